This design comes from an exercise in tuning for small area on the open sky130 flow, not from production work.
Where RTL was checked, it was by simulation tests only, not by an equivalence proof against the original.
Runs are listed by start time; runs that overlapped did not see each other's results, and the first one shown may already differ from the original design.
Some runs may be left out. An edit can pass the tests and still lose a function that they never use.
For runs 3 to 6 and 8, only the layout was checked, not whether the RTL still works.
In runs 13 and 14 the design's own scripts or RTL, not TritonCTS, make the clock network.
The clock port is modelled as an ideal driver, which makes a skipped or thinned clock tree look cheaper than it is; a real chip needs a root buffer or a tree.
No activity file was given, so power comes from the tool's default toggle rates.

===== flow/design.v =====
module bullsCows (
    input logic [15:0] guess,
    input logic confirm,
    input logic clock,
    input logic reset,
    output logic [5:0] d1,
    output logic [5:0] d2,
    output logic [5:0] d3,
    output logic [5:0] d4,
    output logic [5:0] d5,
    output logic [5:0] d6,
    output logic [5:0] d7,
    output logic [5:0] d8,
    output logic [7:0] j1_count,
    output logic [7:0] j2_count
  );
  typedef enum {
      SECRET_J1,
      SECRET_J2,
      GUESS_J1,
      GUESS_J2,
      DISPLAY,
      FIM
  } state_t;
state_t current_state;
logic [2:0] bulls, cows;
logic [7:0] aux;
logic [15:0] secret_j1, secret_j2;
logic [15:0] guess_i;
logic confirmed, jogador;
logic btn_prev, btn_tick;
  always @(posedge clock) begin
    btn_tick <= confirm & ~btn_prev;
    btn_prev <= confirm;
  end
  function automatic repetidos(input logic [15:0] arr);
    logic [3:0] num0, num1, num2, num3;
    num0 = arr[3:0];
    num1 = arr[7:4];
    num2 = arr[11:8];
    num3 = arr[15:12];
    if (num0 == num1 || num0 == num2 || num0 == num3 ||
        num1 == num2 || num1 == num3 || num2 == num3) begin
      repetidos = 1'b1;
    end else begin
      repetidos = 1'b0;
    end
  endfunction
  function automatic [2:0] count_bulls(input logic [15:0] guess, input logic [15:0] secret);
    logic [3:0] num0, num1, num2, num3;
    logic [2:0] bulls;
    num0 = guess[3:0];
    num1 = guess[7:4];
    num2 = guess[11:8];
    num3 = guess[15:12];
    bulls = 0;
    if (num0 == secret[3:0]) bulls = bulls + 1;
    if (num1 == secret[7:4]) bulls = bulls + 1;
    if (num2 == secret[11:8]) bulls = bulls + 1;
    if (num3 == secret[15:12]) bulls = bulls + 1;
    count_bulls = bulls;
  endfunction
  function automatic [2:0] count_cows(input logic [15:0] guess, input logic [15:0] secret);
    logic [3:0] g0, g1, g2, g3;
    logic [3:0] s0, s1, s2, s3;
    logic [2:0] cows;
    logic bull0, bull1, bull2, bull3;
    g0 = guess[3:0];
    g1 = guess[7:4];
    g2 = guess[11:8];
    g3 = guess[15:12];
    s0 = secret[3:0];
    s1 = secret[7:4];
    s2 = secret[11:8];
    s3 = secret[15:12];
    bull0 = (g0 == s0);
    bull1 = (g1 == s1);
    bull2 = (g2 == s2);
    bull3 = (g3 == s3);
    cows = 0;
    if (!bull0 && (g0 == s1 || g0 == s2 || g0 == s3)) cows += 1;
    if (!bull1 && (g1 == s0 || g1 == s2 || g1 == s3)) cows += 1;
    if (!bull2 && (g2 == s0 || g2 == s1 || g2 == s3)) cows += 1;
    if (!bull3 && (g3 == s0 || g3 == s1 || g3 == s2)) cows += 1;
    count_cows = cows;
  endfunction
  always @(posedge clock , posedge reset) begin
    if (reset) begin
      current_state <= SECRET_J1;
      d1 <= 6'b100001; d2 <= 6'b100001; d3 <= 6'b100001; d4 <= 6'b100001;
      d5 <= 6'b100001; d6 <= 6'b100001; d7 <= 6'b100001; d8 <= 6'b100001;
      j1_count <= 0;
      j2_count <= 0;
      bulls <= 0;
      cows <= 0;
      secret_j1 <= 0;
      secret_j2 <= 0;
      confirmed <= 0;
      jogador <= 0;
    end else begin
      case (current_state)
        SECRET_J1: begin
          d1 <= 6'b111011; d2 <= 6'b111001; d3 <= 6'b101111; d4 <= 6'b111101;
          d5 <= 6'b101011; d6 <= 6'b000001; d7 <= 6'b100011; d8 <= 6'b110111;
          if (btn_tick) begin
            if (repetidos(guess)) begin
              d1 <= 6'b100001; d2 <= 6'b100001; d3 <= 6'b100001; d4 <= 6'b100001;
              d5 <= 6'b100001; d6 <= 6'b100001; d7 <= 6'b100001; d8 <= 6'b100001;
            end else begin
              secret_j1 <= guess;
              current_state <= SECRET_J2;
            end
          end
        end
        SECRET_J2: begin
          d1 <= 6'b111011; d2 <= 6'b111001; d3 <= 6'b101111; d4 <= 6'b111101;
          d5 <= 6'b101011; d6 <= 6'b000001; d7 <= 6'b100101; d8 <= 6'b110111;
          if (btn_tick) begin
            if (repetidos(guess)) begin
              d1 <= 6'b100001; d2 <= 6'b100001; d3 <= 6'b100001; d4 <= 6'b100001;
              d5 <= 6'b100001; d6 <= 6'b100001; d7 <= 6'b100001; d8 <= 6'b100001;
            end else begin
              secret_j2 <= guess;
              current_state <= GUESS_J1;
            end
          end
        end
        GUESS_J1: begin
          d1 <= 6'b000000; d2 <= 6'b000000; d3 <= 6'b000000; d4 <= 6'b000000;
          d5 <= 6'b000000; d6 <= 6'b000000; d7 <= 6'b100011; d8 <= 6'b110111;
          if (btn_tick) begin
            logic [2:0] current_bulls, current_cows;
              current_bulls = count_bulls(guess, secret_j2);
                      current_cows = count_cows(guess, secret_j2);
            bulls <= current_bulls;
            cows <= current_cows;
            if (current_bulls == 3'b100) begin  
              j1_count <= j1_count + 1;
              current_state <= FIM;
            end else begin 
              jogador <= 0;
              current_state <= DISPLAY;
            end
          end
        end
        GUESS_J2: begin
          d1 <= 6'b000000; d2 <= 6'b000000; d3 <= 6'b000000; d4 <= 6'b000000;
          d5 <= 6'b000000; d6 <= 6'b000000; d7 <= 6'b100101; d8 <= 6'b110111;
          if (btn_tick) begin
            logic [2:0] current_bulls, current_cows;
            current_bulls = count_bulls(guess, secret_j1);
            current_cows = count_cows(guess, secret_j1);
            bulls <= current_bulls;
            cows <= current_cows;
            if (current_bulls == 3'b100) begin  
              j2_count <= j2_count + 1;
              current_state <= FIM;
            end else begin
              jogador <= 1;
              current_state <= DISPLAY;
            end
          end
        end
        DISPLAY: begin
          d1 <= 6'b110101;
          d2 <= 6'b111001;
          d3 <= 6'b000000;
          d4 <= {2'b10, cows, 1'b1};
          d5 <= 6'b100001;
          d6 <= 6'b101111;
          d7 <= 6'b000000;
          d8 <= {2'b10, bulls, 1'b1};
          if (btn_tick) begin
            bulls <= 0;
            cows <= 0;
            current_state <= !jogador ? GUESS_J2 : GUESS_J1;
          end
        end
        FIM: begin
          d1 <= 6'b111101; d2 <= 6'b101001; d3 <= 6'b111101; d4 <= 6'b101011;
          d5 <= 6'b110011; d6 <= 6'b110011; d7 <= 6'b111001; d8 <= 6'b110001;
          if (btn_tick) begin
            current_state <= SECRET_J1;
          end
        end
      endcase
    end
  end
endmodule

===== flow/run.sh =====
#!/bin/bash
# synth_recipe.tcl (not shown) runs the flow's synth.tcl, then flattens the netlist and writes it again
# the make line also repeats each setting of config.mk as NAME=value (left out here)
make -C /OpenROAD-flow-scripts/flow DESIGN_CONFIG=/design/flow/config.mk WORK_HOME=/design/flow/orfs CLKGATE_MAP_FILE= SYNTH_SCRIPT=/design/flow/synth_recipe.tcl finish

===== flow/config.mk =====
export PLATFORM = sky130hd
export DESIGN_NAME = bullsCows
export DESIGN_NICKNAME = bullsCows
export VERILOG_FILES = /design/flow/design.v
export SDC_FILE = /design/flow/constraint.sdc
export NUM_CORES = 4
export LEC_CHECK = 0
export CAP_MARGIN = 20
export CORE_MARGIN = 2
export CORE_UTILIZATION = 40
export SLEW_MARGIN = 20

===== flow/constraint.sdc =====
create_clock -name core_clock -period 5.0 [get_ports {clock}]
set_input_delay 1.0000 -clock core_clock [delete_from_list [all_inputs] [get_ports {clock}]]
set_output_delay 1.0000 -clock core_clock [all_outputs]
set_load 0.01 [all_outputs]

==> impl_metrics.json, run 1 <==
{
  "nFillCells": 1465,
  "design.die.area_um2": 16900,
  "dr_total_vias": 4613,
  "synth_top_cell_area_share": 0.3073,
  "clkLatencyLatePin_ps": 350,
  "normalized_max_slew_margin": 0.4371,
  "layout.core_utilization": 0.4640,
  "dpl_cell_area_um2": 7008,
  "grt_antenna_before_repair": 0,
  "drcViolationCount": 0,
  "synthAdderAreaFrac": 0.02364,
  "endpoint_kind": "register",
  "setup_violations": 0,
  "top_cell_type_by_total_area_after_synthesis": "dfrtp_1",
  "holdBufCountCts": 0,
  "tns_ps": 0,
  "std_cell_rows": 46,
  "cp_data_required_time_ps": 5240,
  "main_combinational_cell_family_by_area_after_synthesis": "XOR/XNOR gates",
  "rsz0062_at_grt": "no",
  "cts_setup_buffers": 0,
  "cts_resized": 0,
  "cts_tree": "yes",
  "finalMaxSlewViolations": 0,
  "number_of_i_o_port_buffers": 77,
  "cts_root_buffer": "clkbuf_16",
  "numCtsBuffers": 9,
  "portion_of_the_clock_cycle_consumed_by_the_worst_path_in_the_final_layout": 0.8323,
  "fmax_mhz": 240.3,
  "critical_path.max_fanout": 9,
  "gp_congestion": 0.8910,
  "power.leakage_nw": 2.977,
  "cts_buffer_depth": 2,
  "yosys_warnings": 1,
  "netlist_top_cells_area": "dfrtp_1 31%, xnor2_1 13%, xor2_1 10%, buf_4 4.1%, mux2_2 4.1%",
  "maximum_number_of_pins_on_one_net_before_global_route_repair": 60,
  "first_global_vias": 4654,
  "outcome": "finished clean",
  "p_per_area_nw_per_um2": 546.8,
  "antenna_cells": 0,
  "mappedNetlistArea_um2": 6351,
  "layout.cells.most_common": "xnor2_1",
  "drv.max_cap_violation_count": 0,
  "synthDistinctLibCells": 68,
  "fp.coreArea_um2": 15710,
  "synth_simple_gate_area_share": 0.1424,
  "cts_sinks": 84,
  "synth-compound-area-share": 0.08117,
  "avgViaCountPerCell": 5.248,
  "timing.hold.worst.class": "reg2reg",
  "worst-setup-path-type": "in2reg",
  "finish.instance_area_um2": 7291,
  "ys_ff_latch": 84,
  "worst_clock_skew_ps": 7.077,
  "h-tree-depth": 3,
  "synth_edf_count": 0,
  "synthFlopType": "dfrtp_1",
  "place_hpwl_um": 10980,
  "global_route.usage.total": 0.1916,
  "final_antenna_net_count": 0,
  "synth-xor-area-share": 0.2480,
  "drtPass1Iterations": 4,
  "cp_data_arrival_time_ps": 4400,
  "width_of_the_die_um": 130.0,
  "chipHeight_um": 130.0,
  "io-pin-count": 83,
  "fin_crit_ps": 4161,
  "async_reset_ff_frac": 0.9762,
  "syn-mean-instance-area_um2": 9.970,
  "wirelength_um": 15110,
  "worst_setup_path_start_kind": "input pin",
  "routed_wl_per_cell_um": 17.19,
  "syn_to_final_growth_pct": 14.80,
  "muxShareOfSynthArea": 0.07486,
  "timing_hold_violations_final": 0,
  "layout.nets": 689,
  "grt.overflow.total": 0,
  "layout-drive-gt1-share": 0.1554,
  "initial_utilization": 0.4042,
  "multi_input_gate_area_um2": 3640,
  "grt_first_pass_wirelength_um": 24980,
  "path_clk_slew_ps": 70,
  "most-common-layout-cells": "94 x xnor2_1, 78 x dfrtp_1, 77 x clkdlybuf4s50_1",
  "drt_iter0_markers": 254,
  "timing_worst_slew_pin_value_ps": 844.4,
  "register_area_um2": 2097,
  "worst_ir_drop_vdd_mv": 0.3347,
  "synthCells": 637,
  "part_of_the_yosys_area_used_for_sequential_elements": 0.3302
}
==> worst paths after layout <==
| kind | startpoint | endpoint | slack, ps | depth (start not counted) |
|---|---|---|---|---|
| worst max-delay path | guess[1] | j1_count[1] | 840 | 10 |
| min in group asynchronous | reset | d7[4] | 1120 | 2 |
| worst min register to register | btn_prev | btn_tick | 390 | 1 |
| worst min-delay path | btn_prev | btn_tick | 390 | 1 |
| max in group asynchronous | reset | secret_j1[13] | 3080 | 3 |
| worst max register to register | secret_j2[1] | j1_count[1] | 1720 | 9 |
==> report_power, final <==
part / switching [mW] / internal (mW) / leakage, nW
Clock: 0.298 / 0.343 / 0.137
Sequential: 0.434 / 0.944 / 1.04
Combinational: 0.922 / 1.05 / 1.80
Total: 1.65 / 2.33 / 2.98
==> through the flow <==
step / cells / setup WS (ps) / power (mW) / hold WS (ps)
6_report: 879 / 838.5 / 3.986 / 388.4
2_1_floorplan: 640 / 1331 / 2.858 / 367.4
3_5_place_dp: 863 / 493.1 / 3.355 / 372.5
3_3_place_gp: 863 / 578.2 / 3.290 / 375.1
4_1_cts: 879 / 856.8 / 4.022 / 389.7
5_1_grt: 879 / 619.8 / 4.301 / 409.5
==> final cells by class <==
type                            count  share of cell area
Clock buffer                        9             0.03089
Multi-Input combinational cell    449              0.4992
Sequential cell                    84              0.2876
Timing Repair Buffer              101              0.1304
Tap cell                          216             0.03707
Inverter                           13            0.007036
Clock inverter                      7            0.007723
==> metal layers <==
layer | share of wire | GRT usage
met5 | 0 | 0
met4 | 0.026 | 0.06894
met3 | 0.052 | 0.04674
met1 | 0.46 | 0.2532
met2 | 0.46 | 0.3067
==> critical path: stages <==
cell and delay, ps:
clkdlybuf4s50_1 620, xor2_1 250, nor4_1 600, ha_1 380
xnor2_1 140, ha_1 190, a211oi_1 330, o211ai_2 320
nor3_4 250, mux2_4 310
==> cell usage after synthesis, types with 10 or more instances <==
library cell  count
nor4_1           11
dfrtp_1          78
nor2_1           14
nor3_1           11
a21oi_1          17
xor2_1           74
ha_1             12
buf_1            10
nand4_1          28
clkbuf_1         28
mux2_4           11
and3_1           12
o21ai_0          10
mux2_2           23
xnor2_1          94
buf_4            35
inv_1            13
nand2_1          34
==> flip-flops by register name (all words and copies together) (netlist names), 5 cells and up <==
| name | cells |
|---|---|
| secret_j2 | 16 |
| j2_count | 8 |
| j1_count | 8 |
| d6 | 5 |
| secret_j1 | 16 |
==> cells by family after synthesis <==
kind of cell    Yosys count
xor+xnor                174
fa+ha+maj                12
simple gates            146
flops                    84
buf+inv                 107
mux                      39
other cells               2
compound gates           73
==> run 2: changes to the inputs <==
==> flow/design.v (replaced) <==
module bullsCows (
    input logic [15:0] guess,
    input logic confirm,
    input logic clock,
    input logic reset,
    output logic [5:0] d1,
    output logic [5:0] d2,
    output logic [5:0] d3,
    output logic [5:0] d4,
    output logic [5:0] d5,
    output logic [5:0] d6,
    output logic [5:0] d7,
    output logic [5:0] d8,
    output logic [7:0] j1_count,
    output logic [7:0] j2_count
  );
  localparam logic [2:0] S1 = 3'd0, S2 = 3'd1, G1 = 3'd2, G2 = 3'd3,
                         D1 = 3'd4, D2 = 3'd5, FM = 3'd6, BL = 3'd7;
  logic [2:0] st, dm;
  logic [15:0] secret_j1, secret_j2;
  logic [1:0] bulls;
  logic [2:0] cows;
  logic btn_prev, btn_tick;
  always @(posedge clock) begin
    btn_tick <= confirm & ~btn_prev;
    btn_prev <= confirm;
  end
  wire setup = (st == S1) | (st == S2);
  logic [15:0] opb;
  always_comb begin
    if (setup) opb = guess;
    else if (st == G1) opb = secret_j2;
    else opb = secret_j1;
  end
  logic [15:0] eq;
  logic [3:0] bl, cw;
  genvar gi, gj;
  generate
    for (gi = 0; gi < 4; gi++) begin : g_i
      for (gj = 0; gj < 4; gj++) begin : g_j
        assign eq[4*gi+gj] = (guess[4*gi +: 4] == opb[4*gj +: 4]);
      end
      assign bl[gi] = eq[5*gi];
      assign cw[gi] = |(eq[4*gi +: 4] & ~(4'b0001 << gi));
    end
  endgenerate
  wire rep = |cw;
  wire win = &bl;
  wire [1:0] nb = bl[0] + bl[1] + bl[2] + bl[3];
  wire [2:0] nc = cw[0] + cw[1] + cw[2] + cw[3];
  always @(posedge clock) begin
    if (btn_tick) begin
      if (st == S1 && !rep) secret_j1 <= guess;
      if (st == S2 && !rep) secret_j2 <= guess;
      if (st == G1 || st == G2) begin
        bulls <= nb;
        cows <= nc;
      end
    end
  end
  always @(posedge clock, posedge reset) begin
    if (reset) begin
      st <= S1;
      dm <= BL;
      j1_count <= 0;
      j2_count <= 0;
    end else begin
      dm <= (setup && btn_tick && rep) ? BL : st;
      if (btn_tick) begin
        case (st)
          S1: if (!rep) st <= S2;
          S2: if (!rep) st <= G1;
          G1: if (win) begin st <= FM; j1_count <= j1_count + 1; end else st <= D1;
          G2: if (win) begin st <= FM; j2_count <= j2_count + 1; end else st <= D2;
          D1: st <= G2;
          D2: st <= G1;
          default: st <= S1;
        endcase
      end
    end
  end
  wire cB = (dm == BL);
  wire cT = (dm == S1) | (dm == S2);
  wire cG = (dm == G1) | (dm == G2);
  wire cD = (dm == D1) | (dm == D2);
  wire cF = (dm == FM);
  wire p = dm[0];
  always_comb begin
    d1 = 6'b000000; d2 = 6'b000000; d3 = 6'b000000; d4 = 6'b000000;
    d5 = 6'b000000; d6 = 6'b000000; d7 = 6'b000000; d8 = 6'b000000;
    if (cB) begin
      d1 = 6'b100001; d2 = 6'b100001; d3 = 6'b100001; d4 = 6'b100001;
      d5 = 6'b100001; d6 = 6'b100001; d7 = 6'b100001; d8 = 6'b100001;
    end
    if (cT) begin
      d1 = 6'b111011; d2 = 6'b111001; d3 = 6'b101111; d4 = 6'b111101;
      d5 = 6'b101011; d6 = 6'b000001; d7 = p ? 6'b100101 : 6'b100011; d8 = 6'b110111;
    end
    if (cG) begin
      d7 = p ? 6'b100101 : 6'b100011; d8 = 6'b110111;
    end
    if (cD) begin
      d1 = 6'b110101; d2 = 6'b111001; d3 = 6'b000000; d4 = {2'b10, cows, 1'b1};
      d5 = 6'b100001; d6 = 6'b101111; d7 = 6'b000000; d8 = {3'b100, bulls, 1'b1};
    end
    if (cF) begin
      d1 = 6'b111101; d2 = 6'b101001; d3 = 6'b111101; d4 = 6'b101011;
      d5 = 6'b110011; d6 = 6'b110011; d7 = 6'b111001; d8 = 6'b110001;
    end
  end
endmodule
==> run 2 against run 1 <==
Area after synthesis decreased by 34%. Power is 35% lower. Utilization increased by 2.2 points. Final cell count decreased by 33%. Critical path depth is 1 lower. Wire length shrank 36%. Largest power group unchanged.
==> impl_metrics.json, run 2 <==
{
  "number_of_i_o_port_buffers": 76,
  "cts_buffer_depth": 2,
  "cts_tree": "yes",
  "postLayoutSetupSlackWorst_ps": 854.8,
  "worst_path_dominant_cell_family": "simple AND/OR/NAND/NOR gates",
  "power.leakage_nw": 1.829,
  "fin_crit_ps": 4145,
  "io-pin-count": 83,
  "part_of_the_yosys_area_used_for_sequential_elements": 0.4098,
  "synth_top_cell_area_share": 0.2670,
  "worst-r2r-cell-count": 10,
  "finalNonFillerCells": 586,
  "syn-mean-instance-area_um2": 10.20,
  "first_global_vias": 3025,
  "drt_iter0_markers": 209,
  "outcome": "finished clean",
  "cts_resized": 0,
  "finalMaxSlewViolations": 0,
  "path_clk_slew_ps": 80,
  "layout-drive-gt1-share": 0.08000,
  "grt.overflow.total": 0,
  "grt_first_pass_wirelength_um": 15570,
  "synthDistinctLibCells": 58,
  "drtPass1Iterations": 4,
  "layout.cells.most_common": "clkdlybuf4s50_1",
  "antenna_cells": 0,
  "rsz0062_at_grt": "no",
  "nFillCells": 955,
  "avgViaCountPerCell": 5.312,
  "synthTopCellsByCount": "69 x xnor2_1, 37 x edfxtp_1, 33 x buf_4",
  "top_cell_type_by_total_area_after_synthesis": "edfxtp_1",
  "chipHeight_um": 106,
  "multi_input_gate_area_um2": 2043,
  "fmax_mhz": 241.2,
  "final_antenna_net_count": 0,
  "worst_setup_path_start_kind": "input pin",
  "layout.nets": 472,
  "fin_total_pwr_mw": 2.579,
  "endpoint_kind": "register",
  "gp_congestion": 0.8512,
  "seqPwrFrac": 0.282,
  "place_hpwl_um": 7037,
  "synth_edf_count": 37,
  "place.detailed.instances": 570,
  "critical_path_max_stage_delay_ps": 820,
  "timing_worst_slew_pin_value_ps": 1125,
  "cp_data_arrival_time_ps": 4180,
  "h-tree-depth": 3,
  "width_of_the_die_um": 106,
  "synthCells": 408,
  "worst-path-buf-inv": 2,
  "most-common-layout-cells": "76 x clkdlybuf4s50_1, 69 x xnor2_1, 37 x edfxtp_1",
  "p_per_area_nw_per_um2": 518.5,
  "clock_network_power_share": 0.168,
  "cts_setup_buffers": 0,
  "numCtsBuffers": 9,
  "normalized_max_slew_margin": 0.2487,
  "drcViolationCount": 0,
  "cp_data_required_time_ps": 5030,
  "worst_r2r_startpoint": "st[1]",
  "timing_hold_violations_final": 0,
  "yosys_warnings": 1,
  "cell_internal_pwr_mw": 1.515,
  "register_area_um2": 1705,
  "reg.largest.list": "secret_j1: 16 flops, secret_j2: 16 flops",
  "std_cell_rows": 37,
  "netlist_top_cells_area": "edfxtp_1 27%, xnor2_1 15%, dfrtp_1 11%, buf_4 6.0%, xor2_1 4.2%",
  "worst_ir_drop_vdd_mv": 0.2166,
  "wirelength_um": 9708,
  "worst_clock_skew_ps": 12.09,
  "synthFlopType": "edfxtp_1",
  "setup.worst_path.end": "secret_j2[5]",
  "comb_power_frac": 0.550,
  "dr_total_vias": 3113,
  "crit_path_cell_trace": "clkdlybuf4s50_1, a221oi_1, xnor2_1, nor4_1, nor3_1, nand4_1, or2_1, nor2_1, buf_4",
  "routed_wl_per_cell_um": 16.57,
  "critPathSlowestCell": "a221oi_1",
  "timing.hold.worst.class": "reg2reg",
  "ys_ff_latch": 61,
  "clkLatencyLatePin_ps": 350,
  "cts_sinks": 61,
  "drv.max_cap_violation_count": 0,
  "critical_path.max_fanout": 16,
  "critical_path.startpoint": "guess[11]",
  "maximum_number_of_pins_on_one_net_before_global_route_repair": 23,
  "dp_slack_ps": 509.5,
  "fp.coreArea_um2": 10230,
  "r2r_setup_slack_ps": 960,
  "yosys.cell_count.top_type": "xnor2_1",
  "global_route.usage.total": 0.1787,
  "grt_antenna_before_repair": 0,
  "cp.depth": 9,
  "tns_ps": 0,
  "cts_root_buffer": "clkbuf_8",
  "layout.core_utilization": 0.4861,
  "setup_violations": 0,
  "holdBufCountCts": 0,
  "syn_to_final_growth_pct": 19.51,
  "crit-reg2reg-capture": "secret_j2[5]",
  "power.net_switching_mw": 1.064,
  "async_reset_ff_frac": 0.3607,
  "mappedNetlistArea_um2": 4161,
  "worst-setup-path-type": "in2reg",
  "portion_of_the_clock_cycle_consumed_by_the_worst_path_in_the_final_layout": 0.8290,
  "design.die.area_um2": 11240,
  "swShare": 0.4124,
  "initial_utilization": 0.4068
}
[run 2: changes by cell type after synthesis, sizes merged, moves of 17 or more]
cell    previous run  this run
nand4             29        11
buf               64        45
edfxtp             0        37
xor2              75        20
nand2             34        14
mux2              35         2
clkbuf            30        13
dfrtp             78        19
xnor2             98        69
[run 2: cell type report]
class / instances / area share
clock buffer: 10 / 0.02994
clock inverter: 6 / 0.01031
inverter: 17 / 0.01283
multi-input combinational: 276 / 0.4108
sequential: 61 / 0.3429
tap: 136 / 0.03421
timing repair buffer: 80 / 0.1590
[run 2: how the worst min path moves through the flow]
| stage | slack, ps | depth (start not counted) | end | from |
|---|---|---|---|---|
| CTS | 390 | 1 | btn_tick | btn_prev |
| detailed placement | 380 | 1 | btn_tick | btn_prev |
| floorplan | 370 | 1 | btn_tick | btn_prev |
| global route | 400 | 1 | btn_tick | btn_prev |
| global placement | 370 | 1 | btn_tick | btn_prev |
| finish | 390 | 1 | btn_tick | btn_prev |
[run 2: layer usage]
metal | wire [um] | vias to the layer above | global-route usage
met5 | 0 | - | 0
met4 | 154 | 0 | 0.06015
met3 | 680 | 17 | 0.04169
met2 | 4649 | 140 | 0.2991
met1 | 4223 | 1479 | 0.2276
li1 | - | 1477 | -
[run 2: per-stage QoR]
stage	hold slack, ps	cell area [um2]
floorplan	367.4	4177
global placement	372.1	4773
detailed placement	378.0	4773
CTS	390.0	4974
global route	402.9	4974
finish	386.7	4974
[run 2: kinds of logic after synthesis]
group,after synthesis,synth area share
adder cells (fa/ha/maj),8,0.02766
AO/OA/AOI/OAI,66,0.1197
other,2,0.001805
XOR/XNOR,89,0.1873
multiplexers,2,0.005412
flip-flops,61,0.4098
AND/OR/NAND/NOR,105,0.1443
buffers and inverters,75,0.1040
[run 2: power groups by stage]
stage                     registers, mW  clock network [mW]  logic, mW
final                             0.727               0.435       1.42
after floorplan                   0.703                   0       1.01
after CTS                         0.728               0.449       1.42
after global placement            0.737                   0       1.39
after detailed placement          0.739                   0       1.41
after global routing              0.739               0.474       1.55
==> run 3: changes to the inputs <==
--- a/flow/design.v
+++ b/flow/design.v
@@ -16,5 +16,7 @@
   );
-  localparam logic [2:0] S1 = 3'd0, S2 = 3'd1, G1 = 3'd2, G2 = 3'd3,
-                         D1 = 3'd4, D2 = 3'd5, FM = 3'd6, BL = 3'd7;
-  logic [2:0] st, dm;
+  localparam logic [1:0] PS = 2'b00, PG = 2'b01, PD = 2'b10, PF = 2'b11;
+  logic [1:0] ph;
+  logic pl;
+  logic [1:0] dph;
+  logic dpl;
   logic [15:0] secret_j1, secret_j2;
@@ -27,9 +29,5 @@
   end
-  wire setup = (st == S1) | (st == S2);
-  logic [15:0] opb;
-  always_comb begin
-    if (setup) opb = guess;
-    else if (st == G1) opb = secret_j2;
-    else opb = secret_j1;
-  end
+  wire setup = (ph == PS);
+  wire guessing = (ph == PG);
+  wire [15:0] opb = setup ? guess : (pl ? secret_j1 : secret_j2);
   logic [15:0] eq;
@@ -52,5 +50,5 @@
     if (btn_tick) begin
-      if (st == S1 && !rep) secret_j1 <= guess;
-      if (st == S2 && !rep) secret_j2 <= guess;
-      if (st == G1 || st == G2) begin
+      if (setup && !rep && !pl) secret_j1 <= guess;
+      if (setup && !rep && pl) secret_j2 <= guess;
+      if (guessing) begin
         bulls <= nb;
@@ -62,4 +60,6 @@
     if (reset) begin
-      st <= S1;
-      dm <= BL;
+      ph <= PS;
+      pl <= 1'b0;
+      dph <= PF;
+      dpl <= 1'b1;
       j1_count <= 0;
@@ -67,12 +67,26 @@
     end else begin
-      dm <= (setup && btn_tick && rep) ? BL : st;
+      if (setup && btn_tick && rep) begin
+        dph <= PF;
+        dpl <= 1'b1;
+      end else begin
+        dph <= ph;
+        dpl <= pl;
+      end
       if (btn_tick) begin
-        case (st)
-          S1: if (!rep) st <= S2;
-          S2: if (!rep) st <= G1;
-          G1: if (win) begin st <= FM; j1_count <= j1_count + 1; end else st <= D1;
-          G2: if (win) begin st <= FM; j2_count <= j2_count + 1; end else st <= D2;
-          D1: st <= G2;
-          D2: st <= G1;
-          default: st <= S1;
+        case (ph)
+          PS: if (!rep) begin
+                ph <= pl ? PG : PS;
+                pl <= ~pl;
+              end
+          PG: if (win) begin
+                ph <= PF;
+                pl <= 1'b0;
+                if (pl) j2_count <= j2_count + 1;
+                else j1_count <= j1_count + 1;
+              end else ph <= PD;
+          PD: begin
+                ph <= PG;
+                pl <= ~pl;
+              end
+          default: ph <= PS;
         endcase
@@ -81,8 +95,7 @@
   end
-  wire cB = (dm == BL);
-  wire cT = (dm == S1) | (dm == S2);
-  wire cG = (dm == G1) | (dm == G2);
-  wire cD = (dm == D1) | (dm == D2);
-  wire cF = (dm == FM);
-  wire p = dm[0];
+  wire cT = (dph == PS);
+  wire cG = (dph == PG);
+  wire cD = (dph == PD);
+  wire cF = (dph == PF) & ~dpl;
+  wire cB = (dph == PF) & dpl;
   always_comb begin
@@ -96,6 +109,6 @@
       d1 = 6'b111011; d2 = 6'b111001; d3 = 6'b101111; d4 = 6'b111101;
-      d5 = 6'b101011; d6 = 6'b000001; d7 = p ? 6'b100101 : 6'b100011; d8 = 6'b110111;
+      d5 = 6'b101011; d6 = 6'b000001; d7 = dpl ? 6'b100101 : 6'b100011; d8 = 6'b110111;
     end
     if (cG) begin
-      d7 = p ? 6'b100101 : 6'b100011; d8 = 6'b110111;
+      d7 = dpl ? 6'b100101 : 6'b100011; d8 = 6'b110111;
     end
==> flow/flow/run.sh (new file) <==
#!/bin/bash
# Standard layout, but with the smallest buffer on each input and output port,
# and power recovery (downsizing of non-critical gates) after global routing.
set -euo pipefail
export BUFFER_PORTS_ARGS="-buffer_cell sky130_fd_sc_hd__buf_1"
export RECOVER_POWER=100
bash standard.sh > make_finish.log 2>&1
==> flow/standard.sh (new file) <==
#!/bin/bash
# synth_recipe.tcl (not shown) runs the flow's synth.tcl, then flattens the netlist and writes it again
# the make line also repeats each setting of config.mk as NAME=value (left out here)
make -C /OpenROAD-flow-scripts/flow DESIGN_CONFIG=/design/flow/config.mk WORK_HOME=/design/flow/orfs CLKGATE_MAP_FILE= SYNTH_SCRIPT=/design/flow/synth_recipe.tcl "${@:-finish}"
removed: flow/run.sh
==> run 3 against run 2 <==
Critical endpoint is now secret_j1[11]. Register-to-register slack better by 90 ps. Sequential power grew 7.2%. Final cell count decreased by 10%. Setup slack gained 190 ps. Sequential cell count unchanged. Critical path type is now reg2reg. Non-clock buffer count fell by 2. Count of clock-buffer cells in the layout rose by 4.
==> impl_metrics.json, run 3 <==
{
  "worst_ir_drop_vdd_mv": 0.1991,
  "part_of_the_yosys_area_used_for_sequential_elements": 0.4407,
  "global_route.usage.total": 0.1527,
  "synthDistinctLibCells": 41,
  "reg.largest.list": "secret_j1: 16 flops, secret_j2: 16 flops",
  "synthCells": 356,
  "cts_setup_buffers": 0,
  "number_of_i_o_port_buffers": 76,
  "finalMaxSlewViolations": 0,
  "grt.met2_usage": 0.2348,
  "synth-xor-area-share": 0.1788,
  "avgViaCountPerCell": 4.951,
  "cts_resized": 0,
  "tns_ps": 0,
  "worst-path-buf-inv": 1,
  "yosys.cell_count.top_type": "xor2_1",
  "fin_crit_ps": 3955,
  "numCtsBuffers": 9,
  "layout-drive-gt1-share": 0.06801,
  "fmax_mhz": 252.8,
  "worst_clock_skew_ps": 11.15,
  "syn-mean-instance-area_um2": 10.87,
  "grt_first_pass_wirelength_um": 12100,
  "synthAdderAreaFrac": 0.02974,
  "antenna_cells": 0,
  "async_reset_ff_frac": 0.3607,
  "synth-compound-area-share": 0.07759,
  "cts_sinks": 61,
  "portion_of_the_clock_cycle_consumed_by_the_worst_path_in_the_final_layout": 0.7910,
  "muxShareOfSynthArea": 0.04817,
  "synthTopCellsByCount": "54 x xor2_1, 37 x edfxtp_1, 30 x buf_4",
  "gr-usage-met3": 0.02873,
  "grt.met1_usage": 0.2077,
  "endpoint_kind": "register",
  "drtPass1Iterations": 4,
  "outcome": "finished clean",
  "maximum_number_of_pins_on_one_net_before_global_route_repair": 25,
  "yosys_warnings": 1,
  "timing.hold.worst.class": "reg2reg",
  "cpMostUsedCell": "nand3_1",
  "final_antenna_net_count": 0,
  "top_cell_type_by_total_area_after_synthesis": "edfxtp_1",
  "width_of_the_die_um": 102.4,
  "fp.coreArea_um2": 9328,
  "main_combinational_cell_family_by_area_after_synthesis": "XOR/XNOR gates",
  "layout.nets": 419,
  "power.leakage_nw": 1.681,
  "crit_path_cell_trace": "or2_0, a21o_1, xor2_1, nand4_1, nand3_1, nor4_2, nand3_1, nor2_1, buf_4",
  "dpl_cell_area_um2": 3995,
  "rsz0062_at_grt": "no",
  "cts_root_buffer": "clkbuf_8",
  "most-common-layout-cells": "60 x buf_1, 54 x xor2_1, 37 x edfxtp_1",
  "syn_to_final_growth_pct": 7.954,
  "finish.instance_area_um2": 4178,
  "wirelength_um": 7828,
  "setup_violations": 0,
  "synth_top_cell_area_share": 0.2871,
  "std_cell_rows": 35,
  "nFillCells": 890,
  "worst-setup-path-type": "reg2reg",
  "drcViolationCount": 0,
  "critical_path_max_stage_delay_ps": 990,
  "clkLatencyLatePin_ps": 340,
  "worst_path_dominant_cell_family": "simple AND/OR/NAND/NOR gates",
  "io-pin-count": 83,
  "routed_wl_per_cell_um": 14.88,
  "synthFlopType": "edfxtp_1",
  "design.die.area_um2": 10480,
  "h-tree-depth": 3,
  "cp_data_required_time_ps": 5020,
  "place_hpwl_um": 5644,
  "drv.max_cap_violation_count": 0,
  "cts_buffer_depth": 2,
  "grt.overflow.total": 0,
  "critPathSlowestCell": "or2_0",
  "dr_total_vias": 2604,
  "p_per_area_nw_per_um2": 582.9,
  "normalized_max_slew_margin": 0.2033,
  "synth_edf_count": 37,
  "timing_worst_slew_pin_value_ps": 1195,
  "critical_path.max_fanout": 22,
  "register_area_um2": 1705,
  "first_global_vias": 2342,
  "grt_antenna_before_repair": 0,
  "busiest_layer": "met2",
  "gp_congestion": 0.9383,
  "synth_simple_gate_area_share": 0.1187,
  "initial_utilization": 0.4149,
  "cts_tree": "yes",
  "drt_iter0_markers": 198,
  "path_clk_slew_ps": 70,
  "layout.cells.most_common": "buf_1",
  "netlist_top_cells_area": "edfxtp_1 29%, dfrtp_1 12%, xor2_1 12%, buf_4 5.8%, xnor2_1 5.7%",
  "timing_hold_violations_final": 0,
  "ys_ff_latch": 61,
  "multi_input_gate_area_um2": 1743,
  "worst_setup_path_start_kind": "register",
  "chipHeight_um": 102.4,
  "cp_data_arrival_time_ps": 3970,
  "holdBufCountCts": 0,
  "mappedNetlistArea_um2": 3870
}
==> run 3: cell count changes after synthesis, sizes merged, moves of 10 or more <==
cell	before	now
a21o	2	18
a2bb2oi	10	0
mux2i	0	16
nor2	20	10
nor3	6	18
o221ai	11	0
xnor2	69	25
xor2	20	54
==> run 3: cells by family after synthesis <==
family,Yosys count
simple gates,79
compound gates,38
other cells,2
xor+xnor,79
fa+ha+maj,8
buf+inv,71
flops,61
mux,18
==> run 3: through the flow <==
stage	utilization	total power [mW]	std cells	setup slack, ps	hold WS (ps)
5_1_grt	0.4479	2.641	526	714.2	396.4
3_3_place_gp	0.4283	1.992	510	1428	373.4
3_5_place_dp	0.4283	2.007	510	1389	375.7
2_1_floorplan	-	1.791	360	1416	367.4
4_1_cts	0.4514	2.470	526	1358	385.3
6_report	0.4479	2.435	526	1045	383.7
==> run 3: cell type report <==
type	instances	share of cell area
inverter	14	0.01258
clock buffer	14	0.04912
multi-input combinational	228	0.4172
timing repair buffer	78	0.07188
sequential	61	0.4082
tap	129	0.03863
clock inverter	2	0.002396
==> run 3: power breakdown <==
group | switching, mW | leakage (nW) | internal (mW)
registers | 0.132 | 0.605 | 0.647
logic | 0.743 | 0.964 | 0.463
clock network | 0.185 | 0.113 | 0.266
==> run 3: worst paths after layout <==
check,start,end,slack (ps),cells after the start
max in group asynchronous,reset,pl,3680,2
min in group asynchronous,reset,j2_count[5],790,2
setup reg to reg,ph[1],secret_j1[11],1050,9
hold reg to reg,btn_prev,btn_tick,380,1
hold / removal,btn_prev,btn_tick,380,1
setup / recovery,ph[1],secret_j1[11],1050,9
==> run 3: per-layer routing <==
layer,part of all wire,wire (um),vias to the layer above
met5,0,0,-
met4,0.021,163,0
met3,0.047,370,13
met2,0.46,3584,88
met1,0.47,3710,1237
li1,-,-,1266
==> run 4: changes to the inputs <==
==> flow/flow/run.sh (replaced) <==
#!/bin/bash
# Standard layout, but with the smallest buffer on each input and output port.
set -euo pipefail
export BUFFER_PORTS_ARGS="-buffer_cell sky130_fd_sc_hd__buf_1"
bash standard.sh > make_finish.log 2>&1
==> run 4 against run 3 <==
Count of clock-buffer cells in the layout stayed put. Still clean. Cell area increased by 0.78%. Register-to-register slack better by 300 ps. Area after synthesis did not move. Sequential power hardly changed. Setup slack improved by 300 ps. Via count shrank 0.15%. Synthesized cell count unchanged.
==> impl_metrics.json, run 4 <==
{
  "chipHeight_um": 102.4,
  "yosys_warnings": 1,
  "grt.met2_usage": 0.2348,
  "final_antenna_net_count": 0,
  "gr-usage-met3": 0.02873,
  "place.detailed.instances": 510,
  "routed_wl_per_cell_um": 14.78,
  "drcViolationCount": 0,
  "cts_buffer_depth": 2,
  "grt.met1_usage": 0.2077,
  "io-pin-count": 83,
  "critical_path.max_fanout": 22,
  "width_of_the_die_um": 102.4,
  "netlist_top_cells_area": "edfxtp_1 29%, dfrtp_1 12%, xor2_1 12%, buf_4 5.8%, xnor2_1 5.7%",
  "cp_data_arrival_time_ps": 3660,
  "worst_setup_path_start_kind": "register",
  "place_hpwl_um": 5644,
  "clkLatencyLatePin_ps": 330,
  "layout.cells.most_common": "buf_1",
  "worst-path-buf-inv": 1,
  "most-common-layout-cells": "76 x buf_1, 54 x xor2_1, 37 x edfxtp_1",
  "holdBufCountCts": 0,
  "power.leakage_nw": 1.691,
  "std_cell_rows": 35,
  "numCtsBuffers": 9,
  "avgViaCountPerCell": 4.943,
  "cts_tree": "yes",
  "critical_path_max_stage_delay_ps": 820,
  "initial_utilization": 0.4149,
  "syn-mean-instance-area_um2": 10.87,
  "drv.max_cap_violation_count": 0,
  "finalMaxSlewViolations": 0,
  "busiest_layer": "met2",
  "h-tree-depth": 3,
  "maximum_number_of_pins_on_one_net_before_global_route_repair": 25,
  "synthDistinctLibCells": 41,
  "cts_resized": 0,
  "grt_first_pass_wirelength_um": 12100,
  "reg.largest.list": "secret_j1: 16 flops, secret_j2: 16 flops",
  "tns_ps": 0,
  "global_route.usage.total": 0.1527,
  "layout.nets": 419,
  "cp_data_required_time_ps": 5010,
  "antenna_cells": 0,
  "drt_iter0_markers": 223,
  "fp.coreArea_um2": 9328,
  "fin_crit_ps": 3655,
  "gp_congestion": 0.9383,
  "rsz0062_at_grt": "no",
  "worst_path_dominant_cell_family": "simple AND/OR/NAND/NOR gates",
  "endpoint_kind": "register",
  "synthTopCellsByCount": "54 x xor2_1, 37 x edfxtp_1, 30 x buf_4",
  "part_of_the_yosys_area_used_for_sequential_elements": 0.4407,
  "cts_setup_buffers": 0,
  "top_cell_type_by_total_area_after_synthesis": "edfxtp_1",
  "synth_top_cell_area_share": 0.2871,
  "yosys.cell_count.top_type": "xor2_1",
  "synthFlopType": "edfxtp_1",
  "grt.overflow.total": 0,
  "mappedNetlistArea_um2": 3870,
  "dr_total_vias": 2600,
  "outcome": "finished clean",
  "async_reset_ff_frac": 0.3607,
  "cts_sinks": 61,
  "timing_worst_slew_pin_value_ps": 1087,
  "synthCells": 356,
  "design.die.area_um2": 10480,
  "normalized_max_slew_margin": 0.2753,
  "worst_ir_drop_vdd_mv": 0.2000,
  "grt_antenna_before_repair": 0,
  "setup_violations": 0,
  "fmax_mhz": 273.6,
  "first_global_vias": 2342,
  "layout-drive-gt1-share": 0.08564,
  "critPathSlowestCell": "dfrtp_1",
  "ys_ff_latch": 61,
  "path_clk_slew_ps": 70,
  "synth_edf_count": 37,
  "timing_hold_violations_final": 0,
  "wirelength_um": 7772,
  "syn_to_final_growth_pct": 8.794,
  "worst_clock_skew_ps": 9.512,
  "drtPass1Iterations": 4,
  "portion_of_the_clock_cycle_consumed_by_the_worst_path_in_the_final_layout": 0.7309,
  "p_per_area_nw_per_um2": 580.9,
  "number_of_i_o_port_buffers": 76,
  "crit_path_cell_trace": "or2_1, a21o_1, xor2_1, nand4_1, nand3_1, nor4_2, nand3_1, nor2_1, buf_4",
  "cpMostUsedCell": "nand3_1",
  "cts_root_buffer": "clkbuf_8",
  "worst-setup-path-type": "reg2reg",
  "finalNonFillerCells": 526,
  "timing.hold.worst.class": "reg2reg"
}
==> run 4: changes by cell type in the layout (fill, tap and decap cells not counted), sizes merged <==
cell    before  now
clkbuf      30   14
buf         62   78
==> run 4: worst paths after layout <==
check	depth (start not counted)	slack, ps	to	start
hold reg to reg	1	380	btn_tick	btn_prev
hold / removal	1	380	btn_tick	btn_prev
setup reg to reg	9	1350	secret_j1[11]	ph[1]
setup / recovery	9	1350	secret_j1[11]	ph[1]
max in group asynchronous	2	3670	pl	reset
min in group asynchronous	2	800	j2_count[5]	reset
==> run 4: layout make-up <==
| type | instances | area (um2) |
|---|---|---|
| clock inverters | 2 | 10.01 |
| flip-flops and latches | 61 | 1705 |
| fillers | 882 | 5117 |
| repair buffers | 78 | 300.3 |
| multi-input cells | 228 | 1775 |
| inverters | 14 | 52.55 |
| well taps | 129 | 161.4 |
| clock buffers | 14 | 205.2 |
==> run 4: power breakdown <==
| part | switching [mW] | internal [mW] |
|---|---|---|
| registers | 0.131 | 0.650 |
| logic | 0.749 | 0.466 |
| clock network | 0.183 | 0.266 |
==> run 4: cells by family (layout without fill, tap and decap cells) <==
logic type      Yosys count  in the layout  synth area share
flops                    61             61            0.4407
mux                      18             18           0.04817
other cells               2              6          0.001941
fa+ha+maj                 8              8           0.02974
simple gates             79             79            0.1187
xor+xnor                 79             79            0.1788
buf+inv                  71            108            0.1044
compound gates           38             38           0.07760
==> run 4: routing by layer <==
layer  part of all wire  vias to the layer above
met2               0.46                       95
met5                  0                        -
met1               0.47                     1234
met4              0.019                        0
met3              0.051                       12
li1                   -                     1259
==> run 4: through the flow <==
stage / hold slack, ps / total power, mW / util / setup slack (ps) / instance area, um2
after global placement: 373.4 / 1.992 / 0.4283 / 1428 / 3995
after global routing: 396.4 / 2.654 / 0.4514 / 1044 / 4210
final: 384.0 / 2.446 / 0.4514 / 1345 / 4210
after floorplan: 367.4 / 1.791 / - / 1416 / 3885
after CTS: 385.3 / 2.470 / 0.4514 / 1358 / 4210
after detailed placement: 375.7 / 2.007 / 0.4283 / 1389 / 3995
==> run 4: worst register-to-register path, cell delays in order (launching register included) <==
cell,delay [ps]
dfrtp_1,820
or2_1,690
a21o_1,340
xor2_1,100
nand4_1,150
nand3_1,160
nor4_2,510
nand3_1,170
nor2_1,110
buf_4,290
==> run 5: changes to the inputs <==
==> flow/flow/run.sh (replaced) <==
#!/bin/bash
# Standard layout, but with the smallest buffer on each input and output port,
# and power recovery (downsizing of non-critical gates) after global routing.
set -euo pipefail
export BUFFER_PORTS_ARGS="-buffer_cell sky130_fd_sc_hd__buf_1"
export RECOVER_POWER=100
bash standard.sh > make_finish.log 2>&1
--- a/flow/config.mk
+++ b/flow/config.mk
@@ -9,3 +9,4 @@
 export CORE_MARGIN = 2
-export CORE_UTILIZATION = 40
+export CORE_UTILIZATION = 70
+export CTS_BUF_LIST = sky130_fd_sc_hd__clkbuf_8
 export SLEW_MARGIN = 20
==> run 5 against run 4 <==
Still clean on timing, DRC and antenna. Count of clock-buffer cells in the layout is 3 lower. Utilization rose by 31 points. Non-clock buffer count unchanged. Clock power fell by 3%. Cell area down 2.8%. Setup slack worse by 250 ps. Maximum frequency shrank 6.4%. Critical path type unchanged. Largest cell class unchanged. Largest power group unchanged.
==> impl_metrics.json, run 5 <==
{
  "outcome": "finished clean",
  "power.net_switching_mw": 1.019,
  "dpl_cell_area_um2": 3924,
  "top_cell_type_by_total_area_after_synthesis": "edfxtp_1",
  "synthTopCellsByCount": "54 x xor2_1, 37 x edfxtp_1, 30 x buf_4",
  "tns_ps": 0,
  "number_of_i_o_port_buffers": 76,
  "synthCells": 356,
  "avgViaCountPerCell": 5.465,
  "netlist_top_cells_area": "edfxtp_1 29%, dfrtp_1 12%, xor2_1 12%, buf_4 5.8%, xnor2_1 5.7%",
  "dr_total_vias": 2563,
  "rsz0062_at_grt": "no",
  "fin_total_pwr_mw": 2.380,
  "fmax_mhz": 256.1,
  "endpoint_kind": "register",
  "clock_network_power_share": 0.182,
  "gp_congestion": 1.010,
  "first_global_vias": 2364,
  "nFillCells": 397,
  "worst_ir_drop_vdd_mv": 0.3180,
  "worst_setup_path_start_kind": "register",
  "swShare": 0.4280,
  "cp_data_arrival_time_ps": 4180,
  "fin_crit_ps": 3905,
  "most-common-layout-cells": "60 x buf_1, 54 x xor2_1, 37 x edfxtp_1",
  "holdBufCountCts": 0,
  "setup_violations": 0,
  "drt_iter0_markers": 148,
  "final_antenna_net_count": 0,
  "layout.cells.most_common": "buf_1",
  "synth_top_cell_area_share": 0.2871,
  "worst_clock_skew_ps": 11.17,
  "grt_first_pass_wirelength_um": 11540,
  "power.leakage_nw": 1.679,
  "timing.hold.worst.class": "reg2reg",
  "design.die.area_um2": 6140,
  "synthFlopType": "edfxtp_1",
  "timing_hold_violations_final": 0,
  "cp_data_required_time_ps": 5270,
  "grt_antenna_before_repair": 0,
  "syn-mean-instance-area_um2": 10.87,
  "yosys.cell_count.top_type": "xor2_1",
  "h-tree-depth": 3,
  "antenna_cells": 0,
  "cts_buffer_depth": 2,
  "clkLatencyLatePin_ps": 340,
  "drtPass1Iterations": 4,
  "normalized_max_slew_margin": 0.2227,
  "layout-drive-gt1-share": 0.06801,
  "synth_edf_count": 37,
  "grt.overflow.total": 0,
  "place_hpwl_um": 5085,
  "layout.core_utilization": 0.7572,
  "layout.nets": 419,
  "initial_utilization": 0.7160,
  "critical_path.max_fanout": 21,
  "chipHeight_um": 78.36,
  "seqPwrFrac": 0.325,
  "reg.largest.list": "secret_j1: 16 flops, secret_j2: 16 flops",
  "p_per_area_nw_per_um2": 581.6,
  "global_route.usage.total": 0.2481,
  "finish.instance_area_um2": 4093,
  "fp.coreArea_um2": 5405,
  "syn_to_final_growth_pct": 5.755,
  "maximum_number_of_pins_on_one_net_before_global_route_repair": 25,
  "numCtsBuffers": 9,
  "timing_worst_slew_pin_value_ps": 1166,
  "yosys_warnings": 1,
  "cell_internal_pwr_mw": 1.362,
  "ys_ff_latch": 61,
  "width_of_the_die_um": 78.36,
  "cts_setup_buffers": 0,
  "cts_root_buffer": "clkbuf_8",
  "io-pin-count": 83,
  "comb_power_frac": 0.493,
  "routed_wl_per_cell_um": 14.83,
  "part_of_the_yosys_area_used_for_sequential_elements": 0.4407,
  "path_clk_slew_ps": 70,
  "worst-setup-path-type": "reg2reg",
  "cts_sinks": 61,
  "std_cell_rows": 27,
  "wirelength_um": 6955,
  "drv.max_cap_violation_count": 0,
  "cts_resized": 0,
  "async_reset_ff_frac": 0.3607,
  "cts_tree": "yes",
  "drcViolationCount": 0,
  "finalMaxSlewViolations": 0,
  "minimum_hold_slack_ps": 387.0,
  "synthDistinctLibCells": 41,
  "portion_of_the_clock_cycle_consumed_by_the_worst_path_in_the_final_layout": 0.7810,
  "mappedNetlistArea_um2": 3870
}
## run 5: final timing paths
| path | cells past startpoint | endpoint | start | slack (ps) |
|---|---|---|---|---|
| setup / recovery | 7 | j1_count[7] | pl | 1100 |
| hold reg to reg | 1 | btn_tick | btn_prev | 390 |
| setup reg to reg | 7 | j1_count[7] | pl | 1100 |
| max in group asynchronous | 2 | j1_count[3] | reset | 3730 |
| hold / removal | 1 | btn_tick | btn_prev | 390 |
| min in group asynchronous | 2 | j1_count[0] | reset | 770 |
## run 5: area by class of cell
cell class,count,area [um2],area share
Multi-Input combinational cell,228,1743,0.4259
Sequential cell,61,1705,0.4167
Timing Repair Buffer,78,300.3,0.07337
Clock buffer,11,151.4,0.03699
Tap cell,72,90.09,0.02201
Inverter,14,52.55,0.01284
Clock inverter,5,50.05,0.01223
## run 5: critical path, stage by stage (launching register included)
cell and delay (ps):
dfrtp_1 1030, mux2i_1 360, xnor2_1 100, o41ai_1 870
nand2_2 160, or4_1 690, nor4_1 420, xor2_1 180
## run 5: metal layers
layer / vias to the layer above / routed length [um] / track usage
met3: 16 / 451 / 0.05862
met1: 1196 / 3284 / 0.3575
met4: 0 / 154 / 0.09474
met2: 89 / 3064 / 0.3681
met5: - / 0 / 0
li1: 1262 / - / -
## run 5: power by group through the flow
stage | Combinational (mW) | Clock [mW] | Sequential [mW]
2_1_floorplan | 1.07 | 0 | 0.722
3_3_place_gp | 1.17 | 0 | 0.784
3_5_place_dp | 1.17 | 0 | 0.786
4_1_cts | 1.18 | 0.442 | 0.777
5_1_grt | 1.31 | 0.466 | 0.793
6_report | 1.17 | 0.434 | 0.773
## run 5: cells by family (layout without fill, tap and decap cells)
kind of cell	count (synthesis)	count (layout)	synth area share
XOR/XNOR	79	79	0.1788
AND/OR/NAND/NOR	79	79	0.1187
buffers and inverters	71	108	0.1044
flip-flops	61	61	0.4407
AO/OA/AOI/OAI	38	38	0.07760
multiplexers	18	18	0.04817
adder cells (fa/ha/maj)	8	8	0.02974
other	2	6	0.001941
## run 5: per-stage QoR
stage / instances / worst slack [ps]
final: 469 / 1095
after global routing: 469 / 799.8
after CTS: 469 / 1431
after detailed placement: 453 / 1452
after global placement: 453 / 1482
after floorplan: 360 / 1416
==> run 6: changes to the inputs <==
--- a/flow/config.mk
+++ b/flow/config.mk
@@ -10,3 +10,3 @@
 export CORE_UTILIZATION = 70
-export CTS_BUF_LIST = sky130_fd_sc_hd__clkbuf_8
+export CTS_BUF_LIST = sky130_fd_sc_hd__clkbuf_4
 export SLEW_MARGIN = 20
==> run 6 against run 5 <==
Still clean. Power is 4.7% lower. Worst hold slack better by 3.9 ps. Die area unchanged. Sequential share of layout area grew 0.75 points. Cell area fell by 1.8%. Sequential cell count is the same. Non-clock buffer count is the same. Setup slack worse by 23 ps. Largest cell class unchanged.
==> impl_metrics.json, run 6 <==
{
  "outcome": "finished clean",
  "fp.coreArea_um2": 5405,
  "avgViaCountPerCell": 5.510,
  "finalMaxSlewViolations": 0,
  "holdBufCountCts": 0,
  "worst-setup-path-type": "reg2reg",
  "critical_path_max_stage_delay_ps": 1050,
  "timing.hold.worst.class": "reg2reg",
  "top_cell_type_by_total_area_after_synthesis": "edfxtp_1",
  "rsz0062_at_grt": "no",
  "wirelength_um": 6985,
  "reg.largest.list": "secret_j1: 16 flops, secret_j2: 16 flops",
  "critical_path.max_fanout": 21,
  "holdPathStages": 1,
  "cts_setup_buffers": 0,
  "drcViolationCount": 0,
  "layout-drive-gt1-share": 0.06801,
  "drt_iter0_markers": 152,
  "cts_sinks": 61,
  "width_of_the_die_um": 78.36,
  "drtPass1Iterations": 4,
  "critPathSlowestCell": "dfrtp_1",
  "antenna_cells": 0,
  "worst_path_dominant_cell_family": "simple AND/OR/NAND/NOR gates",
  "layout.cells.most_common": "buf_1",
  "layout.nets": 419,
  "cp.depth": 7,
  "clkLatencyLatePin_ps": 420,
  "fin_crit_ps": 3928,
  "syn_to_final_growth_pct": 3.880,
  "finalNonFillerCells": 469,
  "worst_clock_skew_ps": 20.60,
  "timing_hold_violations_final": 0,
  "worst-path-buf-inv": 0,
  "final_antenna_net_count": 0,
  "drv.max_cap_violation_count": 0,
  "fmax_mhz": 254.6,
  "cp_data_required_time_ps": 5350,
  "first_global_vias": 2366,
  "numCtsBuffers": 9,
  "netlist_top_cells_area": "edfxtp_1 29%, dfrtp_1 12%, xor2_1 12%, buf_4 5.8%, xnor2_1 5.7%",
  "cts_resized": 0,
  "synthCells": 356,
  "grt.overflow.total": 0,
  "cts_tree": "yes",
  "worst_ir_drop_vdd_mv": 0.3464,
  "ys_ff_latch": 61,
  "maximum_number_of_pins_on_one_net_before_global_route_repair": 25,
  "number_of_i_o_port_buffers": 76,
  "gp_congestion": 1.010,
  "power.leakage_nw": 1.647,
  "io-pin-count": 83,
  "p_per_area_nw_per_um2": 564.5,
  "async_reset_ff_frac": 0.3607,
  "std_cell_rows": 27,
  "grt_antenna_before_repair": 0,
  "grt_first_pass_wirelength_um": 11520,
  "synthTopCellsByCount": "54 x xor2_1, 37 x edfxtp_1, 30 x buf_4",
  "dr_total_vias": 2584,
  "part_of_the_yosys_area_used_for_sequential_elements": 0.4407,
  "mappedNetlistArea_um2": 3870,
  "cp_data_arrival_time_ps": 4280,
  "global_route.usage.total": 0.2469,
  "routed_wl_per_cell_um": 14.89,
  "place_hpwl_um": 5085,
  "endpoint_kind": "register",
  "yosys.cell_count.top_type": "xor2_1",
  "setup_violations": 0,
  "syn-mean-instance-area_um2": 10.87,
  "design.die.area_um2": 6140,
  "most-common-layout-cells": "60 x buf_1, 54 x xor2_1, 37 x edfxtp_1",
  "worst_setup_path_start_kind": "register",
  "timing_worst_slew_pin_value_ps": 1171,
  "yosys_warnings": 1,
  "synth_edf_count": 37,
  "place.detailed.instances": 453,
  "h-tree-depth": 3,
  "crit_path_cell_trace": "mux2i_1, xnor2_1, o41ai_1, nand2_2, or4_1, nor4_1, xor2_1",
  "worst-r2r-cell-count": 7,
  "normalized_max_slew_margin": 0.2195,
  "path_clk_slew_ps": 110,
  "portion_of_the_clock_cycle_consumed_by_the_worst_path_in_the_final_layout": 0.7856,
  "tns_ps": 0,
  "synth_top_cell_area_share": 0.2871,
  "synthDistinctLibCells": 41,
  "cts_root_buffer": "clkbuf_4",
  "cts_buffer_depth": 2,
  "chipHeight_um": 78.36,
  "synthFlopType": "edfxtp_1",
  "initial_utilization": 0.7160
}
==> run 6: cell counts after synthesis <==
Identical to the previous run, type by type.
==> run 6: stage by stage <==
step                hold slack [ps]  setup slack, ps  power [mW]    util  cell area, um2
detailed placement            381.2             1452       1.961  0.7259            3924
global route                  421.3            777.9       2.455  0.7438            4020
floorplan                     367.4             1416       1.791       -            3885
CTS                           393.9             1418       2.288  0.7498            4053
global placement              371.3             1482       1.950  0.7259            3924
finish                        390.9             1072       2.269  0.7438            4020
==> run 6: kinds of logic (layout without fill, tap and decap cells) <==
| kind of cell | Yosys count | in the layout | synth area share |
|---|---|---|---|
| compound gates | 38 | 38 | 0.07760 |
| xor+xnor | 79 | 79 | 0.1788 |
| fa+ha+maj | 8 | 8 | 0.02974 |
| buf+inv | 71 | 108 | 0.1044 |
| flops | 61 | 61 | 0.4407 |
| mux | 18 | 18 | 0.04817 |
| other cells | 2 | 6 | 0.001941 |
| simple gates | 79 | 79 | 0.1187 |
==> run 6: path summary, 6_finish.rpt <==
| path | startpoint | end | slack [ps] |
|---|---|---|---|
| max reg2reg | pl | j1_count[7] | 1070 |
| max in group asynchronous | reset | j2_count[0] | 3810 |
| min | btn_prev | btn_tick | 390 |
| min reg2reg | btn_prev | btn_tick | 390 |
| min in group asynchronous | reset | pl | 690 |
| max | pl | j1_count[7] | 1070 |
==> run 6: routing by layer <==
metal  share of wire  track usage
met4           0.026       0.1105
met1            0.47       0.3583
met3           0.062      0.04483
met2            0.44       0.3655
met5               0            0
==> run 6: final cells by class <==
| type | instances | area (um2) |
|---|---|---|
| clock buffer | 10 | 75.07 |
| clock inverter | 6 | 53.80 |
| fill | 402 | 1385 |
| inverter | 14 | 52.55 |
| multi-input combinational | 228 | 1743 |
| sequential | 61 | 1705 |
| tap | 72 | 90.09 |
| timing repair buffer | 78 | 300.3 |
==> run 6: worst reg2reg max path, delay by kind of cell (launching register included) <==
family	cells	cell delay, ps
AND/OR/NAND/NOR	3	1280
flip-flops	1	1050
AO/OA/AOI/OAI	1	860
multiplexers	1	380
XOR/XNOR	2	280
==> run 6: power by group <==
group	switching (mW)	internal (mW)
Combinational	0.710	0.459
Clock	0.172	0.154
Sequential	0.128	0.646
Total	1.01	1.26
==> run 7: changes to the inputs <==
--- a/flow/design.v
+++ b/flow/design.v
@@ -58,2 +58,20 @@
   end
+  logic [7:0] t1, t2;
+  always_comb begin
+    t1[0] = btn_tick & guessing & win & ~pl;
+    t2[0] = btn_tick & guessing & win & pl;
+    for (int k = 1; k < 8; k++) begin
+      t1[k] = t1[k-1] & j1_count[k-1];
+      t2[k] = t2[k-1] & j2_count[k-1];
+    end
+  end
+  always @(posedge clock, posedge reset) begin
+    if (reset) begin
+      j1_count <= 0;
+      j2_count <= 0;
+    end else begin
+      j1_count <= j1_count ^ t1;
+      j2_count <= j2_count ^ t2;
+    end
+  end
   always @(posedge clock, posedge reset) begin
@@ -64,4 +82,2 @@
       dpl <= 1'b1;
-      j1_count <= 0;
-      j2_count <= 0;
     end else begin
@@ -83,4 +99,2 @@
                 pl <= 1'b0;
-                if (pl) j2_count <= j2_count + 1;
-                else j1_count <= j1_count + 1;
               end else ph <= PD;
==> flow/flow/run.sh (replaced) <==
#!/bin/bash
# Own layout flow: the standard synthesis, its combinational logic re-mapped
# for area (registers untouched), then the standard layout steps with the
# smallest buffer on each port and a smaller clock tree.
set -euo pipefail
work=$(pwd)
res=$work/orfs/results/$FLOW_PLATFORM/bullsCows/base
export LIB=$FLOW_HOME/platforms/sky130hd/lib/sky130_fd_sc_hd__tt_025C_1v80.lib
export BUFFER_PORTS_ARGS="-buffer_cell sky130_fd_sc_hd__buf_1"
if [[ -f flow/cts_args ]]; then export CTS_ARGS="$(cat flow/cts_args)"; fi

bash standard.sh "$res/1_2_yosys.v" > make_synth.log 2>&1
cp "$res/1_2_yosys.v" standard_synth.v
NETLIST_IN=$work/standard_synth.v NETLIST_OUT=$res/1_2_yosys.v ABC_SCRIPT=$work/flow/resynth.abc \
  yosys -c flow/resynth.tcl > yosys_resynth.log 2>&1
bash standard.sh > make_finish.log 2>&1
==> flow/flow/cts_args (new file) <==
-sink_clustering_enable -repair_clock_nets -buf_list sky130_fd_sc_hd__clkbuf_4 -dont_use_dummy_load
==> flow/flow/resynth.abc (new file) <==
strash
&get -n
&fraig -x
&put
scorr
dc2
strash
&get -n
&dch -f
&nf -R 1000
&put
strash
&get -n
&dch -f
&nf -R 1000
&put
topo
stime -c
==> flow/flow/resynth.tcl (new file) <==
# Re-map the combinational logic of the standard synthesis for area.
# Registers (and tie cells) are kept as they are: same cells, same names.
yosys read_liberty -ignore_miss_func $::env(LIB)
yosys read_verilog $::env(NETLIST_IN)
yosys hierarchy -top $::env(FLOW_TOP)
yosys setattr -mod -set keep_hierarchy 1 sky130_fd_sc_hd__df* sky130_fd_sc_hd__edf* sky130_fd_sc_hd__conb*
yosys flatten
yosys delete t:\$scopeinfo
yosys blackbox sky130_fd_sc_hd__*
yosys rename -hide w:*.*
yosys opt_clean -purge
yosys abc -liberty $::env(LIB) -dont_use sky130_fd_sc_hd__fill_1 -dont_use sky130_fd_sc_hd__fill_2 -dont_use sky130_fd_sc_hd__fill_4 -dont_use sky130_fd_sc_hd__fill_8 -dont_use sky130_fd_sc_hd__lpflow_bleeder_1 -dont_use sky130_fd_sc_hd__lpflow_clkbufkapwr_1 -dont_use sky130_fd_sc_hd__lpflow_clkbufkapwr_16 -dont_use sky130_fd_sc_hd__lpflow_clkbufkapwr_2 -dont_use sky130_fd_sc_hd__lpflow_clkbufkapwr_4 -dont_use sky130_fd_sc_hd__lpflow_clkbufkapwr_8 -dont_use sky130_fd_sc_hd__lpflow_clkinvkapwr_1 -dont_use sky130_fd_sc_hd__lpflow_clkinvkapwr_16 -dont_use sky130_fd_sc_hd__lpflow_clkinvkapwr_2 -dont_use sky130_fd_sc_hd__lpflow_clkinvkapwr_4 -dont_use sky130_fd_sc_hd__lpflow_clkinvkapwr_8 -dont_use sky130_fd_sc_hd__lpflow_decapkapwr_12 -dont_use sky130_fd_sc_hd__lpflow_decapkapwr_3 -dont_use sky130_fd_sc_hd__lpflow_decapkapwr_4 -dont_use sky130_fd_sc_hd__lpflow_decapkapwr_6 -dont_use sky130_fd_sc_hd__lpflow_decapkapwr_8 -dont_use sky130_fd_sc_hd__lpflow_inputiso0n_1 -dont_use sky130_fd_sc_hd__lpflow_inputiso0p_1 -dont_use sky130_fd_sc_hd__lpflow_inputiso1n_1 -dont_use sky130_fd_sc_hd__lpflow_inputiso1p_1 -dont_use sky130_fd_sc_hd__lpflow_inputisolatch_1 -dont_use sky130_fd_sc_hd__lpflow_isobufsrc_1 -dont_use sky130_fd_sc_hd__lpflow_isobufsrc_16 -dont_use sky130_fd_sc_hd__lpflow_isobufsrc_2 -dont_use sky130_fd_sc_hd__lpflow_isobufsrc_4 -dont_use sky130_fd_sc_hd__lpflow_isobufsrc_8 -dont_use sky130_fd_sc_hd__lpflow_isobufsrckapwr_16 -dont_use sky130_fd_sc_hd__lpflow_lsbuf_lh_hl_isowell_tap_1 -dont_use sky130_fd_sc_hd__lpflow_lsbuf_lh_hl_isowell_tap_2 -dont_use sky130_fd_sc_hd__lpflow_lsbuf_lh_hl_isowell_tap_4 -dont_use sky130_fd_sc_hd__lpflow_lsbuf_lh_isowell_4 -dont_use sky130_fd_sc_hd__lpflow_lsbuf_lh_isowell_tap_1 -dont_use sky130_fd_sc_hd__lpflow_lsbuf_lh_isowell_tap_2 -dont_use sky130_fd_sc_hd__lpflow_lsbuf_lh_isowell_tap_4 -dont_use sky130_fd_sc_hd__probe_p_8 -dont_use sky130_fd_sc_hd__probec_p_8  -script $::env(ABC_SCRIPT)
yosys read_liberty -lib -overwrite -ignore_miss_func $::env(LIB)
yosys splitnets
yosys rename -hide w:*.*
yosys opt_clean -purge
yosys hilomap -singleton -hicell sky130_fd_sc_hd__conb_1 HI -locell sky130_fd_sc_hd__conb_1 LO
yosys insbuf -buf sky130_fd_sc_hd__buf_1 A X
yosys check -assert
yosys stat -liberty $::env(LIB)
yosys write_verilog -noattr -nohex -nodec $::env(NETLIST_OUT)
--- a/flow/config.mk
+++ b/flow/config.mk
@@ -10,3 +10,2 @@
 export CORE_UTILIZATION = 70
-export CTS_BUF_LIST = sky130_fd_sc_hd__clkbuf_4
 export SLEW_MARGIN = 20
==> run 7 against run 6 <==
Still clean on timing, DRC and antenna. Power fell by 8.9%. Sequential share of layout area up 2.8 points. Critical path depth grew 4. Critical endpoint is now j2_count[7]. Highest routed layer unchanged. First-iteration DRC count is 20% higher. Clock skew increased by 14 ps. Wire length decreased by 0.11%. Non-clock buffer count did not move.
==> impl_metrics.json, run 7 <==
{
  "worst_ir_drop_vdd_mv": 0.2646,
  "routed_wl_per_cell_um": 15.27,
  "cp_data_required_time_ps": 5350,
  "cts_buffer_depth": 2,
  "drt_iter0_markers": 183,
  "critical_path.max_fanout": 22,
  "layout-drive-gt1-share": 0.03846,
  "grt_antenna_before_repair": 0,
  "critical_path.startpoint": "pl",
  "normalized_max_slew_margin": 0.2744,
  "r2r_setup_slack_ps": 900,
  "reg.largest.list": "secret_j1: 16 flops, secret_j2: 16 flops",
  "seqPwrFrac": 0.348,
  "dpl_cell_area_um2": 3700,
  "outcome": "finished clean",
  "syn_to_final_growth_pct": 10.45,
  "maximum_number_of_pins_on_one_net_before_global_route_repair": 36,
  "antenna_cells": 0,
  "portion_of_the_clock_cycle_consumed_by_the_worst_path_in_the_final_layout": 0.8199,
  "place.detailed.instances": 448,
  "drcViolationCount": 0,
  "critPathSlowestCell": "dfrtp_1",
  "cpMostUsedCell": "and3_1",
  "timing_worst_slew_pin_value_ps": 1088,
  "std_cell_rows": 25,
  "yosys_warnings": 1,
  "grt.overflow.total": 0,
  "fin_total_pwr_mw": 2.068,
  "worst_r2r_startpoint": "pl",
  "worst-setup-path-type": "reg2reg",
  "rsz0062_at_grt": "no",
  "design.die.area_um2": 5447,
  "avgViaCountPerCell": 5.551,
  "first_global_vias": 2351,
  "power.net_switching_mw": 0.9245,
  "syn-mean-instance-area_um2": 10.34,
  "layout.core_utilization": 0.7976,
  "fp.coreArea_um2": 4723,
  "setup_violations": 0,
  "place_hpwl_um": 5202,
  "grt_first_pass_wirelength_um": 10900,
  "mappedNetlistArea_um2": 3411,
  "hold_path_startpoint": "btn_prev",
  "crit_path_cell_trace": "mux2i_1, xnor2_1, nor4_1, a21oi_1, nor4b_1, and3_1, and3_1, nand4_1, nor2_1, and3_1, xor2_1",
  "clkLatencyLatePin_ps": 410,
  "synthCells": 330,
  "layout.nets": 411,
  "timing_hold_violations_final": 0,
  "finalMaxSlewViolations": 0,
  "initial_utilization": 0.7221,
  "cts_setup_buffers": 0,
  "chipHeight_um": 73.81,
  "worst_clock_skew_ps": 34.79,
  "drv.max_cap_violation_count": 0,
  "global_route.usage.total": 0.2742,
  "dp_slack_ps": 948.6,
  "cell_internal_pwr_mw": 1.144,
  "minimum_hold_slack_ps": 387.9,
  "fin_crit_ps": 4100,
  "h-tree-depth": 3,
  "cts_resized": 0,
  "layout.cells.most_common": "buf_1",
  "p_per_area_nw_per_um2": 549.0,
  "gp_congestion": 0.8460,
  "finalNonFillerCells": 457,
  "swShare": 0.4470,
  "cp_data_arrival_time_ps": 4450,
  "cts_tree": "yes",
  "number_of_i_o_port_buffers": 76,
  "numCtsBuffers": 9,
  "tns_ps": 0,
  "postLayoutSetupSlackWorst_ps": 900.5,
  "path_clk_slew_ps": 100,
  "worst_setup_path_start_kind": "register",
  "drtPass1Iterations": 4,
  "most-common-layout-cells": "76 x buf_1, 46 x xnor2_1, 37 x edfxtp_1",
  "holdBufCountCts": 0,
  "finish.instance_area_um2": 3767,
  "comb_power_frac": 0.539,
  "clock_network_power_share": 0.113,
  "dr_total_vias": 2537,
  "cts_sinks": 61,
  "timing.hold.worst.class": "reg2reg",
  "critical_path_max_stage_delay_ps": 1070,
  "io-pin-count": 83,
  "final_antenna_net_count": 0,
  "endpoint_kind": "register",
  "cts_root_buffer": "clkbuf_4",
  "width_of_the_die_um": 73.81,
  "wirelength_um": 6977,
  "fmax_mhz": 243.9,
  "power.leakage_nw": 1.429
}
run 7: critical path: cells and delay by family (launching register included):
| kind | cells | cell delay [ps] |
|---|---|---|
| compound gates | 1 | 180 |
| simple gates | 7 | 2140 |
| mux | 1 | 360 |
| xor+xnor | 2 | 290 |
| flops | 1 | 1070 |
run 7: final cells by class:
cell class | count | area, um2
Sequential cell | 61 | 1705
Fill cell | 312 | 955.9
Clock buffer | 9 | 67.56
Tap cell | 67 | 83.83
Inverter | 9 | 33.78
Multi-Input combinational cell | 233 | 1577
Timing Repair Buffer | 78 | 300.3
run 7: power by group through the flow:
stage          combinational, mW  clock [mW]  sequential (mW)
2_1_floorplan              0.867           0            0.707
4_1_cts                     1.11       0.238            0.718
5_1_grt                     1.23       0.258            0.730
6_report                    1.12       0.233            0.719
3_3_place_gp                1.08           0            0.725
3_5_place_dp                1.11           0            0.729
run 7: per-layer routing:
metal,track usage,up-vias,share of wire
met1,0.3207,1193,0.41
met3,0.06447,15,0.050
li1,-,1239,-
met5,0,-,0
met4,0.1374,0,0.022
met2,0.4692,90,0.52
run 7: final timing paths:
check | to | cells past startpoint
worst max-delay path | j2_count[7] | 11
worst min-delay path | btn_tick | 1
worst max register to register | j2_count[7] | 11
worst min register to register | btn_tick | 1
max in group asynchronous | dph[0] | 2
min in group asynchronous | j2_count[2] | 2
==> run 8: changes to the inputs <==
--- a/flow/design.v
+++ b/flow/design.v
@@ -31,3 +31,4 @@
   wire guessing = (ph == PG);
-  wire [15:0] opb = setup ? guess : (pl ? secret_j1 : secret_j2);
+  wire selg = setup, sel1 = ~setup & pl, sel2 = ~setup & ~pl;
+  wire [15:0] opb = (guess & {16{selg}}) | (secret_j1 & {16{sel1}}) | (secret_j2 & {16{sel2}});
   logic [15:0] eq;
==> flow/flow/cts_args (replaced) <==
-sink_clustering_enable -repair_clock_nets -buf_list sky130_fd_sc_hd__clkbuf_4 -dont_use_dummy_load -sink_clustering_size 32 -sink_clustering_max_diameter 300
==> flow/flow/resynth.abc (replaced) <==
strash
&get -n
&fraig -x
&put
scorr
dc2
strash
dc2
dch -f
amap
topo
stime -c
==> run 8 against run 7 <==
First-iteration DRC count increased by 97%. Via count up 30%. Count of clock-buffer cells in the layout stayed put. Critical path type unchanged. Critical endpoint is now secret_j2[5]. Setup slack worse by 81 ps. Still clean on timing, DRC and antenna.
==> impl_metrics.json, run 8 <==
{
  "yosys_warnings": 1,
  "fmax_mhz": 239.2,
  "layout.cells.most_common": "buf_1",
  "cts_root_buffer": "clkbuf_4",
  "minimum_hold_slack_ps": 398.9,
  "chipHeight_um": 72.59,
  "cts_resized": 0,
  "p_per_area_nw_per_um2": 557.5,
  "rsz0062_at_grt": "no",
  "global_route.usage.total": 0.3362,
  "cpMostUsedCell": "clkinv_1",
  "routed_wl_per_cell_um": 16.76,
  "grt_first_pass_wirelength_um": 13500,
  "finish.instance_area_um2": 3645,
  "fp.coreArea_um2": 4444,
  "gp_congestion": 1.062,
  "io-pin-count": 83,
  "maximum_number_of_pins_on_one_net_before_global_route_repair": 24,
  "design.die.area_um2": 5269,
  "drcViolationCount": 0,
  "layout.nets": 464,
  "timing_hold_violations_final": 0,
  "dr_total_vias": 3308,
  "cts_setup_buffers": 0,
  "syn-mean-instance-area_um2": 8.643,
  "normalized_max_slew_margin": 0.4989,
  "h-tree-depth": 3,
  "power.leakage_nw": 1.315,
  "endpoint_kind": "register",
  "crit_path_cell_trace": "nor2_1, buf_4, clkinv_1, o22ai_1, clkinv_1, o22ai_1, nor4_1, nor3_1, nand3_1, clkinv_1, nand2_1, nor2_1, buf_4",
  "drt_iter0_markers": 361,
  "tns_ps": 0,
  "dp_slack_ps": 995.4,
  "comb_power_frac": 0.554,
  "clkLatencyLatePin_ps": 400,
  "postLayoutSetupSlackWorst_ps": 819.3,
  "drv.max_cap_violation_count": 0,
  "cts_sinks": 61,
  "timing.hold.worst.class": "reg2reg",
  "holdBufCountCts": 0,
  "setup_violations": 0,
  "drtPass1Iterations": 6,
  "grt.overflow.total": 0,
  "final_antenna_net_count": 0,
  "finalMaxSlewViolations": 0,
  "first_global_vias": 2985,
  "clock_network_power_share": 0.111,
  "numCtsBuffers": 9,
  "mappedNetlistArea_um2": 3293,
  "cts_tree": "yes",
  "width_of_the_die_um": 72.59,
  "seqPwrFrac": 0.335,
  "worst_ir_drop_vdd_mv": 0.3381,
  "reg.largest.list": "secret_j1: 16 flops, secret_j2: 16 flops",
  "dpl_cell_area_um2": 3577,
  "outcome": "finished clean",
  "timing_worst_slew_pin_value_ps": 747.0,
  "wirelength_um": 8296,
  "synthCells": 381,
  "worst_clock_skew_ps": 25.53,
  "cp_data_arrival_time_ps": 4250,
  "number_of_i_o_port_buffers": 76,
  "critPathSlowestCell": "nor3_1",
  "layout-drive-gt1-share": 0.03837,
  "path_clk_slew_ps": 90,
  "cell_internal_pwr_mw": 1.048,
  "most-common-layout-cells": "76 x buf_1, 68 x o22ai_1, 63 x nor2_1",
  "critical_path_max_stage_delay_ps": 630,
  "initial_utilization": 0.7410,
  "std_cell_rows": 24,
  "syn_to_final_growth_pct": 10.68,
  "avgViaCountPerCell": 6.683,
  "worst_setup_path_start_kind": "register",
  "power.net_switching_mw": 0.9840,
  "antenna_cells": 0,
  "swShare": 0.4842,
  "cp_data_required_time_ps": 5070,
  "place_hpwl_um": 6176,
  "cts_buffer_depth": 2,
  "critical_path.max_fanout": 23,
  "portion_of_the_clock_cycle_consumed_by_the_worst_path_in_the_final_layout": 0.8361,
  "grt_antenna_before_repair": 0,
  "worst-setup-path-type": "reg2reg",
  "fin_crit_ps": 4181
}
## run 8: path summary, 6_finish.rpt
kind,end,depth (start not counted),from,slack [ps]
max in group asynchronous,dph[0],2,reset,4030
min in group asynchronous,j1_count[7],2,reset,590
worst min register to register,btn_tick,1,btn_prev,400
worst min-delay path,btn_tick,1,btn_prev,400
worst max register to register,secret_j2[5],13,ph[1],820
worst max-delay path,secret_j2[5],13,ph[1],820
## run 8: final cells by class
cell class / count / area (um2)
Sequential cell: 61 / 1705
Fill cell: 290 / 799.5
Timing Repair Buffer: 80 / 315.3
Inverter: 48 / 180.2
Tap cell: 52 / 65.06
Clock buffer: 9 / 67.56
Multi-Input combinational cell: 245 / 1311
## run 8: per-layer routing
metal,track usage,vias up,part of all wire
met5,0,-,0
met4,0.1626,0,0.042
met3,0.1022,50,0.12
met2,0.5525,256,0.49
met1,0.4045,1491,0.35
li1,-,1511,-
## run 8: stage by stage
stage	power [mW]	cells	util
final	2.032	495	0.8201
after global routing	2.162	495	0.8201
after CTS	1.990	495	0.8201
after detailed placement	1.768	486	0.8049
after global placement	1.724	486	0.8049
after floorplan	1.479	385	-
## run 8: worst max-delay path: cells and delay by family, from the launching register on
kind / cells / cell delay [ps]
AOI/OAI and AO/OA: 2 / 730
buffers and inverters: 5 / 1370
DFF: 1 / 440
and+or+nand+nor: 6 / 1290
## run 8: power groups by stage
stage / Combinational [mW] / Clock, mW / Sequential, mW
floorplan: 0.804 / 0 / 0.676
global placement: 1.04 / 0 / 0.687
detailed placement: 1.08 / 0 / 0.691
CTS: 1.08 / 0.229 / 0.680
global route: 1.22 / 0.248 / 0.690
finish: 1.12 / 0.226 / 0.681
==> run 9: changes to the inputs <==
--- a/flow/design.v
+++ b/flow/design.v
@@ -19,4 +19,5 @@
   logic pl;
-  logic [1:0] dph;
-  logic dpl;
+  logic [2:0] ndm;
+  wire [1:0] dph = ~ndm[2:1];
+  wire dpl = ~ndm[0];
   logic [15:0] secret_j1, secret_j2;
@@ -50,9 +51,7 @@
   always @(posedge clock) begin
-    if (btn_tick) begin
-      if (setup && !rep && !pl) secret_j1 <= guess;
-      if (setup && !rep && pl) secret_j2 <= guess;
-      if (guessing) begin
-        bulls <= nb;
-        cows <= nc;
-      end
+    if (setup && !pl) secret_j1 <= guess;
+    if (setup && pl) secret_j2 <= guess;
+    if (!ph[1]) begin
+      bulls <= nb;
+      cows <= nc;
     end
@@ -81,12 +80,6 @@
       pl <= 1'b0;
-      dph <= PF;
-      dpl <= 1'b1;
+      ndm <= 3'b000;
     end else begin
-      if (setup && btn_tick && rep) begin
-        dph <= PF;
-        dpl <= 1'b1;
-      end else begin
-        dph <= ph;
-        dpl <= pl;
-      end
+      if (setup && btn_tick && rep) ndm <= 3'b000;
+      else ndm <= ~{ph, pl};
       if (btn_tick) begin
==> run 9 against run 8 <==
Utilization fell by 0.20 points. Critical path type unchanged. Final cell count fell by 0.81%. Global-route usage fell by 1.0 points. Register-to-register slack improved by 60 ps. Largest cell class unchanged. Sequential cell count did not move. Count of clock-buffer cells in the layout did not move. Worst hold slack got worse by 30 ps. Sequential power rose by 17%. Die area fell by 0.33%. Clock power rose by 4%. Non-clock buffer count rose by 1. Maximum frequency rose by 1.4%.
==> impl_metrics.json, run 9 <==
{
  "finalNonFillerCells": 491,
  "layout-drive-gt1-share": 0.03189,
  "timing_hold_violations_final": 0,
  "dpl_cell_area_um2": 3568,
  "cp_data_arrival_time_ps": 4270,
  "cts_setup_buffers": 0,
  "global_route.usage.total": 0.3259,
  "fp.coreArea_um2": 4444,
  "cts_sinks": 61,
  "cpMostUsedCell": "nor2_1",
  "critical_path.max_fanout": 20,
  "number_of_i_o_port_buffers": 76,
  "clkLatencyLatePin_ps": 420,
  "final_antenna_net_count": 0,
  "first_global_vias": 2840,
  "holdBufCountCts": 0,
  "power.leakage_nw": 1.343,
  "worst-setup-path-type": "reg2reg",
  "routed_wl_per_cell_um": 16.42,
  "dp_slack_ps": 693.8,
  "design.die.area_um2": 5252,
  "numCtsBuffers": 9,
  "avgViaCountPerCell": 6.310,
  "drtPass1Iterations": 6,
  "width_of_the_die_um": 72.47,
  "place_hpwl_um": 6036,
  "fin_crit_ps": 4123,
  "layout.cells.most_common": "buf_1",
  "critPathSlowestCell": "o22ai_1",
  "reg.largest.list": "secret_j1: 16 flops, secret_j2: 16 flops",
  "cts_resized": 0,
  "fmax_mhz": 242.6,
  "worst_ir_drop_vdd_mv": 0.3139,
  "place.detailed.instances": 482,
  "postLayoutSetupSlackWorst_ps": 877.3,
  "initial_utilization": 0.7385,
  "h-tree-depth": 3,
  "synthCells": 376,
  "setup_violations": 0,
  "dr_total_vias": 3098,
  "crit_path_cell_trace": "nor2_1, buf_4, clkinv_1, o22ai_1, clkinv_1, o22ai_1, o221ai_1, o311a_1, o21ai_0, clkinv_1, o21ai_0, nor2_1, nor2_1, nor2_1",
  "grt_first_pass_wirelength_um": 12880,
  "hold_path_startpoint": "btn_prev",
  "p_per_area_nw_per_um2": 584.9,
  "path_clk_slew_ps": 110,
  "multi_input_gate_area_um2": 1295,
  "maximum_number_of_pins_on_one_net_before_global_route_repair": 23,
  "minimum_hold_slack_ps": 369.3,
  "timing_worst_slew_pin_value_ps": 771.7,
  "cts_buffer_depth": 2,
  "worst_r2r_startpoint": "ph[0]",
  "endpoint_kind": "register",
  "layout.nets": 460,
  "std_cell_rows": 24,
  "register_area_um2": 1702,
  "drv.max_cap_violation_count": 0,
  "tns_ps": 0,
  "worst_clock_skew_ps": 35.80,
  "cp_data_required_time_ps": 5150,
  "syn_to_final_growth_pct": 10.79,
  "finish.instance_area_um2": 3636,
  "syn-mean-instance-area_um2": 8.728,
  "worst-path-buf-inv": 4,
  "cts_root_buffer": "clkbuf_4",
  "gp_congestion": 1.127,
  "grt.overflow.total": 0,
  "rsz0062_at_grt": "no",
  "critical_path.startpoint": "ph[0]",
  "finalMaxSlewViolations": 0,
  "timing.hold.worst.class": "reg2reg",
  "normalized_max_slew_margin": 0.4836,
  "most-common-layout-cells": "76 x buf_1, 65 x o22ai_1, 56 x nor2_1",
  "grt_antenna_before_repair": 0,
  "yosys_warnings": 1,
  "worst_path_dominant_cell_family": "compound AO/OA/AOI/OAI gates",
  "portion_of_the_clock_cycle_consumed_by_the_worst_path_in_the_final_layout": 0.8245,
  "antenna_cells": 0,
  "cts_tree": "yes",
  "wirelength_um": 8061,
  "nFillCells": 321,
  "outcome": "finished clean",
  "drcViolationCount": 0,
  "io-pin-count": 83,
  "mappedNetlistArea_um2": 3282,
  "chipHeight_um": 72.47,
  "drt_iter0_markers": 339,
  "critical_path_max_stage_delay_ps": 520,
  "worst_setup_path_start_kind": "register"
}
run 9: cell count changes in the layout (fill, tap and decap cells not counted), moves of 4 or more:
cell	change
a21oi_1	-8
nand2_1	+4
nor2_1	-7
nor4_1	-4
o21ai_0	+5
run 9: report_power, final:
part	switching [mW]	leakage (nW)	total, mW	internal (mW)
Sequential	0.0627	0.675	0.796	0.734
Combinational	0.758	0.626	1.10	0.337
Clock	0.152	0.0414	0.235	0.0834
Total	0.972	1.34	2.13	1.15
run 9: layout make-up:
class,count,area share
sequential,61,0.4680
inverter,49,0.05058
clock buffer,9,0.01858
timing repair buffer,81,0.08878
tap,52,0.01789
multi-input combinational,239,0.3562
run 9: final timing paths:
kind | endpoint | slack [ps] | cells past startpoint
max in group asynchronous | ndm[2] | 4020 | 2
max reg2reg | cows[1] | 880 | 14
min | btn_tick | 370 | 1
min reg2reg | btn_tick | 370 | 1
min in group asynchronous | ndm[1] | 590 | 2
max | cows[1] | 880 | 14
run 9: routing by layer:
layer,routed length [um],vias to the layer above,part of all wire,track usage
li1,-,1492,-,-
met1,2990,1402,0.37,0.3878
met2,4004,170,0.50,0.5586
met3,812,34,0.10,0.07500
met4,255,0,0.032,0.1584
met5,0,-,0,0
run 9: stage by stage:
stage	util	power, mW
2_1_floorplan	-	1.559
3_3_place_gp	0.8029	1.832
3_5_place_dp	0.8029	1.876
4_1_cts	0.8181	2.103
5_1_grt	0.8181	2.268
6_report	0.8181	2.127
==> run 10: changes to the inputs <==
--- a/flow/config.mk
+++ b/flow/config.mk
@@ -7,5 +7,5 @@
 export LEC_CHECK = 0
-export CAP_MARGIN = 20
+export CAP_MARGIN = 0
 export CORE_MARGIN = 2
 export CORE_UTILIZATION = 70
-export SLEW_MARGIN = 20
+export SLEW_MARGIN = 0
==> run 10 against run 9 <==
Synthesized cell count stayed put. Maximum frequency did not move. Power stayed put. Area after synthesis unchanged. Cell area unchanged. Clock power about the same. Global-route usage unchanged. Register-to-register slack hardly changed. Still clean on timing, DRC and antenna. Sequential share of layout area is the same. Sequential power barely moved.
==> impl_metrics.json, run 10 <==
{
  "chipHeight_um": 72.47,
  "maximum_number_of_pins_on_one_net_before_global_route_repair": 23,
  "cts_setup_buffers": 0,
  "tns_ps": 0,
  "outcome": "finished clean",
  "fin_total_pwr_mw": 2.127,
  "fin_crit_ps": 4123,
  "multi_input_gate_area_um2": 1295,
  "cts_sinks": 61,
  "layout-drive-gt1-share": 0.03189,
  "path_clk_slew_ps": 110,
  "dr_total_vias": 3098,
  "dpl_cell_area_um2": 3568,
  "finish.instance_area_um2": 3636,
  "antenna_cells": 0,
  "critical_path.max_fanout": 20,
  "drt_iter0_markers": 339,
  "r2r_setup_slack_ps": 880,
  "cts_resized": 0,
  "p_per_area_nw_per_um2": 584.9,
  "cts_root_buffer": "clkbuf_4",
  "gp_congestion": 1.127,
  "width_of_the_die_um": 72.47,
  "cts_tree": "yes",
  "register_area_um2": 1702,
  "reg.largest.list": "secret_j1: 16 flops, secret_j2: 16 flops",
  "most-common-layout-cells": "76 x buf_1, 65 x o22ai_1, 56 x nor2_1",
  "portion_of_the_clock_cycle_consumed_by_the_worst_path_in_the_final_layout": 0.8245,
  "cp_data_required_time_ps": 5150,
  "grt_antenna_before_repair": 0,
  "finalMaxSlewViolations": 0,
  "worst_path_dominant_cell_family": "compound AO/OA/AOI/OAI gates",
  "timing_hold_violations_final": 0,
  "drtPass1Iterations": 6,
  "initial_utilization": 0.7385,
  "critical_path_max_stage_delay_ps": 520,
  "drv.max_cap_violation_count": 0,
  "syn_to_final_growth_pct": 10.79,
  "timing_worst_slew_pin_value_ps": 771.7,
  "crit_path_cell_trace": "nor2_1, buf_4, clkinv_1, o22ai_1, clkinv_1, o22ai_1, o221ai_1, o311a_1, o21ai_0, clkinv_1, o21ai_0, nor2_1, nor2_1, nor2_1",
  "wirelength_um": 8061,
  "place.detailed.instances": 482,
  "design.die.area_um2": 5252,
  "place_hpwl_um": 6036,
  "io-pin-count": 83,
  "holdBufCountCts": 0,
  "drcViolationCount": 0,
  "clkLatencyLatePin_ps": 420,
  "h-tree-depth": 3,
  "layout.nets": 460,
  "critPathSlowestCell": "o22ai_1",
  "syn-mean-instance-area_um2": 8.728,
  "worst-path-buf-inv": 4,
  "grt_first_pass_wirelength_um": 12880,
  "cts_buffer_depth": 2,
  "routed_wl_per_cell_um": 16.42,
  "worst-setup-path-type": "reg2reg",
  "timing.hold.worst.class": "reg2reg",
  "fmax_mhz": 242.6,
  "worst_setup_path_start_kind": "register",
  "setup_violations": 0,
  "number_of_i_o_port_buffers": 76,
  "endpoint_kind": "register",
  "nFillCells": 321,
  "first_global_vias": 2840,
  "cpMostUsedCell": "nor2_1",
  "global_route.usage.total": 0.3259,
  "yosys_warnings": 1,
  "mappedNetlistArea_um2": 3282,
  "std_cell_rows": 24,
  "numCtsBuffers": 9,
  "layout.core_utilization": 0.8181,
  "avgViaCountPerCell": 6.310,
  "grt.overflow.total": 0,
  "final_antenna_net_count": 0,
  "rsz0062_at_grt": "no",
  "finalNonFillerCells": 491,
  "cp_data_arrival_time_ps": 4270,
  "normalized_max_slew_margin": 0.4836,
  "worst_ir_drop_vdd_mv": 0.3139,
  "layout.cells.most_common": "buf_1",
  "fp.coreArea_um2": 4444,
  "synthCells": 376,
  "power.leakage_nw": 1.343,
  "worst_clock_skew_ps": 35.80
}
-- run 10: cell counts in the layout (fill, tap and decap cells not counted) --
No cell type changed its count.
-- run 10: report_power, final --
| part | switching, mW | internal, mW | total, mW |
|---|---|---|---|
| clock network | 0.152 | 0.0834 | 0.235 |
| registers | 0.0627 | 0.734 | 0.796 |
| logic | 0.758 | 0.337 | 1.10 |
-- run 10: path summary, 6_finish.rpt --
| path | from | to | cells after the start |
|---|---|---|---|
| worst max-delay path | ph[0] | cows[1] | 14 |
| worst min-delay path | btn_prev | btn_tick | 1 |
| worst max register to register | ph[0] | cows[1] | 14 |
| worst min register to register | btn_prev | btn_tick | 1 |
| max in group asynchronous | reset | ndm[2] | 2 |
| min in group asynchronous | reset | ndm[1] | 2 |
-- run 10: metal layers --
layer / vias up / part of all wire / track usage
met2: 170 / 0.50 / 0.5586
met5: - / 0 / 0
met1: 1402 / 0.37 / 0.3878
li1: 1492 / - / -
met3: 34 / 0.10 / 0.07500
met4: 0 / 0.032 / 0.1584
-- run 10: layout make-up --
type,instances,area share
repair buffers,81,0.08878
flip-flops and latches,61,0.4680
clock buffers,9,0.01858
well taps,52,0.01789
inverters,49,0.05058
multi-input cells,239,0.3562
-- run 10: through the flow --
stage	setup WS, ps	hold slack (ps)
floorplan	1054	367.4
global placement	906.8	374.7
detailed placement	693.8	381.3
CTS	985.2	372.9
global route	466.6	381.5
finish	877.3	369.3
==> run 11: changes to the inputs <==
--- a/flow/design.v
+++ b/flow/design.v
@@ -33,3 +33,4 @@
   wire selg = setup, sel1 = ~setup & pl, sel2 = ~setup & ~pl;
-  wire [15:0] opb = (guess & {16{selg}}) | (secret_j1 & {16{sel1}}) | (secret_j2 & {16{sel2}});
+  wire [15:0] opb = (guess & {{12{selg}}, 4'b0000}) | (secret_j1 & {{12{sel1}}, {4{pl}}}) |
+                    (secret_j2 & {{12{sel2}}, {4{~pl}}});
   logic [15:0] eq;
@@ -46,3 +47,3 @@
   endgenerate
-  wire rep = |cw;
+  wire rep = |(eq & 16'b0111_1011_1101_1110 & 16'hEEEE);
   wire win = &bl;
--- a/flow/config.mk
+++ b/flow/config.mk
@@ -7,5 +7,5 @@
 export LEC_CHECK = 0
-export CAP_MARGIN = 0
+export CAP_MARGIN = 20
 export CORE_MARGIN = 2
 export CORE_UTILIZATION = 70
-export SLEW_MARGIN = 0
+export SLEW_MARGIN = 20
==> run 11 against run 10 <==
Combinational power is 17% higher. Wire length is 0.12% higher. Synthesized cell count is 1.9% lower. Critical path depth is 3 higher. Sequential power is 3.4% lower. Global-route usage is 0.66 points higher. Non-clock buffer count stayed put. Maximum frequency is 6.2% higher. Utilization is 0.27 points lower. Critical endpoint is now j2_count[7]. Register-to-register slack better by 240 ps. Clock skew is 6.5 ps lower. Count of clock-buffer cells in the layout stayed put.
==> impl_metrics.json, run 11 <==
{
  "first_global_vias": 2789,
  "cp_data_arrival_time_ps": 4170,
  "cts_sinks": 61,
  "layout.cells.most_common": "buf_1",
  "cts_buffer_depth": 2,
  "design.die.area_um2": 5203,
  "normalized_max_slew_margin": 0.4966,
  "initial_utilization": 0.7361,
  "drv.max_cap_violation_count": 0,
  "number_of_i_o_port_buffers": 76,
  "global_route.usage.total": 0.3324,
  "finish.instance_area_um2": 3600,
  "mappedNetlistArea_um2": 3249,
  "dr_total_vias": 3159,
  "worstHoldEndpoint": "btn_tick",
  "dpl_cell_area_um2": 3532,
  "drtPass1Iterations": 5,
  "finalNonFillerCells": 483,
  "avgViaCountPerCell": 6.540,
  "tns_ps": 0,
  "fp.coreArea_um2": 4414,
  "minimum_hold_slack_ps": 393.8,
  "gp_congestion": 1.143,
  "maximum_number_of_pins_on_one_net_before_global_route_repair": 23,
  "grt_first_pass_wirelength_um": 12970,
  "drt_iter0_markers": 326,
  "drcViolationCount": 0,
  "portion_of_the_clock_cycle_consumed_by_the_worst_path_in_the_final_layout": 0.7762,
  "worst_path_dominant_cell_family": "simple AND/OR/NAND/NOR gates",
  "rsz0062_at_grt": "no",
  "final_antenna_net_count": 0,
  "grt.overflow.total": 0,
  "worst_r2r_startpoint": "pl",
  "setup_violations": 0,
  "antenna_cells": 0,
  "cts_setup_buffers": 0,
  "worst_setup_path_start_kind": "register",
  "syn_to_final_growth_pct": 10.78,
  "layout.nets": 452,
  "grt_antenna_before_repair": 0,
  "place_hpwl_um": 5976,
  "chipHeight_um": 72.13,
  "holdPathStages": 1,
  "fin_crit_ps": 3881,
  "cts_tree": "yes",
  "outcome": "finished clean",
  "worst_clock_skew_ps": 29.34,
  "yosys_warnings": 1,
  "critical_path.max_fanout": 20,
  "dp_slack_ps": 804.3,
  "clkLatencyLatePin_ps": 400,
  "reg.largest.list": "secret_j1: 16 flops, secret_j2: 16 flops",
  "routed_wl_per_cell_um": 16.71,
  "most-common-layout-cells": "76 x buf_1, 63 x o22ai_1, 46 x clkinv_1, 46 x nor2_1, 37 x edfxtp_1",
  "synthCells": 369,
  "holdBufCountCts": 0,
  "cts_root_buffer": "clkbuf_4",
  "h-tree-depth": 3,
  "wirelength_um": 8071,
  "critPathSlowestCell": "nor3b_1",
  "crit_path_cell_trace": "clkinv_1, buf_4, o22ai_1, nand2_1, o21ai_0, nor4_1, nor2_1, nor2_1, o21ai_0, nor3b_1, and3_1, and2_0, and3_1, and3_1, nand2_1, nand2_1, o21ai_0",
  "worst-setup-path-type": "reg2reg",
  "syn-mean-instance-area_um2": 8.806,
  "place.detailed.instances": 474,
  "layout-drive-gt1-share": 0.03248,
  "fmax_mhz": 257.7,
  "grt.met1_usage": 0.4138,
  "p_per_area_nw_per_um2": 636.5,
  "hold_path_startpoint": "btn_prev",
  "crit-reg2reg-capture": "j2_count[7]",
  "worst-r2r-cell-count": 17,
  "power.leakage_nw": 1.339,
  "cp_data_required_time_ps": 5290,
  "postLayoutSetupSlackWorst_ps": 1119,
  "critical_path_max_stage_delay_ps": 580,
  "timing_worst_slew_pin_value_ps": 750.5,
  "busiest_layer": "met2",
  "finalMaxSlewViolations": 0,
  "gr-usage-met3": 0.09306,
  "cts_resized": 0,
  "width_of_the_die_um": 72.13,
  "io-pin-count": 83,
  "timing.hold.worst.class": "reg2reg",
  "worst-path-buf-inv": 2,
  "std_cell_rows": 24,
  "endpoint_kind": "register",
  "path_clk_slew_ps": 100,
  "grt.met2_usage": 0.5291,
  "worst_ir_drop_vdd_mv": 0.3881,
  "timing_hold_violations_final": 0,
  "r2r_setup_slack_ps": 1120,
  "numCtsBuffers": 9
}
run 11: worst max path at each step:
stage	from	end	slack, ps	cells past startpoint
detailed placement	guess[5]	j2_count[7]	800	14
global placement	guess[5]	j1_count[7]	1020	14
CTS	pl	j2_count[7]	1160	17
finish	pl	j2_count[7]	1120	17
floorplan	pl	j2_count[7]	1270	15
global route	pl	j1_count[7]	670	14
run 11: area by class of cell:
| type | count | area, um2 |
|---|---|---|
| well taps | 52 | 65.06 |
| multi-input cells | 234 | 1270 |
| inverters | 46 | 172.7 |
| clock buffers | 9 | 67.56 |
| fillers | 303 | 814.5 |
| flip-flops and latches | 61 | 1702 |
| repair buffers | 81 | 322.8 |
run 11: routing by layer:
layer,part of all wire,vias to the layer above
li1,-,1472
met1,0.37,1426
met2,0.48,221
met3,0.10,40
met4,0.047,0
met5,0,-
run 11: report_power, final:
part | internal [mW] | total [mW] | switching, mW
Clock | 0.0834 | 0.231 | 0.148
Combinational | 0.400 | 1.29 | 0.890
Sequential | 0.713 | 0.769 | 0.0559
Total | 1.20 | 2.29 | 1.09
run 11: metrics by stage:
step,utilization,total power [mW]
2_1_floorplan,-,1.680
3_3_place_gp,0.8002,1.988
3_5_place_dp,0.8002,2.030
4_1_cts,0.8155,2.263
5_1_grt,0.8155,2.451
6_report,0.8155,2.291
==> run 12: changes to the inputs <==
==> flow/flow/resynth.abc (replaced) <==
strash
balance -l
resub -K 6 -l
rewrite -l
resub -K 6 -N 2 -l
refactor -l
resub -K 8 -l
balance -l
resub -K 8 -N 2 -l
rewrite -l
resub -K 10 -l
rewrite -z -l
resub -K 10 -N 2 -l
balance -l
resub -K 12 -l
refactor -z -l
resub -K 12 -N 2 -l
rewrite -z -l
balance -l
dch -f
amap
topo
stime -c
==> run 12 against run 11 <==
Still clean. Non-clock buffer count unchanged. Utilization down 0.21 points. Count of clock-buffer cells in the layout unchanged. Critical path type unchanged. Critical endpoint unchanged. Largest cell class unchanged.
==> impl_metrics.json, run 12 <==
{
  "clock_network_power_share": 0.095,
  "cts_setup_buffers": 0,
  "drcViolationCount": 0,
  "worst_r2r_startpoint": "pl",
  "finalNonFillerCells": 474,
  "antenna_cells": 0,
  "p_per_area_nw_per_um2": 697.7,
  "nFillCells": 286,
  "fp.coreArea_um2": 4384,
  "yosys_warnings": 1,
  "comb_power_frac": 0.577,
  "maximum_number_of_pins_on_one_net_before_global_route_repair": 23,
  "chipHeight_um": 71.73,
  "holdBufCountCts": 0,
  "avgViaCountPerCell": 6.525,
  "swShare": 0.4876,
  "layout.cells.most_common": "buf_1",
  "power.leakage_nw": 1.319,
  "global_route.usage.total": 0.3542,
  "worst_setup_path_start_kind": "register",
  "layout-drive-gt1-share": 0.03555,
  "syn_to_final_growth_pct": 11.07,
  "grt_first_pass_wirelength_um": 13410,
  "tns_ps": 0,
  "normalized_max_slew_margin": 0.4701,
  "worst_ir_drop_vdd_mv": 0.4056,
  "fmax_mhz": 231.2,
  "drv.max_cap_violation_count": 0,
  "grt.overflow.total": 0,
  "reg.largest.list": "secret_j1: 16 flops, secret_j2: 16 flops",
  "routed_wl_per_cell_um": 17.98,
  "fin_crit_ps": 4326,
  "design.die.area_um2": 5144,
  "drtPass1Iterations": 8,
  "clkLatencyLatePin_ps": 410,
  "portion_of_the_clock_cycle_consumed_by_the_worst_path_in_the_final_layout": 0.8652,
  "cts_sinks": 61,
  "worst_clock_skew_ps": 21.43,
  "std_cell_rows": 24,
  "place.detailed.instances": 465,
  "layout.nets": 443,
  "dr_total_vias": 3093,
  "critical_path.startpoint": "pl",
  "multi_input_gate_area_um2": 1244,
  "cell_internal_pwr_mw": 1.275,
  "grt_antenna_before_repair": 0,
  "final_antenna_net_count": 0,
  "most-common-layout-cells": "76 x buf_1, 69 x o22ai_1, 46 x nor2_1",
  "initial_utilization": 0.7323,
  "timing.hold.worst.class": "reg2reg",
  "path_clk_slew_ps": 90,
  "place_hpwl_um": 6447,
  "mappedNetlistArea_um2": 3211,
  "hold_path_startpoint": "btn_prev",
  "power.net_switching_mw": 1.213,
  "synthCells": 360,
  "first_global_vias": 2844,
  "timing_worst_slew_pin_value_ps": 791.9,
  "critical_path.max_fanout": 14,
  "drt_iter0_markers": 374,
  "cts_root_buffer": "clkbuf_4",
  "finalMaxSlewViolations": 0,
  "endpoint_kind": "register",
  "number_of_i_o_port_buffers": 76,
  "cts_tree": "yes",
  "numCtsBuffers": 9,
  "seqPwrFrac": 0.328,
  "width_of_the_die_um": 71.73,
  "fin_total_pwr_mw": 2.488,
  "syn-mean-instance-area_um2": 8.918,
  "worst-setup-path-type": "reg2reg",
  "cp_data_arrival_time_ps": 4620,
  "cts_buffer_depth": 2,
  "wirelength_um": 8521,
  "timing_hold_violations_final": 0,
  "outcome": "finished clean",
  "cts_resized": 0,
  "io-pin-count": 83,
  "gp_congestion": 1.111,
  "h-tree-depth": 3,
  "setup_violations": 0,
  "register_area_um2": 1702,
  "cp_data_required_time_ps": 5300,
  "rsz0062_at_grt": "no"
}
-- run 12: per-layer routing --
metal  global-route usage  wire [um]  vias to the layer above  part of all wire
met4               0.1824        456                        0             0.054
met3              0.09986        888                       63              0.10
met5                    0          0                        -                 0
met1               0.4196       3019                     1368              0.35
li1                     -          -                     1429                 -
met2               0.5905       4156                      233              0.49
-- run 12: layout make-up --
| cell class | instances | share of cell area |
|---|---|---|
| clock buffers | 9 | 0.01895 |
| inverters | 44 | 0.04632 |
| multi-input cells | 227 | 0.3488 |
| flip-flops and latches | 61 | 0.4772 |
| well taps | 52 | 0.01825 |
| repair buffers | 81 | 0.09053 |
-- run 12: critical path, cell delays in order (launching register included) --
cell	delay (ps)
dfrtp_1	370
clkinv_1	330
o22ai_1	460
clkinv_1	230
o22ai_1	160
o221ai_1	140
nor3_1	320
nor2_1	70
a21oi_1	170
nand2_1	80
o21ai_0	110
nand2_1	150
nor3_2	420
and3_1	300
and2_0	230
and3_1	240
and3_1	210
nand2_1	90
nand2_1	70
o21ai_0	80
-- run 12: worst paths after layout --
path / depth (start not counted) / to / slack (ps)
worst max-delay path: 19 / j2_count[7] / 670
max in group asynchronous: 2 / ndm[0] / 4020
worst min register to register: 1 / btn_tick / 410
worst max register to register: 19 / j2_count[7] / 670
worst min-delay path: 1 / btn_tick / 410
min in group asynchronous: 2 / pl / 590
-- run 12: through the flow --
step | instance area (um2) | hold slack, ps | setup WS (ps) | utilization
CTS | 3561 | 406.1 | 572.0 | 0.8122
global placement | 3493 | 378.1 | 709.5 | 0.7968
finish | 3566 | 408.3 | 674.2 | 0.8134
floorplan | 3226 | 367.4 | 758.2 | -
global route | 3566 | 431.6 | 125.8 | 0.8134
detailed placement | 3493 | 392.7 | 428.7 | 0.7968
-- run 12: power by group through the flow --
stage	Combinational, mW	Sequential, mW	Clock [mW]
finish	1.44	0.816	0.236
global route	1.57	0.828	0.258
CTS	1.39	0.813	0.239
detailed placement	1.38	0.824	0
global placement	1.36	0.811	0
floorplan	0.984	0.820	0
==> run 13: changes to the inputs <==
--- a/flow/flow/run.sh
+++ b/flow/flow/run.sh
@@ -10,2 +10,8 @@
 if [[ -f flow/cts_args ]]; then export CTS_ARGS="$(cat flow/cts_args)"; fi
+if [[ -f flow/post_cts.tcl ]]; then
+  export POST_CTS_TCL=$work/flow/post_cts.tcl
+  export CLK_PORT_NET=clock
+  export CLK_ROOT_BUF=sky130_fd_sc_hd__clkbuf_8
+  export CLK_NBUF=4
+fi
 
==> flow/flow/post_cts.tcl (new file) <==
set block [ord::get_db_block]
set db [ord::get_db]
set root_net [$block findNet $::env(CLK_PORT_NET)]
set bufs {}
set sinks {}
set todo [list $root_net]
while {[llength $todo] > 0} {
  set net [lindex $todo 0]
  set todo [lrange $todo 1 end]
  foreach it [$net getITerms] {
    if {[$it isOutputSignal]} { continue }
    set inst [$it getInst]
    set m [[$inst getMaster] getName]
    if {[string match "sky130_fd_sc_hd__clkbuf_*" $m]} {
      lappend bufs $inst
      foreach o [$inst getITerms] {
        if {[$o isOutputSignal] && [$o getNet] != "NULL"} { lappend todo [$o getNet] }
      }
    } else {
      lappend sinks $it
    }
  }
}
puts "post_cts: [llength $bufs] clock buffers, [llength $sinks] clock sinks"
foreach it $sinks { $it disconnect }
foreach inst $bufs {
  foreach o [$inst getITerms] {
    if {[$o isOutputSignal] && [$o getNet] != "NULL"} {
      set n [$o getNet]
      $o disconnect
      odb::dbNet_destroy $n
    }
  }
  odb::dbInst_destroy $inst
}
set master [$db findMaster $::env(CLK_ROOT_BUF)]
set K $::env(CLK_NBUF)
# Group the clock pins into K clusters by position (k-means), one buffer each.
set pts {}
foreach it $sinks {
  set inst [$it getInst]
  set loc [$inst getLocation]
  set w [[$inst getMaster] getWidth]
  lappend pts [list [expr {[lindex $loc 0] + $w / 2}] [expr {[lindex $loc 1]}]]
}
set n [llength $pts]
set cents {}
for {set k 0} {$k < $K} {incr k} {
  lappend cents [lindex $pts [expr {($k * $n) / $K}]]
}
for {set iter 0} {$iter < 50} {incr iter} {
  set asg {}
  foreach p $pts {
    set best 0; set bd 1e30
    for {set k 0} {$k < $K} {incr k} {
      set c [lindex $cents $k]
      set d [expr {abs([lindex $p 0] - [lindex $c 0]) + abs([lindex $p 1] - [lindex $c 1])}]
      if {$d < $bd} { set bd $d; set best $k }
    }
    lappend asg $best
  }
  set newc {}
  for {set k 0} {$k < $K} {incr k} {
    set sx 0; set sy 0; set m 0
    foreach p $pts a $asg {
      if {$a == $k} { set sx [expr {$sx + [lindex $p 0]}]; set sy [expr {$sy + [lindex $p 1]}]; incr m }
    }
    if {$m > 0} { lappend newc [list [expr {$sx / $m}] [expr {$sy / $m}]] } else { lappend newc [lindex $cents $k] }
  }
  set cents $newc
}
for {set k 0} {$k < $K} {incr k} {
  set buf [odb::dbInst_create $block $master clkbuf_root_$k]
  set net [odb::dbNet_create $block clk_root_$k]
  $net setSigType CLOCK
  [$buf findITerm A] connect $root_net
  [$buf findITerm X] connect $net
  set m 0
  foreach it $sinks a $asg { if {$a == $k} { $it connect $net; incr m } }
  puts "post_cts: buffer $k drives $m clock pins"
  set c [lindex $cents $k]
  $buf setLocation [expr {int([lindex $c 0])}] [expr {int([lindex $c 1])}]
  $buf setPlacementStatus PLACED
}
detailed_placement
check_placement -verbose
estimate_parasitics -placement
report_clock_skew
set worst 0
foreach pin [get_pins */CLK] {
  set sl [get_property $pin slew_max]
  if {$sl > $worst} {set worst $sl}
}
puts "post_cts: worst clock pin slew $worst"
report_worst_slack -max
report_worst_slack -min
==> run 13 against run 12 <==
Clock power is 17% lower. Clock skew rose by 7.7 ps. Power fell by 2.1%. First-iteration DRC count fell by 3.2%. Critical path depth is the same. Via count is 0.81% lower. Maximum frequency is 1.5% lower. Largest cell class unchanged. Highest routed layer unchanged.
==> impl_metrics.json, run 13 <==
{
  "outcome": "finished clean",
  "initial_utilization": 0.7323,
  "avgViaCountPerCell": 6.542,
  "normalized_max_slew_margin": 0.4897,
  "fp.coreArea_um2": 4384,
  "drtPass1Iterations": 6,
  "syn_to_final_growth_pct": 10.68,
  "most-common-layout-cells": "76 x buf_1, 69 x o22ai_1, 46 x nor2_1",
  "synthCells": 360,
  "path_clk_slew_ps": 110,
  "syn-mean-instance-area_um2": 8.918,
  "number_of_i_o_port_buffers": 76,
  "grt.met2_usage": 0.5905,
  "mappedNetlistArea_um2": 3211,
  "grt.overflow.total": 0,
  "width_of_the_die_um": 71.73,
  "p_per_area_nw_per_um2": 685.4,
  "dr_total_vias": 3068,
  "reg.largest.list": "secret_j1: 16 flops, secret_j2: 16 flops",
  "layout.cells.most_common": "buf_1",
  "wirelength_um": 8470,
  "global_route.usage.total": 0.3464,
  "worstHoldEndpoint": "btn_tick",
  "nFillCells": 287,
  "worst_clock_skew_ps": 29.16,
  "grt_first_pass_wirelength_um": 13460,
  "critical_path_max_stage_delay_ps": 470,
  "multi_input_gate_area_um2": 1244,
  "routed_wl_per_cell_um": 18.06,
  "cts_sinks": 61,
  "layout-drive-gt1-share": 0.02398,
  "place_hpwl_um": 6447,
  "worst_ir_drop_vdd_mv": 0.3904,
  "gp_congestion": 1.111,
  "timing_hold_violations_final": 0,
  "setup_violations": 0,
  "portion_of_the_clock_cycle_consumed_by_the_worst_path_in_the_final_layout": 0.8783,
  "worst-r2r-cell-count": 19,
  "grt.met1_usage": 0.4200,
  "clkLatencyLatePin_ps": 160,
  "critPathSlowestCell": "o22ai_1",
  "finalMaxSlewViolations": 0,
  "fin_crit_ps": 4391,
  "fmax_mhz": 227.7,
  "critical_path.max_fanout": 14,
  "worst-path-buf-inv": 2,
  "power.leakage_nw": 1.306,
  "grt_antenna_before_repair": 0,
  "gr-usage-met3": 0.08439,
  "holdPathStages": 1,
  "crit-reg2reg-capture": "j2_count[7]",
  "timing.hold.worst.class": "reg2reg",
  "std_cell_rows": 24,
  "cp_data_arrival_time_ps": 4450,
  "final_antenna_net_count": 0,
  "cpMostUsedCell": "nand2_1",
  "hold_path_startpoint": "btn_prev",
  "endpoint_kind": "register",
  "busiest_layer": "met2",
  "worst_setup_path_start_kind": "register",
  "worst_path_dominant_cell_family": "simple AND/OR/NAND/NOR gates",
  "antenna_cells": 0,
  "layout.nets": 438,
  "drcViolationCount": 0,
  "io-pin-count": 83,
  "drt_iter0_markers": 362,
  "crit_path_cell_trace": "clkinv_1, o22ai_1, clkinv_1, o22ai_1, o221ai_1, nor3_1, nor2_1, a21oi_1, nand2_1, o21ai_0, nand2_1, nor3_2, and3_1, and2_0, and3_1, and3_1, nand2_1, nand2_1, o21ai_0",
  "minimum_hold_slack_ps": 407.3,
  "drv.max_cap_violation_count": 0,
  "first_global_vias": 2827,
  "timing_worst_slew_pin_value_ps": 760.7,
  "maximum_number_of_pins_on_one_net_before_global_route_repair": 23,
  "cp_data_required_time_ps": 5050,
  "worst_r2r_startpoint": "pl",
  "chipHeight_um": 71.73,
  "register_area_um2": 1702,
  "yosys_warnings": 1,
  "design.die.area_um2": 5144,
  "tns_ps": 0,
  "worst-setup-path-type": "reg2reg",
  "rsz0062_at_grt": "no",
  "r2r_setup_slack_ps": 610
}
[run 13: layer usage]
layer,share of wire,vias up
li1,-,1432
met1,0.36,1367
met2,0.50,217
met3,0.10,52
met4,0.041,0
met5,0,-
[run 13: final cells by class]
type,instances,share of cell area
buffer,4,0.01549
inverter,44,0.04648
multi-input combinational,227,0.3500
sequential,61,0.4789
tap,52,0.01831
timing repair buffer,81,0.09085
[run 13: worst max-delay path by stage]
stage	startpoint	endpoint	slack, ps	cells after the start
2_1_floorplan	pl	j2_count[7]	760	19
3_3_place_gp	guess[3]	j1_count[7]	710	18
3_5_place_dp	guess[4]	j2_count[7]	430	16
5_1_grt	pl	j2_count[7]	150	19
6_report	pl	j2_count[7]	610	19
[run 13: where the power goes]
part	switching [mW]	total (mW)	internal [mW]
sequential	0.0709	0.816	0.745
combinational	0.978	1.42	0.446
clock	0.122	0.196	0.0741
[run 13: stage by stage]
step                  util  instance area, um2  power, mW  worst slack (ps)  instances
global route        0.8105                3553      2.610             148.0        469
floorplan                -                3226      1.804             758.2        364
finish              0.8105                3553      2.435             608.6        469
global placement    0.7968                3493      2.172             709.5        465
detailed placement  0.7968                3493      2.206             428.7        465
==> run 14: changes to the inputs <==
--- a/flow/flow/run.sh
+++ b/flow/flow/run.sh
@@ -10,2 +10,3 @@
 if [[ -f flow/cts_args ]]; then export CTS_ARGS="$(cat flow/cts_args)"; fi
+if [[ -f flow/pre_gpl.tcl ]]; then export PRE_GLOBAL_PLACE_TCL=$work/flow/pre_gpl.tcl; fi
 if [[ -f flow/post_cts.tcl ]]; then
==> flow/flow/pre_gpl.tcl (new file) <==
remove_buffers
--- a/flow/config.mk
+++ b/flow/config.mk
@@ -10,2 +10,3 @@
 export CORE_UTILIZATION = 70
+export GPL_TIMING_DRIVEN = 0
 export SLEW_MARGIN = 20
==> run 14 against run 13 <==
Power increased by 1.7%. Utilization is 0.29 points lower. First-iteration DRC count is 27% higher. Largest cell class unchanged.
==> impl_metrics.json, run 14 <==
{
  "hold_path_startpoint": "btn_prev",
  "layout.cells.most_common": "buf_1",
  "power.net_switching_mw": 1.231,
  "global_route.usage.total": 0.3674,
  "worst-setup-path-type": "reg2reg",
  "worstHoldEndpoint": "btn_tick",
  "clkLatencyLatePin_ps": 160,
  "holdPathStages": 1,
  "worst-r2r-cell-count": 17,
  "mappedNetlistArea_um2": 3211,
  "comb_power_frac": 0.579,
  "grt_antenna_before_repair": 0,
  "fmax_mhz": 214.5,
  "first_global_vias": 2860,
  "r2r_setup_slack_ps": 340,
  "timing_hold_violations_final": 0,
  "layout.nets": 433,
  "critical_path.max_fanout": 23,
  "path_clk_slew_ps": 100,
  "worst_clock_skew_ps": 17.63,
  "grt.overflow.total": 0,
  "rsz0062_at_grt": "no",
  "syn_to_final_growth_pct": 10.29,
  "critical_path_max_stage_delay_ps": 620,
  "chipHeight_um": 71.73,
  "p_per_area_nw_per_um2": 699.3,
  "drtPass1Iterations": 5,
  "portion_of_the_clock_cycle_consumed_by_the_worst_path_in_the_final_layout": 0.9323,
  "routed_wl_per_cell_um": 19.39,
  "most-common-layout-cells": "76 x buf_1, 68 x o22ai_1, 43 x clkinv_1, 43 x nor2_1, 37 x edfxtp_1",
  "place_hpwl_um": 6527,
  "clock_network_power_share": 0.077,
  "swShare": 0.4970,
  "reg.largest.list": "secret_j1: 16 flops, secret_j2: 16 flops",
  "worst_r2r_startpoint": "pl",
  "cts_sinks": 61,
  "cp_data_arrival_time_ps": 4710,
  "finalMaxSlewViolations": 0,
  "layout.core_utilization": 0.8076,
  "timing.hold.worst.class": "reg2reg",
  "power.leakage_nw": 1.287,
  "normalized_max_slew_margin": 0.4147,
  "initial_utilization": 0.7323,
  "synthCells": 360,
  "setup_violations": 0,
  "avgViaCountPerCell": 6.696,
  "crit-reg2reg-capture": "j2_count[7]",
  "drcViolationCount": 0,
  "drt_iter0_markers": 459,
  "std_cell_rows": 24,
  "timing_worst_slew_pin_value_ps": 877.1,
  "critPathSlowestCell": "dfrtp_4",
  "yosys_warnings": 1,
  "wirelength_um": 8997,
  "number_of_i_o_port_buffers": 76,
  "dr_total_vias": 3107,
  "crit_path_cell_trace": "inv_4, o22ai_1, clkinv_1, o221ai_1, nor3_2, a21oi_1, nand2_1, o21ai_0, nand2_1, nor3_2, and3_1, and2_0, and3_1, and3_1, nand2_1, nand2_1, o21ai_0",
  "cell_internal_pwr_mw": 1.246,
  "gp_congestion": 1.164,
  "final_antenna_net_count": 0,
  "grt_first_pass_wirelength_um": 14360,
  "antenna_cells": 0,
  "io-pin-count": 83,
  "worst_setup_path_start_kind": "register",
  "outcome": "finished clean",
  "fin_crit_ps": 4661,
  "worst_ir_drop_vdd_mv": 0.4002,
  "endpoint_kind": "register",
  "width_of_the_die_um": 71.73,
  "fp.coreArea_um2": 4384,
  "cpMostUsedCell": "nand2_1",
  "syn-mean-instance-area_um2": 8.918,
  "dp_slack_ps": -999.0,
  "drv.max_cap_violation_count": 0,
  "maximum_number_of_pins_on_one_net_before_global_route_repair": 24,
  "postLayoutSetupSlackWorst_ps": 338.5,
  "cp_data_required_time_ps": 5050,
  "layout-drive-gt1-share": 0.02913,
  "seqPwrFrac": 0.344,
  "minimum_hold_slack_ps": 415.4,
  "design.die.area_um2": 5144
}
==> run 14: power by group through the flow <==
stage          Sequential [mW]  Clock [mW]  Combinational, mW
2_1_floorplan            0.820           0              0.984
3_3_place_gp             0.837           0               1.31
3_5_place_dp             0.849           0               1.35
5_1_grt                  0.867       0.208               1.55
6_report                 0.851       0.192               1.43
==> run 14: layout make-up <==
class | instances | area [um2]
Multi-Input combinational cell | 227 | 1262
Fill cell | 277 | 843.3
Tap cell | 52 | 65.06
Timing Repair Buffer | 76 | 285.3
Inverter | 44 | 167.7
Buffer | 4 | 55.05
Sequential cell | 61 | 1705
==> run 14: worst max-delay path by stage <==
stage | start | end | slack, ps | depth (start not counted)
2_1_floorplan | pl | j2_count[7] | 760 | 19
3_3_place_gp | pl | j2_count[7] | -670 | 19
3_5_place_dp | pl | j2_count[7] | -1000 | 19
5_1_grt | ph[1] | cows[1] | 30 | 15
6_report | pl | j2_count[7] | 340 | 17
==> run 14: through the flow <==
stage | instances | total power [mW] | TNS [ps] | area (um2)
after detailed placement | 460 | 2.202 | -9238 | 3461
after global routing | 464 | 2.623 | 0 | 3541
after floorplan | 364 | 1.804 | 0 | 3226
after global placement | 460 | 2.150 | -5404 | 3456
final | 464 | 2.476 | 0 | 3541
==> run 14: layer usage <==
metal | track usage | routed length [um] | up-vias
li1 | - | - | 1422
met1 | 0.4628 | 3326 | 1422
met2 | 0.6286 | 4521 | 212
met3 | 0.07595 | 796 | 51
met4 | 0.1363 | 353 | 0
met5 | 0 | 0 | -
==> run 14: critical path, delay by kind of cell, from the launching register on <==
family                 cells  cell delay (ps)
buffers and inverters      2              550
DFF                        1              620
AOI/OAI and AO/OA          5             1350
and+or+nand+nor           10             2030

-- afterwards: timing with drivers on the ports --
How much do the figures lean on ideal ports? The routed layouts below were timed once more, with nothing changed but the port constraints.
Step 1 assumes that a clkbuf_16 drives the clock port and a buf_2 every other input.
Step 2 moves the port delays by t, midway between the first and last clock arrival at a register: inputs arrive t later, outputs are due t later. That takes back most of the time a late clock gives input paths.
a / b / c = ideal / step 1 / step 2; a / b = the first two.
| run | t (ns) | setup slack, ns | hold slack, ns | worst register clock-pin slew, ns | worst slew at a driven data input, ns |
|---|---|---|---|---|---|
| run 1 | 0.389 | 0.839 / 0.853 / 0.464 | 0.388 / 0.388 / 0.388 | 0.07 / 0.07 | 0.03 |
| run 2 | 0.377 | 0.855 / 0.864 / 0.487 | 0.387 / 0.387 / 0.387 | 0.08 / 0.08 | 0.03 |
| run 3 | 0.360 | 1.045 / 1.045 / 1.045 | 0.384 / 0.384 / 0.384 | 0.07 / 0.07 | 0.03 |
| run 4 | 0.354 | 1.345 / 1.345 / 1.345 | 0.384 / 0.384 / 0.384 | 0.07 / 0.07 | 0.03 |
| run 5 | 0.365 | 1.095 / 1.095 / 1.095 | 0.387 / 0.387 / 0.387 | 0.07 / 0.07 | 0.04 |
| run 6 | 0.432 | 1.072 / 1.072 / 1.072 | 0.391 / 0.391 / 0.391 | 0.11 / 0.11 | 0.04 |
| run 7 | 0.424 | 0.900 / 0.900 / 0.900 | 0.388 / 0.388 / 0.388 | 0.10 / 0.10 | 0.03 |
| run 8 | 0.419 | 0.819 / 0.819 / 0.800 | 0.399 / 0.399 / 0.399 | 0.10 / 0.10 | 0.03 |
| run 9 | 0.425 | 0.877 / 0.877 / 0.607 | 0.369 / 0.369 / 0.369 | 0.11 / 0.11 | 0.04 |
| run 10 | 0.425 | 0.877 / 0.877 / 0.607 | 0.369 / 0.369 / 0.369 | 0.11 / 0.11 | 0.04 |
| run 11 | 0.415 | 1.119 / 1.119 / 0.773 | 0.394 / 0.394 / 0.394 | 0.10 / 0.10 | 0.04 |
| run 12 | 0.429 | 0.674 / 0.674 / 0.523 | 0.408 / 0.408 / 0.408 | 0.09 / 0.09 | 0.04 |
| run 13 | 0.216 | 0.609 / 0.609 / 0.509 | 0.407 / 0.407 / 0.407 | 0.11 / 0.11 | 0.04 |
| run 14 | 0.212 | 0.339 / 0.339 / 0.324 | 0.415 / 0.415 / 0.415 | 0.10 / 0.10 | 0.04 |
After both steps setup and hold are still met in every run listed. The setup slack of run 1, which loses most, moves by +0.014 ns with the drivers and by -0.375 ns with both steps.
